This design comes from an exercise in tuning for small area on the open sky130 flow, not from production work. Where RTL was checked, it was by simulation tests only, not by an equivalence proof against the original. Runs are listed by start time; runs that overlapped did not see each other's results, and the first one shown may already differ from the original design. Not every run is shown, and edits may drop behaviour that the tests do not exercise. The RTL of runs 1 to 3 was laid out without a check of its function. The clock port is modelled as an ideal driver; clocking choices that lean on that would not hold on a real chip. Power and IR drop assume default switching activity.

## flow/run.sh

```bash
#!/bin/bash
# The standard layout, with two synthesis/placement choices changed:
#  - no half/full adder cells (ADDER_MAP_FILE empty): abc maps the arithmetic,
#  - the port buffers are sky130_fd_sc_hd__buf_1.
# The registers are the standard synthesis's (same script, same names).
set -euo pipefail
bash standard.sh ADDER_MAP_FILE= "BUFFER_PORTS_ARGS=-buffer_cell sky130_fd_sc_hd__buf_1" finish > standard_flow.log 2>&1
```

## standard.sh

```bash
#!/bin/bash
# synth_recipe.tcl (not shown) runs the flow's synth.tcl, then flattens the netlist and writes it again
# the make line also repeats each setting of config.mk as NAME=value (left out here)
make -C /OpenROAD-flow-scripts/flow DESIGN_CONFIG=/design/flow/config.mk WORK_HOME=/design/flow/orfs CLKGATE_MAP_FILE= SYNTH_SCRIPT=/design/flow/synth_recipe.tcl "${@:-finish}"
```

## config.mk

```make
export PLATFORM = sky130hd
export DESIGN_NAME = flappy_core
export DESIGN_NICKNAME = flappy_core
export VERILOG_FILES = /design/flow/design.v
export SDC_FILE = /design/flow/constraint.sdc
export NUM_CORES = 4
export LEC_CHECK = 0
export ABC_AREA = 1
export CAP_MARGIN = 20
export CORE_MARGIN = 2
export CORE_UTILIZATION = 70
export PLACE_DENSITY = 0.8
export SLEW_MARGIN = 20
```

## constraint.sdc

```tcl
create_clock -name core_clock -period 20.0 [get_ports {clk}]
set_input_delay 4.0000 -clock core_clock [delete_from_list [all_inputs] [get_ports {clk}]]
set_output_delay 4.0000 -clock core_clock [all_outputs]
set_load 0.01 [all_outputs]
```

## design.v

```verilog
module flappy_core(
	input clk,
	input resetn,
	input go,
	input stop,
	input jump,
	input [1:0] sw,
	output [7:0] x,
	output [6:0] y,
	output [2:0] colour,
	output [7:0] HEX0,
	output [7:0] HEX1,
	output [7:0] HEX2,
	output [7:0] HEX3,
	output [14:0] LEDR
	);
	localparam S_READY = 2'd0, S_READY_WAIT = 2'd1, S_MOVE = 2'd2, S_STOP = 2'd3;
	reg [1:0] cur;
	reg lose;
	wire start = (cur == S_READY);
	always @(posedge clk) begin
		if (!resetn)
			cur <= S_READY;
		else case (cur)
			S_READY: cur <= go ? S_READY_WAIT : S_READY;
			S_READY_WAIT: cur <= S_MOVE;
			S_MOVE: cur <= stop ? S_STOP : (lose ? S_READY : S_MOVE);
			default: cur <= S_READY;
		endcase
	end
	localparam [10:0] TICK_STATE = 11'd1427;
	reg [10:0] timer;
	wire tick = (timer == TICK_STATE);
	wire [10:0] timer_load =
		(sw == 2'b00) ? 11'd1930 :    
		(sw == 2'b01) ? 11'd1946 :    
		(sw == 2'b10) ? 11'd1422 :    
		                11'd926;      
	reg [1:0] count2;
	reg [6:0] height;
	reg going_up;
	reg [3:0] start_falling;
	reg bird_vis;           
	reg p_neg;
	reg [3:0] p_a, p_b;
	reg [3:0] d0, d1, d2, d3;
	reg d4;                 
	wire shift = (count2 == 2'd0);
	localparam [16*8-1:0] OBST = {
		8'd0, 8'd0, 8'd0,
		8'd64 + 8'd10, 8'd64 + 8'd35, 8'd64 + 8'd25, 8'd64 + 8'd45,
		8'd64 + 8'd30, 8'd64 + 8'd20, 8'd64 + 8'd40, 8'd64 + 8'd35,
		8'd0, 8'd0, 8'd0, 8'd0, 8'd0};
	localparam [16*8-1:0] YHI = {
		8'd0, 8'd0, 8'd0,
		8'd75, 8'd50, 8'd60, 8'd40, 8'd55, 8'd65, 8'd45, 8'd50,
		8'd0, 8'd0, 8'd0, 8'd0, 8'd0};
	localparam [16*8-1:0] YLO = {
		8'd0, 8'd0, 8'd0,
		8'd51, 8'd26, 8'd36, 8'd16, 8'd31, 8'd41, 8'd21, 8'd26,
		8'd0, 8'd0, 8'd0, 8'd0, 8'd0};
	localparam [16*8-1:0] HHI = {
		8'd0, 8'd0, 8'd0,
		8'd34, 8'd59, 8'd49, 8'd69, 8'd54, 8'd44, 8'd64, 8'd59,
		8'd0, 8'd0, 8'd0, 8'd0, 8'd0};
	wire [7:0] p_obst = OBST[{p_a, 3'b000} +: 8];
	wire [7:0] p_hhi = HHI[{p_a, 3'b000} +: 8];
	wire bird_pipe_on = !p_neg && p_obst[6] && (shift ? (p_b == 4'd0) : (p_b == 4'd1));
	wire hit = (height == 7'd0) || (height == 7'd80) ||
		(bird_pipe_on && (height < {1'b0, p_obst[5:0]} || height > p_hhi[6:0]));
	wire sf_zero = (start_falling == 4'd0);
	wire up_next = jump | (going_up & !sf_zero);
	always @(posedge clk) begin
		if (!resetn)
			start_falling <= 4'd0;
		else if (!start && tick) begin
			if (jump)
				start_falling <= 4'd15;
			else if (!sf_zero)
				start_falling <= start_falling - 4'd1;
		end
	end
	always @(posedge clk) begin
		if (!resetn || start || tick)
			timer <= timer_load;
		else
			timer <= {timer[9:0], timer[10] ^ timer[8]};
	end
	always @(posedge clk) begin
		if (!resetn || start) begin
			count2 <= 2'd3;
			height <= 7'd40;
			going_up <= 1'b1;
			lose <= 1'b0;
			bird_vis <= 1'b0;
			p_neg <= 1'b1;
			p_a <= 4'd0;
			p_b <= 4'd0;
			d0 <= 4'd0; d1 <= 4'd0; d2 <= 4'd0; d3 <= 4'd0; d4 <= 1'b0;
		end else if (tick) begin
			count2 <= count2 - 2'd1;
			if (shift) begin
				if (p_a == 4'd12 && p_b == 4'd1) begin
					p_a <= 4'd0; p_b <= 4'd0; p_neg <= 1'b0;
				end else if (p_b == 4'd12) begin
					p_b <= 4'd0; p_a <= p_a + 4'd1;
				end else
					p_b <= p_b + 4'd1;
			end
			if (hit)
				lose <= 1'b1;
			going_up <= up_next;
			height <= up_next ? height + 7'd1 : height - 7'd1;
			bird_vis <= 1'b1;
			if (d4 && d3 == 4'd6 && d2 == 4'd3 && d1 == 4'd8 && d0 == 4'd3) begin
				d0 <= 4'd0; d1 <= 4'd0; d2 <= 4'd0; d3 <= 4'd0; d4 <= 1'b0;
			end else if (d0 != 4'd9)
				d0 <= d0 + 4'd1;
			else begin
				d0 <= 4'd0;
				if (d1 != 4'd9)
					d1 <= d1 + 4'd1;
				else begin
					d1 <= 4'd0;
					if (d2 != 4'd9)
						d2 <= d2 + 4'd1;
					else begin
						d2 <= 4'd0;
						if (d3 != 4'd9)
							d3 <= d3 + 4'd1;
						else begin
							d3 <= 4'd0;
							d4 <= 1'b1;
						end
					end
				end
			end
		end
	end
	assign LEDR[14:8] = height;
	assign LEDR[7] = 1'b0;
	assign LEDR[6] = going_up;
	assign LEDR[5:0] = 6'b0;
	reg [7:0] xr;
	reg [6:0] yr;
	reg c0, c1;             
	reg fstart;             
	reg q_neg;
	reg [3:0] q_a, q_b;
	wire col_end = (yr == 7'd5);
	wire last = !fstart && col_end && (xr == 8'd159);
	wire is_bird = fstart || (xr == 8'd0) || (xr == 8'd1 && !col_end);
	wire new_col = fstart || col_end;     
	wire [6:0] rh = bird_vis ? height : 7'd0;
	wire [7:0] bsum = {1'b0, yr} + {1'b0, rh};
	wire bird_on = !new_col && bsum >= 8'd82 && bsum <= 8'd85;
	wire [7:0] q_obst = OBST[{q_a, 3'b000} +: 8];
	wire [7:0] q_yhi = YHI[{q_a, 3'b000} +: 8];
	wire [7:0] q_ylo = YLO[{q_a, 3'b000} +: 8];
	wire pipe_on = !q_neg && q_obst[6] && (q_b == 4'd1) &&
		(new_col || yr > q_yhi[6:0] || yr < q_ylo[6:0]);
	wire q_step = (yr == 7'd6) && (xr[1:0] == 2'b01) && (xr[7:2] != 6'd0);
	always @(posedge clk) begin
		if (!resetn || last) begin
			q_neg <= p_neg; q_a <= p_a; q_b <= p_b;
		end else if (q_step) begin
			if (q_a == 4'd12 && q_b == 4'd1) begin
				q_a <= 4'd0; q_b <= 4'd0; q_neg <= 1'b0;
			end else if (q_b == 4'd12) begin
				q_b <= 4'd0; q_a <= q_a + 4'd1;
			end else
				q_b <= q_b + 4'd1;
		end
	end
	wire x_end = (xr == 8'd159);
	always @(posedge clk) begin
		fstart <= !resetn || last;
		xr <= fstart ? 8'd0 : xr + {7'd0, col_end && !x_end};
		yr <= (fstart || (col_end && !x_end)) ? 7'd84 : (col_end ? 7'd5 : yr - 7'd1);
		if (is_bird) begin
			c0 <= !bird_on;
			c1 <= !bird_on;
		end else begin
			c0 <= !pipe_on;
			c1 <= 1'b1;
		end
	end
	assign x = xr;
	assign y = yr;
	assign colour = {~c0, c1, c0};
	localparam [16*8-1:0] SEG = {
		{6{8'bxxxxxxxx}},
		8'b00011000, 8'b00000000, 8'b01111000, 8'b00000010, 8'b00010010,
		8'b00011001, 8'b00110000, 8'b00100100, 8'b01111001, 8'b01000000};
	assign HEX0 = {1'b0, SEG[{d0, 3'b000} +: 7]};
	assign HEX1 = {1'b0, SEG[{d1, 3'b000} +: 7]};
	assign HEX2 = {1'b0, SEG[{d2, 3'b000} +: 7]};
	assign HEX3 = {1'b0, SEG[{d3, 3'b000} +: 7]};
endmodule
```

==> results of run 1 <==
==> cell usage after synthesis (5+ instances only) <==
cell      number  area share (%)
a211oi_1       5            0.69
a21oi_1       49             4.5
buf_4         15             2.1
clkbuf_1       7            0.49
dfxtp_1       73              27
edfxtp_1       9             5.0
inv_1        103             7.2
inv_2         13            0.90
nand2_1      227              16
nand2_2        7            0.81
nand3_1       62             5.7
nand4_1       15             1.7
nor2_1        95             6.6
nor3_1        16             1.5
nor4_1        12             1.4
o211ai_1       6            0.83
o21ai_0       52             4.8
o22ai_1        5            0.58
xor2_1        13             2.1
==> worst max-delay path, stage by stage (launching register included) <==
cell and delay, ps:
dfxtp_1 370, or2_2 320, nor2_1 90, inv_1 50, nor2_1 120, inv_1 90, nand2_1 60, buf_1 140
==> where the power goes <==
part           switching [uW]  total [uW]  internal, uW
clock network            64.9         124          59.4
logic                    24.4        35.4          11.0
registers                5.70         177           171
==> kinds of logic (layout without fill, tap and decap cells) <==
kind of cell,count (synthesis),in the layout,synth area share (%)
AO/OA/AOI/OAI,146,146,15.60
flip-flops,82,82,32.03
buffers and inverters,146,195,11.48
XOR/XNOR,14,14,2.268
AND/OR/NAND/NOR,463,463,38.56
other,1,11,0.06936
==> layer usage <==
metal  part of all wire [%]  vias up
met1                     42     2675
met2                     49      265
met4                    3.1        0
met5                      0        -
li1                       -     2894
met3                    5.7       53
==> final cells by class <==
class                      instances  area, um^2  share of cell area, %
clock buffer                      10       127.6                  2.188
clock inverter                     6       72.57                  1.244
inverter                         117       441.7                  7.572
multi-input combinational        634        3092                  53.00
sequential                        82        1732                  29.69
tap                              102       127.6                  2.188
timing repair buffer              62       240.2                  4.118
==> metrics by stage <==
step | hold slack, ps | utilization [%] | area (um^2) | cells | setup slack (ps)
floorplan | 424.5 | - | 5444 | 862 | 14820
global placement | 443.1 | 74.05 | 5633 | 997 | 14370
detailed placement | 447.8 | 74.05 | 5633 | 997 | 14290
CTS | 459.4 | 76.68 | 5833 | 1013 | 14400
global route | 478.9 | 76.68 | 5833 | 1013 | 14280
finish | 458.6 | 76.68 | 5833 | 1013 | 14400
==> registers in the layout, indices dropped and copies added (netlist names) <==
name           cells
d1                 4
q_b                4
height             7
c1                 1
yr                 7
p_neg              1
fstart             1
d3                 4
d0                 4
timer             11
d4                 1
cur                2
bird_vis           1
start_falling      4
count2             2
xr                 8
d2                 4
going_up           1
p_a                4
p_b                4
lose               1
q_neg              1
c0                 1
q_a                4
==> worst max path at each step <==
stage | startpoint | cells past startpoint | slack (ps) | endpoint
floorplan | resetn | 6 | 14820 | d0[2]
global placement | resetn | 8 | 14370 | d0[2]
detailed placement | resetn | 8 | 14290 | d0[2]
CTS | d3[2] | 7 | 14400 | HEX3[4]
global route | d3[2] | 7 | 14280 | HEX3[4]
finish | d3[2] | 7 | 14400 | HEX3[4]
==> impl_results.md, run 1 <==
* Mapped Area at around 5400 um^2
* LEAKAGE at around 0.0026 uW
* Run status: no timing/DRC/antenna violations
* Pwr dens at roughly 58 nW/um^2
* Count of cell types in the netlist at between 50 and 60
* Hold violation total from the final report at 0
* Row count at 32
* Setup_tns at 0 ps
* Total power draw at 336.6 uW
* Core box area at about 7600 um^2
* Nets at just over 900
* First-pass GRT wire length at ~24 mm
* Critical path data required time at between 15000 and 20000 ps
* Internal reg-to-reg setup slack at 17630 ps
* Post-CTS Setup Inserts at 0
* GR Overflow Total at 0
* Slew HR at 57.18%
* Global-route total usage across every layer at around 34%
* # setup viols final at 0
* PortBufs at 60
* Min Tclk post-route at between 5000 and 6000 ps
* Commonest non-fill, non-tap cell in the layout: nand2_1
* Die area at around 8400 um^2
* Root Driver: clkbuf_8
* Met1 usage at 40.15%
* Final Cycle Share at roughly 28%
* CP endpoint kind: output port
* Final Slew Violations at 0
* DP Wirelength at approximately 11 mm
* Clock Sinks at 82
* RD Place Congestion at between 0.9 and 1
* TritonCTS buffer count at 9
* Critical Path AT at approximately 1600 ps
* Starting DRC count in detailed routing at 454
* Largest net degree at the start of global routing at 19
* #FFs+latches synth at 82
* Ant. Diodes at 0
* Final wirelength at roughly 14 mm
* Worst-path clk slew at ~90 ps
* Synthesized area per cell at approximately 6.3 um^2
* Most frequent cells in the layout: 227 x nand2_1, 103 x inv_1, 95 x nor2_1
* Initial Utilization at 71.07%
* Worst-skew pair later-pin latency at around 360 ps
* HP Class: reg2reg
* Worst Reg-to-Reg Cells at 6
* Via density at a little under 6
* Routed Antenna Nets at 0
* Die height at 91.89 um
* I/O pins at 72
* Met2 Use GR at roughly three fifths
* CTS tree: built
* Vias post-DR at 5887
* Synth Flop Type: dfxtp_1
* Antenna violations before repair at 0
* Post_cts resized at 0
* TritonRoute pass-1 iters at 9
* R2r startpoint: xr[3]
* Seq/Total Area, Yosys at about 32%
* Final Skew at 18.51 ps
* Share of cells above drive strength 1 at about 7%
* Die Wd at 91.89 um
* Fmax at 0.1786 GHz
* Hold Crit Depth at 2
* Post-synth EDFFs at 9
* Critical path fanouts, max at 7
* Hold worst-path end: timer[5]
* Unrepaired setup endpoints after global routing: no
* Fillers at a little over 600
* GRT Max-Usage Layer: met2
* DR WL/cell at 13.70 um
* Syn. warnings at 1
* Worst r2r dst: q_a[3]
* CTS HTree Levels at 3
* Post-Syn Instances at roughly 850
* Buffer depth of the longest clock path at 2
* Grt met3 use at a little under 5%
* Hold bufs inserted after CTS at 0
* Hold Startpoint: timer[4]
* Number of max-cap violations at 0
* Worst-margin pin slew at roughly 640 ps
* Via count of the first global-routing pass at roughly 5500
* Layout area overhead at 7.892%
* DRC viols at 0
* Asr flop ratio synth at 0%
* Setup CP Type: reg2out
* Max rail drop VDD at 0.00004665 V
* Setup crit start kind: register
==> run 2, diff against run 1 <==
--- a/flow/run.sh
+++ b/flow/run.sh
@@ -5,3 +5,3 @@
 # The registers are the standard synthesis's (same script, same names).
 set -euo pipefail
-bash standard.sh ADDER_MAP_FILE= "BUFFER_PORTS_ARGS=-buffer_cell sky130_fd_sc_hd__buf_1" finish > standard_flow.log 2>&1
+bash standard.sh ADDER_MAP_FILE= "BUFFER_PORTS_ARGS=-buffer_cell sky130_fd_sc_hd__buf_1" "CTS_ARGS=-sink_clustering_enable -repair_clock_nets -dont_use_dummy_load" finish > standard_flow.log 2>&1
==> run 2 against run 1 <==
Still clean on timing, DRC and antenna; die area stayed put; first-iteration DRC count increased by 11%; count of clock-buffer cells in the layout shrank 1; design area down 1.3%; core utilization decreased by 1.0 points; via count is 1.2% lower; combinational power about the same; synthesized area is the same; sequential cell count did not move; total power fell by 9.0%; synthesized cell count is the same; critical path depth did not move; critical path type unchanged; largest cell class unchanged.
==> impl_results.md, run 2 <==
* Run status: no timing/DRC/antenna violations
* Clock Sinks at 82 (unchanged)
* GR Overflow Total at 0 (unchanged)
* Internal reg-to-reg setup slack at 17620 ps (about the same)
* Pwr dens at 53.20 nW/um^2 (-7.8%)
* Die Wd at 91.89 um (unchanged)
* Max rail drop VDD at 0.00004104 V (-12%)
* Via density at 5.784 (-0.47%)
* Number of max-cap violations at 0 (unchanged)
* CP Buf/Inv Count at 3 (unchanged)
* Top delay family on crit path: simple AND/OR/NAND/NOR gates
* Largest regs: timer x11, xr x8
* Biggest register: timer
* Ant. Diodes at 0 (unchanged)
* Post_cts resized at 0 (unchanged)
* First-pass GRT wire length at 23.72 mm (-0.17%)
* Count of cell types in the netlist at 54 (unchanged)
* Setup crit start kind: register
* Area taken by multi-input logic gates at 3092 um^2 (unchanged)
* Post-synth EDFFs at 9 (unchanged)
* TritonRoute pass-1 iters at 9 (unchanged)
* Via count of the first global-routing pass at 5490 (-0.71%)
* Hold violation total from the final report at 0 (unchanged)
* Syn. warnings at 1 (unchanged)
* Synth Flop Type: dfxtp_1
* I/O pins at 72 (unchanged)
* CTS HTree Levels at 3 (unchanged)
* Slew HR at 55.25% (-1.9 points)
* Buffer depth of the longest clock path at 2 (unchanged)
* Commonest cells post-synth: 227 x nand2_1, 103 x inv_1, 95 x nor2_1
* HP Class: reg2reg
* Final wirelength at 13.75 mm (-0.95%)
* Share of cells above drive strength 1 at 6.195% (-0.61 points)
* Asr flop ratio synth at 0% (unchanged)
* Commonest non-fill, non-tap cell in the layout: nand2_1
* CP endpoint kind: output port
* Critical Path AT at 1600 ps (about the same)
* # setup viols final at 0 (unchanged)
* Register area at 1732 um^2 (unchanged)
* PortBufs at 60 (unchanged)
* CTS tree: built
* Largest net degree at the start of global routing at 19 (unchanged)
* Yosys top cell area share at 27.03% (unchanged)
* Post-CTS Setup Inserts at 0 (unchanged)
* Starting DRC count in detailed routing at 502 (+11%)
* Largest area contributor in the synthesized netlist: dfxtp_1
* LEAKAGE at 0.002557 uW (-1.3%)
* CP max stage delay at 370 ps (about the same)
* RD Place Congestion at 0.9691 (unchanged)
* DR WL/cell at 13.67 um (-0.26%)
* #FFs+latches synth at 82 (unchanged)
* Fmax at 0.1786 GHz (about the same)
* TritonCTS buffer count at 9 (unchanged)
* Worst-skew pair later-pin latency at 360 ps (about the same)
* Initial Utilization at 71.07% (unchanged)
* Synth area leaders: dfxtp_1 27%, nand2_1 16%, inv_1 7.2%
* Crit-path slowest cell: dfxtp_1
* Vias post-DR at 5819 (-1.2%)
* Core box area at 7607 um^2 (unchanged)
* Worst-path clk slew at 90 ps (about the same)
* Most frequent cell after synthesis: nand2_1
* Final Cycle Share at 27.99% (about the same)
* Min Tclk post-route at 5599 ps (+1.300 ps)
* Mapped Area at 5406 um^2 (unchanged)
* Setup_tns at 0 ps (unchanged)
* Pre-CTS WS at 14290 ps (unchanged)
* Die area at 8443 um^2 (unchanged)
* Antenna violations before repair at 0 (unchanged)
* Die height at 91.89 um (unchanged)
* Most frequent cells in the layout: 227 x nand2_1, 103 x inv_1, 95 x nor2_1
* Routed Antenna Nets at 0 (unchanged)
* Global-route total usage across every layer at 33.83% (+0.052 points)
* Synthesized area per cell at 6.346 um^2 (unchanged)
* Row count at 32 (unchanged)
* DRC viols at 0 (unchanged)
* Hold bufs inserted after CTS at 0 (unchanged)
* Final Skew at 30.63 ps (+12.12 ps)
* Post-Syn Instances at 852 (unchanged)
* CP Cell Sequence: or2_2, nor2_1, inv_1, nor2_1, inv_1, nand2_1, buf_1
* Seq/Total Area, Yosys at 32.03% (unchanged)
* Root Driver: clkbuf_8
* Fillers at 622 (+1.3%)
* Final Slew Violations at 0 (unchanged)
* Layout area overhead at 6.480%
* Nets at 913 (unchanged)
* Critical path fanouts, max at 7 (unchanged)
* Max reg flops at 11 (unchanged)
* Total power draw at 306.3 uW (-9.0%)
* Setup CP Type: reg2out
* Unrepaired setup endpoints after global routing: no
* Worst setup margin at 14400 ps (-1.300 ps)
* Worst-margin pin slew at 654.3 ps (+18.73 ps)
* Critical path data required time at 16000 ps (about the same)
* DP Wirelength at 10.55 mm (unchanged)
run 2: path summary, 6_finish.rpt:
kind	from	to	cells past startpoint
hold / removal	timer[4]	timer[5]	2
setup / recovery	d3[2]	HEX3[4]	7
setup reg to reg	xr[3]	q_a[3]	6
hold reg to reg	timer[4]	timer[5]	2
run 2: metal layers:
metal | GRT usage, % | vias to the layer above | routed length (um)
li1 | - | 2885 | -
met1 | 40.36 | 2627 | 5702
met2 | 59.87 | 272 | 6782
met3 | 5.998 | 35 | 908
met4 | 14.18 | 0 | 359
met5 | 0 | - | 0
run 2: logic make-up after synthesis:
| family | count (synthesis) | share of synthesized area [%] |
|---|---|---|
| simple gates | 463 | 38.56 |
| compound gates | 146 | 15.60 |
| buf+inv | 146 | 11.48 |
| flops | 82 | 32.03 |
| xor+xnor | 14 | 2.268 |
| other cells | 1 | 0.06936 |
run 2: through the flow:
stage | hold WS, ps | cell area, um^2 | utilization, % | instances
final | 456.6 | 5757 | 75.67 | 1006
after global routing | 476.7 | 5757 | 75.67 | 1006
after detailed placement | 447.8 | 5633 | 74.05 | 997
after CTS | 457.0 | 5757 | 75.67 | 1006
after floorplan | 424.5 | 5444 | - | 862
after global placement | 443.1 | 5633 | 74.05 | 997
run 2: worst min-delay path, stage by stage, from the launching register on:
cell and delay, ps:
dfxtp_1 310, inv_1 60, nor2_1 40
run 2: area by class of cell:
type / instances / share of cell area, %
Timing Repair Buffer: 62 / 4.173
Tap cell: 102 / 2.217
Inverter: 117 / 7.672
Multi-Input combinational cell: 634 / 53.71
Sequential cell: 82 / 30.08
Clock buffer: 9 / 2.152
run 2: report_power, final:
part	switching (uW)	total [uW]	internal [uW]
Sequential	5.72	177	171
Clock	53.6	93.9	40.3
Combinational	24.3	35.3	11.0
Total	83.7	306	223
==> run 3, diff against run 2 <==
==> flow/run.sh (replaced) <==
#!/bin/bash
# The standard layout, with two synthesis/placement choices changed:
#  - no half/full adder cells (ADDER_MAP_FILE empty): abc maps the arithmetic,
#  - the port buffers are sky130_fd_sc_hd__buf_1.
# The registers are the standard synthesis's (same script, same names).
set -euo pipefail
bash standard.sh ADDER_MAP_FILE= "BUFFER_PORTS_ARGS=-buffer_cell sky130_fd_sc_hd__buf_1" "CTS_ARGS=-sink_clustering_enable -repair_clock_nets -dont_use_dummy_load -buf_list sky130_fd_sc_hd__clkbuf_4 -root_buf sky130_fd_sc_hd__clkbuf_8 -sink_clustering_size 10 -sink_clustering_max_diameter 40" finish > standard_flow.log 2>&1
==> run 3 against run 2 <==
Fmax did not move; final cell count did not move; core utilization is the same; register-to-register slack hardly changed; global-route usage stayed put; sequential share of layout area stayed put; wire length unchanged; still clean on timing, DRC and antenna; clock skew unchanged; design area unchanged; die area is the same.
==> impl_results.md, run 3 <==
* Run status: no timing/DRC/antenna violations
* CTS tree: built
* Biggest register: timer
* First-pass GRT wire length at 23.72 mm (unchanged)
* Die height at 91.89 um (unchanged)
* Clock Sinks at 82 (unchanged)
* Global-route total usage across every layer at 33.83% (unchanged)
* CP Buf/Inv Count at 3 (unchanged)
* Worst-margin pin slew at 654.3 ps (unchanged)
* Pwr dens at 53.20 nW/um^2 (unchanged)
* Hold violation total from the final report at 0 (unchanged)
* TritonRoute pass-1 iters at 9 (unchanged)
* Fmax at 0.1786 GHz (unchanged)
* RD Place Congestion at 0.9691 (unchanged)
* Worst-path clk slew at 90 ps (about the same)
* Layout area overhead at 6.480% (unchanged)
* Core box area at 7607 um^2 (unchanged)
* Antenna violations before repair at 0 (unchanged)
* Min Tclk post-route at 5599 ps (unchanged)
* Seq/Total Area, Yosys at 32.03% (unchanged)
* Slew HR at 55.25% (unchanged)
* Nets at 913 (unchanged)
* Post-CTS Setup Inserts at 0 (unchanged)
* DRC viols at 0 (unchanged)
* Final instance area at 5757 um^2 (unchanged)
* Final wirelength at 13.75 mm (unchanged)
* Initial Utilization at 71.07% (unchanged)
* Via count of the first global-routing pass at 5490 (unchanged)
* I/O pins at 72 (unchanged)
* Die area at 8443 um^2 (unchanged)
* Synth Flop Type: dfxtp_1
* Post_cts resized at 0 (unchanged)
* CP max stage delay at 370 ps (about the same)
* #FFs+latches synth at 82 (unchanged)
* Buffer depth of the longest clock path at 2 (unchanged)
* Vias post-DR at 5819 (unchanged)
* Worst setup margin at 14400 ps (unchanged)
* Final Cycle Share at 27.99% (unchanged)
* Number of max-cap violations at 0 (unchanged)
* Commonest non-fill, non-tap cell in the layout: nand2_1
* Crit-path slowest cell: dfxtp_1
* # setup viols final at 0 (unchanged)
* Via density at 5.784 (unchanged)
* CTS HTree Levels at 3 (unchanged)
* Setup crit start kind: register
* Max rail drop VDD at 0.00004104 V (unchanged)
* GR Overflow Total at 0 (unchanged)
* Placed Area at 5633 um^2 (unchanged)
* Critical path data required time at 16000 ps (about the same)
* Starting DRC count in detailed routing at 502 (unchanged)
* Share of cells above drive strength 1 at 6.195% (unchanged)
* Syn. warnings at 1 (unchanged)
* DP Wirelength at 10.55 mm (unchanged)
* Pre-CTS WS at 14290 ps (unchanged)
* Most frequent cell after synthesis: nand2_1
* Worst-skew pair later-pin latency at 360 ps (about the same)
* Critical path fanouts, max at 7 (unchanged)
* Post-synth EDFFs at 9 (unchanged)
* Ant. Diodes at 0 (unchanged)
* Hold bufs inserted after CTS at 0 (unchanged)
* Setup CP Type: reg2out
* CP Cell Sequence: or2_2, nor2_1, inv_1, nor2_1, inv_1, nand2_1, buf_1
* DR WL/cell at 13.67 um (unchanged)
* CP endpoint kind: output port
* Largest net degree at the start of global routing at 19 (unchanged)
* Unrepaired setup endpoints after global routing: no
* Synth area leaders: dfxtp_1 27%, nand2_1 16%, inv_1 7.2%
* Mapped Area at 5406 um^2 (unchanged)
* Post-Syn Instances at 852 (unchanged)
* Final Skew at 30.63 ps (unchanged)
* Row count at 32 (unchanged)
* Largest regs: timer x11, xr x8
* Top delay family on crit path: simple AND/OR/NAND/NOR gates
* Routed Antenna Nets at 0 (unchanged)
* Setup_tns at 0 ps (unchanged)
* TritonCTS buffer count at 9 (unchanged)
* Critical Path AT at 1600 ps (about the same)
* Asr flop ratio synth at 0% (unchanged)
* HP Class: reg2reg
* LEAKAGE at 0.002557 uW (unchanged)
* PortBufs at 60 (unchanged)
* Most frequent cells in the layout: 227 x nand2_1, 103 x inv_1, 95 x nor2_1
* Count of cell types in the netlist at 54 (unchanged)
* Final Slew Violations at 0 (unchanged)
* Yosys top cell area share at 27.03% (unchanged)
* Max reg flops at 11 (unchanged)
* Synthesized area per cell at 6.346 um^2 (unchanged)
* Root Driver: clkbuf_8
* Commonest cells post-synth: 227 x nand2_1, 103 x inv_1, 95 x nor2_1
* Die Wd at 91.89 um (unchanged)
* Largest area contributor in the synthesized netlist: dfxtp_1
run 3: cell counts after synthesis:
No cell type changed its count.
run 3: worst register-to-register path, cell delays in order, from the launching register on:
cell and delay (ps):
dfxtp_1 500, nand4_1 210, nor4_1 450, a21oi_1 140, buf_4 210, o21ai_0 260, o21a_1 310
run 3: cells by family (layout without fill, tap and decap cells):
| family | count (synthesis) | in the layout | synth area share, % |
|---|---|---|---|
| flops | 82 | 82 | 32.03 |
| xor+xnor | 14 | 14 | 2.268 |
| compound gates | 146 | 146 | 15.60 |
| simple gates | 463 | 463 | 38.56 |
| buf+inv | 146 | 188 | 11.48 |
| other cells | 1 | 11 | 0.06936 |
run 3: worst paths after layout:
check                 from  endpoint  slack (ps)  depth (start not counted)
setup reg to reg     xr[3]    q_a[3]       17620                          6
hold / removal    timer[4]  timer[5]         460                          2
setup / recovery     d3[2]   HEX3[4]       14400                          7
hold reg to reg   timer[4]  timer[5]         460                          2
run 3: final cells by class:
class | count | area, um^2
clock buffers | 9 | 123.9
fillers | 622 | 1851
inverters | 117 | 441.7
multi-input cells | 634 | 3092
flip-flops and latches | 82 | 1732
well taps | 102 | 127.6
repair buffers | 62 | 240.2
run 3: routing by layer:
layer  share of wire [%]  vias to the layer above  global-route usage (%)
met5                   0                        -                       0
met4                 2.6                        0                   14.18
met3                 6.6                       35                   5.998
met2                  49                      272                   59.87
met1                  41                     2627                   40.36
li1                    -                     2885                       -
run 3: stage by stage:
stage	utilization [%]	hold slack, ps	cells	total power [uW]
4_1_cts	75.67	457.0	1006	305.5
5_1_grt	75.67	476.7	1006	317.5
3_5_place_dp	74.05	447.8	997	215.3
2_1_floorplan	-	424.5	862	208.0
3_3_place_gp	74.05	443.1	997	213.4
6_report	75.67	456.6	1006	306.3
run 3: where the power goes:
| group | switching (uW) | leakage, uW | total (uW) | internal, uW |
|---|---|---|---|---|
| Combinational | 24.3 | 0.00181 | 35.3 | 11.0 |
| Sequential | 5.72 | 0.000682 | 177 | 171 |
| Clock | 53.6 | 0.0000647 | 93.9 | 40.3 |
| Total | 83.7 | 0.00256 | 306 | 223 |
==> run 4, diff against run 3 <==
==> design.v (replaced) <==
module flappy_core(
	input clk,
	input resetn,
	input go,
	input stop,
	input jump,
	input [1:0] sw,
	output [7:0] x,
	output [6:0] y,
	output [2:0] colour,
	output [7:0] HEX0,
	output [7:0] HEX1,
	output [7:0] HEX2,
	output [7:0] HEX3,
	output [14:0] LEDR
	);
	localparam S_READY = 2'd0, S_READY_WAIT = 2'd1, S_MOVE = 2'd2, S_STOP = 2'd3;
	reg [1:0] cur;
	reg lose;
	wire start = (cur == S_READY);
	always @(posedge clk) begin
		if (!resetn)
			cur <= S_READY;
		else case (cur)
			S_READY: cur <= go ? S_READY_WAIT : S_READY;
			S_READY_WAIT: cur <= S_MOVE;
			S_MOVE: cur <= stop ? S_STOP : (lose ? S_READY : S_MOVE);
			default: cur <= S_READY;
		endcase
	end
	localparam [10:0] TICK_STATE = 11'd1427;
	reg [10:0] timer;
	wire tick = (timer == TICK_STATE);
	wire [10:0] timer_load =
		(sw == 2'b00) ? 11'd1930 :    
		(sw == 2'b01) ? 11'd1946 :    
		(sw == 2'b10) ? 11'd1422 :    
		                11'd926;      
	always @(posedge clk) begin
		if (!resetn || start || tick)
			timer <= timer_load;
		else
			timer <= {timer[9:0], timer[10] ^ timer[8]};
	end
	reg [1:0] count2;
	reg [6:0] height;
	reg going_up;
	reg [3:0] start_falling;
	reg bird_vis;           
	reg p_neg;
	reg [3:0] p_a, p_b;
	reg [3:0] d0, d1, d2, d3;
	reg d4;                 
	wire shift = (count2 == 2'd0);
	localparam [8*8-1:0] OBST = {8'd10, 8'd35, 8'd25, 8'd45, 8'd30, 8'd20, 8'd40, 8'd35};
	function [8:0] seq_next;
		input [8:0] p;    
		begin
			if (p[7:4] == 4'd15 && p[3:0] == 4'd1)
				seq_next = 9'd0;
			else if (p[3:0] == 4'd12)
				seq_next = {p[8], (p[7:4] == 4'd4) ? 4'd8 : p[7:4] + 4'd1, 4'd0};
			else
				seq_next = {p[8:4], p[3:0] + 4'd1};
		end
	endfunction
	wire [5:0] p_h = OBST[{p_a[2:0], 3'b000} +: 6];
	wire bird_pipe_on = !p_neg && p_a[3] && (shift ? (p_b == 4'd0) : (p_b == 4'd1));
	wire hit = (height == 7'd0) || (height == 7'd80) ||
		(bird_pipe_on && (height < {1'b0, p_h} || height > {1'b0, p_h} + 7'd24));
	wire sf_zero = (start_falling == 4'd0);
	wire up_next = jump | (going_up & !sf_zero);
	always @(posedge clk) begin
		if (!resetn)
			start_falling <= 4'd0;
		else if (!start && tick) begin
			if (jump)
				start_falling <= 4'd15;
			else if (!sf_zero)
				start_falling <= start_falling - 4'd1;
		end
	end
	wire c0_9 = (d0 == 4'd9);
	wire c1_9 = c0_9 && (d1 == 4'd9);
	wire c2_9 = c1_9 && (d2 == 4'd9);
	wire c3_9 = c2_9 && (d3 == 4'd9);
	wire wrap = d4 && d3 == 4'd6 && d2 == 4'd3 && d1 == 4'd8 && d0 == 4'd3;
	always @(posedge clk) begin
		if (!resetn || start) begin
			count2 <= 2'd3;
			height <= 7'd40;
			going_up <= 1'b1;
			lose <= 1'b0;
			bird_vis <= 1'b0;
			{p_neg, p_a, p_b} <= {1'b1, 8'd0};
			d0 <= 4'd0; d1 <= 4'd0; d2 <= 4'd0; d3 <= 4'd0; d4 <= 1'b0;
		end else if (tick) begin
			count2 <= count2 - 2'd1;
			if (shift)
				{p_neg, p_a, p_b} <= seq_next({p_neg, p_a, p_b});
			if (hit)
				lose <= 1'b1;
			going_up <= up_next;
			height <= up_next ? height + 7'd1 : height - 7'd1;
			bird_vis <= 1'b1;
			d0 <= (c0_9 || wrap) ? 4'd0 : d0 + 4'd1;
			d1 <= (c1_9 || wrap) ? 4'd0 : d1 + {3'd0, c0_9};
			d2 <= (c2_9 || wrap) ? 4'd0 : d2 + {3'd0, c1_9};
			d3 <= (c3_9 || wrap) ? 4'd0 : d3 + {3'd0, c2_9};
			d4 <= !wrap && (d4 || c3_9);
		end
	end
	assign LEDR[14:8] = height;
	assign LEDR[7] = 1'b0;
	assign LEDR[6] = going_up;
	assign LEDR[5:0] = 6'b0;
	reg [7:0] xr;
	reg [6:0] yr;
	reg c0;                 
	reg fstart;             
	reg q_neg;
	reg [3:0] q_a, q_b;
	wire col_end = (yr == 7'd5);
	wire x_end = (xr == 8'd159);
	wire last = !fstart && col_end && x_end;
	wire is_bird = fstart || (xr == 8'd0) || (xr == 8'd1 && !col_end);
	wire new_col = fstart || col_end;     
	wire [5:0] q_h = OBST[{q_a[2:0], 3'b000} +: 6];
	wire [6:0] opnd = is_bird ? height : {1'b0, q_h};
	wire [7:0] sum = {1'b0, yr} + {1'b0, opnd};
	wire bird_on = !new_col && (bird_vis ? (sum >= 8'd82 && sum <= 8'd85) : (yr >= 7'd82));
	wire pipe_on = !q_neg && q_a[3] && (q_b == 4'd1) && (new_col || sum > 8'd85 || sum < 8'd61);
	wire q_step = (yr == 7'd6) && (xr[1:0] == 2'b01) && (xr[7:2] != 6'd0);
	always @(posedge clk) begin
		if (!resetn || last)
			{q_neg, q_a, q_b} <= {p_neg, p_a, p_b};
		else if (q_step)
			{q_neg, q_a, q_b} <= seq_next({q_neg, q_a, q_b});
	end
	always @(posedge clk) begin
		fstart <= !resetn || last;
		xr <= fstart ? 8'd0 : xr + {7'd0, col_end && !x_end};
		yr <= (fstart || (col_end && !x_end)) ? 7'd84 : (col_end ? 7'd5 : yr - 7'd1);
		c0 <= is_bird ? !bird_on : !pipe_on;
	end
	assign x = xr;
	assign y = yr;
	assign colour = {~c0, c0 | (xr[7:1] != 7'd0), c0};
	localparam [16*8-1:0] SEG = {
		{6{8'bxxxxxxxx}},
		8'b00011000, 8'b00000000, 8'b01111000, 8'b00000010, 8'b00010010,
		8'b00011001, 8'b00110000, 8'b00100100, 8'b01111001, 8'b01000000};
	assign HEX0 = {1'b0, SEG[{d0, 3'b000} +: 7]};
	assign HEX1 = {1'b0, SEG[{d1, 3'b000} +: 7]};
	assign HEX2 = {1'b0, SEG[{d2, 3'b000} +: 7]};
	assign HEX3 = {1'b0, SEG[{d3, 3'b000} +: 7]};
endmodule
==> flow/run.sh (replaced) <==
#!/bin/bash
# The standard layout (standard.sh), with these changes:
#  - synthesis: ORFS's synth.tcl run through the standard flow's own synth_recipe.tcl, with
#    only the abc call changed to use flow/abc.script (area-oriented mapping),
#    and no half/full adder cells (ADDER_MAP_FILE empty), so abc maps the
#    arithmetic too. Everything before abc (and so every register, its name
#    and its cell) is the standard synthesis's.
#  - the port buffers are sky130_fd_sc_hd__buf_1,
#  - clock tree: see CTS_ARGS below.
# Each tool's log is under orfs/logs/; make's output goes to standard_flow.log.
set -euo pipefail
WORK=$(pwd)
FLOWDIR=$WORK/flow
sed "s#log_cmd abc {\*}\$abc_args#log_cmd abc -script $FLOWDIR/abc.script {*}[lrange \$abc_args 2 end]#" \
  "$FLOW_HOME/scripts/synth.tcl" > "$WORK/own_synth.tcl"
grep -q "abc -script $FLOWDIR/abc.script" "$WORK/own_synth.tcl"
sed "s#source \$::env(SCRIPTS_DIR)/synth.tcl#source $WORK/own_synth.tcl#" "$WORK/synth_recipe.tcl" > "$WORK/own_synth_recipe.tcl"
grep -q "source $WORK/own_synth.tcl" "$WORK/own_synth_recipe.tcl"
bash standard.sh SYNTH_SCRIPT="$WORK/own_synth_recipe.tcl" ADDER_MAP_FILE= \
  "BUFFER_PORTS_ARGS=-buffer_cell sky130_fd_sc_hd__buf_1" \
  "CTS_ARGS=-sink_clustering_enable -repair_clock_nets -dont_use_dummy_load" \
  finish > standard_flow.log 2>&1
==> flow/abc.script (new file) <==
strash
dch
map -a
mfs2
strash
dch
map -a
mfs2
strash
dch
map -a
topo
--- a/config.mk
+++ b/config.mk
@@ -6,5 +6,4 @@
 export NUM_CORES = 4
 export LEC_CHECK = 0
-export ABC_AREA = 1
 export CAP_MARGIN = 20
 export CORE_MARGIN = 2
==> run 4 against run 3 <==
Still clean on timing, DRC and antenna; register-to-register slack worse by 1600 ps; global-route usage is 3.9 points lower; first-iteration DRC count is 59% lower.
==> impl_results.md, run 4 <==
* Unrepaired setup endpoints after global routing: no
* Setup CP Type: in2reg
* Register area at 1712 um^2 (-1.2%)
* Seq/Total Area, Yosys at 37.70% (+5.7 points)
* Commonest cells post-synth: 133 x nor2_1, 127 x clkinv_1, 79 x nand2_1
* Placed insts at 817 (-18%)
* DRC viols at 0 (unchanged)
* Global-route total usage across every layer at 29.90% (-3.9 points)
* Worst-margin pin slew at 970.2 ps (+315.8 ps)
* Clock Sinks at 81 (-1.2%)
* CP Buf/Inv Count at 4 (+1)
* Mapped Area at 4541 um^2 (-16%)
* Starting DRC count in detailed routing at 206 (-59%)
* CTS HTree Levels at 3 (unchanged)
* HP Class: reg2reg
* I/O pins at 72 (unchanged)
* RD Place Congestion at 0.9358 (-3.4%)
* GR Overflow Total at 0 (unchanged)
* Setup_tns at 0 ps (unchanged)
* LEAKAGE at 0.001712 uW (-33%)
* Largest net degree at the start of global routing at 18 (-1)
* Final Skew at 22.13 ps (-8.504 ps)
* Ant. Diodes at 0 (unchanged)
* Core box area at 6314 um^2 (-17%)
* Fmax at 0.1559 GHz (-13%)
* Synth Area in Simple Gates at 26.62% (-12 points)
* First-pass GRT wire length at 17.84 mm (-25%)
* DR WL/cell at 12.65 um (-7.4%)
* Vias post-DR at 4765 (-18%)
* Via density at 5.769 (-0.27%)
* Critical Path AT at 6640 ps (+5040 ps)
* Fillers at 484 (-22%)
* Biggest register: timer
* Die height at 84.54 um (-8.0%)
* Largest regs: timer x11, xr x8
* # setup viols final at 0 (unchanged)
* TritonCTS buffer count at 9 (unchanged)
* Most frequent cell after synthesis: nor2_1
* Worst-skew pair later-pin latency at 350 ps (about the same)
* Count of cell types in the netlist at 34 (-37%)
* Synth Flop Type: dfxtp_1
* Die Wd at 84.54 um (-8.0%)
* Compound-Gate Fraction of Synth Area at 20.64% (+5.0 points)
* Synth Area in Adders at 0% (unchanged)
* Largest family of logic cells by synthesized area: simple AND/OR/NAND/NOR gates
* DP Wirelength at 8.017 mm (-24%)
* Post-synth EDFFs at 9 (unchanged)
* Number of max-cap violations at 0 (unchanged)
* Antenna violations before repair at 0 (unchanged)
* Largest area contributor in the synthesized netlist: dfxtp_1
* Mux contribution to synthesized area at 0% (unchanged)
* Initial Utilization at 71.92% (+0.85 points)
* Layout area overhead at 8.652%
* Syn. warnings at 1 (unchanged)
* CP max stage delay at 590 ps (+220 ps)
* CP Cell Sequence: buf_1, clkinv_1, nor2_1, clkinv_1, nor2_1, clkinv_1, or2_2
* CP endpoint kind: register
* Max rail drop VDD at 0.00004266 V (+3.9%)
* Top delay family on crit path: simple AND/OR/NAND/NOR gates
* Synth area leaders: dfxtp_1 32%, nor2_1 11%, clkinv_1 10%
* Nets at 758 (-17%)
* PortBufs at 60 (unchanged)
* Fin cells at 826 (-18%)
* TritonRoute pass-1 iters at 5 (-4)
* Pwr dens at 60.04 nW/um^2 (+13%)
* Critical path data required time at 20230 ps (+4230 ps)
* Run status: no timing/DRC/antenna violations
* Area taken by multi-input logic gates at 2292 um^2 (-26%)
* Hold violation total from the final report at 0 (unchanged)
* CP dominant cell by count: clkinv_1
* Buffer depth of the longest clock path at 2 (unchanged)
* Asr flop ratio synth at 0% (unchanged)
* Row count at 29 (-9.4%)
* Routed Antenna Nets at 0 (unchanged)
* Synth Area in XOR/XNOR at 2.315% (+0.047 points)
* Synthesized area per cell at 6.658 um^2 (+4.9%)
* Via count of the first global-routing pass at 4272 (-22%)
* Max reg flops at 11 (unchanged)
* Slew HR at 35.32% (-20 points)
* Final wirelength at 10.45 mm (-24%)
* Final Slew Violations at 0 (unchanged)
* Commonest non-fill, non-tap cell in the layout: nor2_1
* #FFs+latches synth at 81 (-1.2%)
* Min Tclk post-route at 6414 ps (+815.4 ps)
* Post_cts resized at 0 (unchanged)
* Most frequent cells in the layout: 133 x nor2_1, 127 x clkinv_1, 79 x nand2_1
* Worst-path clk slew at 80 ps (about the same)
* Setup crit start kind: input pin
* Hold bufs inserted after CTS at 0 (unchanged)
* CTS tree: built
* Critical path fanouts, max at 17 (+10)
* Post-CTS Setup Inserts at 0 (unchanged)
* Share of cells above drive strength 1 at 2.804% (-3.4 points)
* Final Cycle Share at 32.07% (+4.1 points)
* Crit-path slowest cell: nor2_1
* Post-Syn Instances at 682 (-20%)
* Die area at 7147 um^2 (-15%)
* Yosys top cell area share at 31.74% (+4.7 points)
* Root Driver: clkbuf_8
==> run 4: cell count changes after synthesis, moves of 9 or more <==
cell,previous run,this run
nand4_1,15,5
o21ai_0,52,61
clkinv_1,0,127
nor3_1,16,29
nor2_1,95,133
inv_1,103,0
nand3_1,62,19
inv_2,13,0
nand2_1,227,79
==> run 4: routing by layer <==
layer	track usage, %	vias up	part of all wire, %
met5	0	-	0
met2	52.68	200	50
met3	4.818	18	6.3
met1	36.06	2149	42
met4	12.70	0	1.8
li1	-	2398	-
==> run 4: worst reg2reg max path: stages (launching register included) <==
cell      delay [ps]
dfxtp_1          350
nor4_1           320
and2_2           230
clkinv_1          60
nor2_1           120
nand2_1           70
nand3_1          220
clkinv_1         250
o21ai_0          390
xor2_1           180
nor2_1           140
clkinv_1         100
nand2_1          100
nand2_1           60
nand2_1          100
nand2_1           80
a31oi_1          220
a21oi_1          160
nor2_1           140
clkinv_1          90
o41ai_1          370
a32oi_1           70
==> run 4: layout make-up <==
type                       count  area share (%)
clock buffer                   9           2.511
timing repair buffer          61           4.717
sequential                    81           34.69
inverter                     127           9.663
multi-input combinational    471           46.46
tap                           77           1.953
==> run 4: worst paths after layout <==
kind / start / endpoint / slack (ps) / cells past startpoint
worst max register to register: xr[2] / c0 / 16040 / 21
worst max-delay path: resetn / timer[3] / 13590 / 7
worst min-delay path: timer[4] / timer[5] / 430 / 2
worst min register to register: timer[4] / timer[5] / 430 / 2
==> run 4: per-stage QoR <==
stage | instance area, um^2 | worst slack (ps) | hold WS, ps | util [%] | power, uW
global placement | 4810 | 13340 | 412.8 | 76.18 | 205.9
floorplan | 4578 | 13870 | 402.6 | - | 201.2
CTS | 4933 | 13630 | 436.2 | 78.14 | 296.9
detailed placement | 4810 | 13270 | 421.3 | 76.18 | 207.5
finish | 4933 | 13590 | 432.8 | 78.14 | 296.2
global route | 4933 | 13260 | 453.9 | 78.14 | 307.6
==> run 4: cells by family (layout without fill, tap and decap cells) <==
family | Yosys count | count (layout)
buf+inv | 140 | 197
simple gates | 287 | 287
other cells | 1 | 11
compound gates | 161 | 161
flops | 81 | 81
xor+xnor | 12 | 12
==> run 4: power by group <==
group / internal [uW] / switching (uW)
Sequential: 169 / 4.31
Clock: 40.3 / 51.4
Combinational: 10.3 / 21.0
==> run 5, diff against run 4 <==
--- a/flow/run.sh
+++ b/flow/run.sh
@@ -19,4 +19,4 @@
 bash standard.sh SYNTH_SCRIPT="$WORK/own_synth_recipe.tcl" ADDER_MAP_FILE= \
   "BUFFER_PORTS_ARGS=-buffer_cell sky130_fd_sc_hd__buf_1" \
-  "CTS_ARGS=-sink_clustering_enable -repair_clock_nets -dont_use_dummy_load" \
+  "CTS_ARGS=-sink_clustering_enable -repair_clock_nets -dont_use_dummy_load -buf_list sky130_fd_sc_hd__clkbuf_4 -root_buf sky130_fd_sc_hd__clkbuf_8 -tree_buf sky130_fd_sc_hd__clkbuf_4" \
   finish > standard_flow.log 2>&1
==> flow/abc.script (replaced) <==
strash
&get -n
&deepsyn -T 60
&put
dch
amap
mfs2
strash
dch
amap
mfs2
strash
dch
amap
topo
==> run 5 against run 4 <==
Wire length fell by 6.4%; combinational power fell by 18%; core utilization is 0.11 points higher; first-iteration DRC count increased by 78%; total power decreased by 2.8%; via count down 9.2%; die area fell by 6.8%; sequential cell count unchanged; sequential power hardly changed; clock power is 2.3% lower; sequential share of layout area grew 2.5 points; critical path type is now reg2out; largest power group unchanged; highest routed layer unchanged.
==> impl_results.md, run 5 <==
* Synthesized area per cell at 7.344 um^2 (+10%)
* Biggest register: timer
* Synth Flop Type: dfxtp_1
* Worst-skew pair later-pin latency at 340 ps (about the same)
* Final Slew Violations at 0 (unchanged)
* Die area at 6659 um^2 (-6.8%)
* Setup CP Type: reg2out
* Final Skew at 21.50 ps (-0.6298 ps)
* Pwr dens at 62.49 nW/um^2 (+4.1%)
* Max reg flops at 11 (unchanged)
* Layout area overhead at 9.261%
* Max rail drop VDD at 0.00004591 V (+7.6%)
* Yosys top cell area share at 34.19% (+2.4 points)
* Slew HR at 43.56% (+8.2 points)
* Hold violation total from the final report at 0 (unchanged)
* Final wirelength at 9.778 mm (-6.4%)
* TritonRoute pass-1 iters at 6 (+1)
* Antenna violations before repair at 0 (unchanged)
* Most frequent cell after synthesis: nor2_1
* Largest net degree at the start of global routing at 28 (+10)
* Run status: no timing/DRC/antenna violations
* LEAKAGE at 0.001499 uW (-12%)
* Setup crit start kind: register
* Die height at 81.60 um (-3.5%)
* Number of max-cap violations at 0 (unchanged)
* Ant. Diodes at 0 (unchanged)
* Hold Startpoint: timer[4]
* Critical Path AT at 1990 ps (-4650 ps)
* Post-Syn Instances at 574 (-16%)
* Final Cycle Share at 29.96% (-2.1 points)
* Vias post-DR at 4325 (-9.2%)
* Clock Sinks at 81 (unchanged)
* Via density at 6.041 (+4.7%)
* Post-synth EDFFs at 9 (unchanged)
* Setup_tns at 0 ps (unchanged)
* PortBufs at 60 (unchanged)
* I/O pins at 72 (unchanged)
* Mapped Area at 4215 um^2 (-7.2%)
* Post_cts resized at 0 (unchanged)
* Routed Antenna Nets at 0 (unchanged)
* Syn. warnings at 1 (unchanged)
* Fmax at 0.1669 GHz (+7.0%)
* DP Wirelength at 7.371 mm (-8.1%)
* Share of cells above drive strength 1 at 1.560% (-1.2 points)
* DRC viols at 0 (unchanged)
* Critical path fanouts, max at 4 (-13)
* Row count at 28 (-3.4%)
* Asr flop ratio synth at 0% (unchanged)
* GR Overflow Total at 0 (unchanged)
* CTS tree: built
* Hold bufs inserted after CTS at 0 (unchanged)
* HP Class: reg2reg
* Post-CTS Setup Inserts at 0 (unchanged)
* DR WL/cell at 13.66 um (+7.9%)
* Via count of the first global-routing pass at 3675 (-14%)
* Most frequent cells in the layout: 113 x nor2_1, 88 x clkinv_1, 72 x dfxtp_1
* Global-route total usage across every layer at 29.70% (-0.20 points)
* Nets at 650 (-14%)
* Largest regs: timer x11, xr x8
* Starting DRC count in detailed routing at 367 (+78%)
* CP endpoint kind: output port
* Die Wd at 81.60 um (-3.5%)
* CTS HTree Levels at 3 (unchanged)
* Synth area leaders: dfxtp_1 34%, nor2_1 10%, clkinv_1 7.8%
* Commonest non-fill, non-tap cell in the layout: nor2_1
* Root Driver: clkbuf_8
* First-pass GRT wire length at 15.53 mm (-13%)
* RD Place Congestion at 0.9183 (-1.9%)
* Largest area contributor in the synthesized netlist: dfxtp_1
* #FFs+latches synth at 81 (unchanged)
* TritonCTS buffer count at 9 (unchanged)
* Commonest cells post-synth: 113 x nor2_1, 88 x clkinv_1, 72 x dfxtp_1
* Internal reg-to-reg setup slack at 15090 ps (-950 ps)
* Initial Utilization at 71.62% (-0.30 points)
* Unrepaired setup endpoints after global routing: no
* R2r startpoint: xr[5]
* Count of cell types in the netlist at 47 (+38%)
* Buffer depth of the longest clock path at 2 (unchanged)
* Worst-path clk slew at 80 ps (about the same)
* Worst-margin pin slew at 840.1 ps (-130.0 ps)
* CP Launch Point: d0[0]
* Seq/Total Area, Yosys at 40.61% (+2.9 points)
* # setup viols final at 0 (unchanged)
* Core box area at 5886 um^2 (-6.8%)
* Core Util, Final at 78.25% (+0.11 points)
* Critical path data required time at 16000 ps (-4230 ps)
* Min Tclk post-route at 5992 ps (-422.0 ps)
run 5: area by class of cell:
class	count	area [um^2]
sequential	81	1712
fill	447	1280
clock buffer	9	123.9
timing repair buffer	61	232.7
tap	75	93.84
multi-input combinational	402	2113
inverter	88	330.3
run 5: path summary, 6_finish.rpt:
| path | endpoint | cells past startpoint |
|---|---|---|
| setup / recovery | HEX0[0] | 7 |
| setup reg to reg | c0 | 20 |
| hold reg to reg | timer[5] | 2 |
| hold / removal | timer[5] | 2 |
run 5: kinds of logic after synthesis:
logic type | synth area share, %
simple gates | 25.41
compound gates | 23.75
buf+inv | 10.15
flops | 40.61
other cells | 0.08896
run 5: report_power, final:
group,internal (uW),switching (uW)
Clock,40.2,49.3
Sequential,169,3.93
Combinational,8.16,17.4
run 5: metal layers:
metal	vias to the layer above	share of wire, %	GRT usage [%]
met5	-	0	0
met4	0	1.5	11.50
met3	19	7.7	7.143
met2	188	47	47.54
met1	1965	44	38.93
li1	2153	-	-
run 5: critical path: stages (launching register included):
cell and delay [ps]:
dfxtp_1 380, clkinv_1 140, nor2_1 180, clkinv_1 120, o32ai_1 220, clkinv_1 220
nor3_1 200, buf_1 180
run 5: metrics by stage:
stage	setup WS (ps)	instances	hold slack, ps	power (uW)	area, um^2
3_3_place_gp	14060	707	402.1	200.3	4482
3_5_place_dp	13960	707	407.1	201.2	4482
4_1_cts	14010	716	423.6	289.5	4606
6_report	14010	716	418.5	287.8	4606
5_1_grt	13810	716	443.8	300.8	4606
2_1_floorplan	14370	584	397.4	196.0	4253
==> run 6, diff against run 5 <==
--- a/flow/run.sh
+++ b/flow/run.sh
@@ -19,4 +19,4 @@
 bash standard.sh SYNTH_SCRIPT="$WORK/own_synth_recipe.tcl" ADDER_MAP_FILE= \
   "BUFFER_PORTS_ARGS=-buffer_cell sky130_fd_sc_hd__buf_1" \
-  "CTS_ARGS=-sink_clustering_enable -repair_clock_nets -dont_use_dummy_load -buf_list sky130_fd_sc_hd__clkbuf_4 -root_buf sky130_fd_sc_hd__clkbuf_8 -tree_buf sky130_fd_sc_hd__clkbuf_4" \
-  finish > standard_flow.log 2>&1
+  "CTS_ARGS=-sink_clustering_enable -repair_clock_nets -dont_use_dummy_load -buf_list sky130_fd_sc_hd__clkbuf_4 -root_buf sky130_fd_sc_hd__clkbuf_4 -tree_buf sky130_fd_sc_hd__clkbuf_4" \
+ SKIP_REPAIR_TIE_FANOUT=1 finish > standard_flow.log 2>&1
==> run 6 against run 5 <==
Still clean on timing, DRC and antenna; clock skew grew 4.7 ps; global-route usage grew 0.67 points; synthesized cell count is the same; sequential share of layout area grew 0.77 points; critical path depth is the same; synthesized area is the same; core utilization shrank 1.6 points; worst hold slack gained 11 ps; final cell count shrank 1.4%; largest cell class unchanged.
==> impl_results.md, run 6 <==
* Most frequent cell after synthesis: nor2_1
* Buffer depth of the longest clock path at 2 (unchanged)
* Setup_tns at 0 ps (unchanged)
* LEAKAGE at 0.001443 uW (-3.7%)
* Routed Antenna Nets at 0 (unchanged)
* Max reg flops at 11 (unchanged)
* Antenna violations before repair at 0 (unchanged)
* Final instance area at 4512 um^2 (-2.0%)
* # setup viols final at 0 (unchanged)
* Count of cell types in the netlist at 47 (unchanged)
* Initial Utilization at 71.62% (unchanged)
* Number of max-cap violations at 0 (unchanged)
* Internal reg-to-reg setup slack at 14910 ps (-180 ps)
* Largest area contributor in the synthesized netlist: dfxtp_1
* Core Util, Final at 76.66% (-1.6 points)
* Pwr dens at 59.35 nW/um^2 (-5.0%)
* Critical path fanouts, max at 4 (unchanged)
* Hold violation total from the final report at 0 (unchanged)
* Die area at 6659 um^2 (unchanged)
* Die height at 81.60 um (unchanged)
* Root Driver: clkbuf_4
* Post-synth EDFFs at 9 (unchanged)
* CP Launch Point: d0[0]
* Post-CTS Setup Inserts at 0 (unchanged)
* Critical path data required time at 16000 ps (about the same)
* Core box area at 5886 um^2 (unchanged)
* Unrepaired setup endpoints after global routing: no
* CP dominant cell by count: clkinv_1
* Final wirelength at 9.950 mm (+1.8%)
* DP Wirelength at 7.564 mm (+2.6%)
* DRC viols at 0 (unchanged)
* Final Cycle Share at 30.21% (+0.25 points)
* Final Skew at 26.21 ps (+4.715 ps)
* Synth Flop Type: dfxtp_1
* Global-route total usage across every layer at 30.37% (+0.67 points)
* I/O pins at 72 (unchanged)
* GR Overflow Total at 0 (unchanged)
* Most frequent cells in the layout: 113 x nor2_1, 88 x clkinv_1, 72 x dfxtp_1
* Hold Startpoint: timer[4]
* Row count at 28 (unchanged)
* Commonest cells post-synth: 113 x nor2_1, 88 x clkinv_1, 72 x dfxtp_1
* Asr flop ratio synth at 0% (unchanged)
* #FFs+latches synth at 81 (unchanged)
* Synthesized area per cell at 7.344 um^2 (unchanged)
* Largest net degree at the start of global routing at 28 (unchanged)
* TritonCTS buffer count at 9 (unchanged)
* HP Class: reg2reg
* First-pass GRT wire length at 15.88 mm (+2.3%)
* Biggest register: timer
* Commonest non-fill, non-tap cell in the layout: nor2_1
* CTS tree: built
* PortBufs at 60 (unchanged)
* Ant. Diodes at 0 (unchanged)
* Hold bufs inserted after CTS at 0 (unchanged)
* R2r startpoint: xr[5]
* Layout area overhead at 7.035%
* Worst-skew pair later-pin latency at 420 ps (+80 ps)
* Worst-path clk slew at 120 ps (+40 ps)
* Share of cells above drive strength 1 at 1.585% (+0.025 points)
* Fmax at 0.1655 GHz (-0.83%)
* CP max stage delay at 390 ps (about the same)
* Synth area leaders: dfxtp_1 34%, nor2_1 10%, clkinv_1 7.8%
* CTS HTree Levels at 3 (unchanged)
* Post_cts resized at 0 (unchanged)
* Min Tclk post-route at 6043 ps (+50.20 ps)
* Largest regs: timer x11, xr x8
* Post-Syn Instances at 574 (unchanged)
* Total power draw at 267.8 uW (-7.0%)
* Seq/Total Area, Yosys at 40.61% (unchanged)
* Run status: no timing/DRC/antenna violations
* Critical Path AT at 2040 ps (+50 ps)
* Via density at 6.164 (+2.0%)
* TritonRoute pass-1 iters at 13 (+7)
* Yosys top cell area share at 34.19% (unchanged)
* CP endpoint kind: output port
* Clock Sinks at 81 (unchanged)
* Vias post-DR at 4352 (+0.62%)
* Via count of the first global-routing pass at 3791 (+3.2%)
* CP Cell Sequence: clkinv_1, nor2_1, clkinv_1, o32ai_1, clkinv_1, nor3_1, buf_1
* RD Place Congestion at 0.8925 (-2.8%)
* Setup CP Type: reg2out
* Starting DRC count in detailed routing at 274 (-25%)
* Setup crit start kind: register
* Worst-margin pin slew at 758.7 ps (-81.46 ps)
* Slew HR at 48.11% (+4.6 points)
* Max rail drop VDD at 0.00004170 V (-9.2%)
* Placed Area at 4444 um^2 (-0.84%)
* Die Wd at 81.60 um (unchanged)
* DR WL/cell at 14.09 um (+3.2%)
* Final Slew Violations at 0 (unchanged)
* Nets at 640 (-1.5%)
* Mapped Area at 4215 um^2 (unchanged)
* Syn. warnings at 1 (unchanged)
* Crit-path slowest cell: dfxtp_1
run 6: cell types whose count changed in the layout (fill, tap and decap cells not counted):
cell | previous run | this run
conb_1 | 11 | 1
clkbuf_4 | 0 | 9
clkbuf_8 | 9 | 0
run 6: metal layers:
| metal | up-vias | global-route usage (%) | share of wire (%) |
|---|---|---|---|
| li1 | 2152 | - | - |
| met1 | 1989 | 39.54 | 45 |
| met2 | 186 | 50.90 | 46 |
| met3 | 25 | 4.725 | 7.3 |
| met4 | 0 | 11.67 | 1.9 |
| met5 | - | 0 | 0 |
run 6: per-stage QoR:
stage	worst slack, ps	hold slack, ps	std cells
after floorplan	14370	397.4	574
after global placement	14050	404.8	697
after detailed placement	14000	416.8	697
after CTS	13960	431.9	706
after global routing	13690	457.1	706
final	13960	429.8	706
run 6: final timing paths:
check	endpoint	cells past startpoint
max	HEX0[0]	7
min	timer[5]	2
max reg2reg	c0	20
min reg2reg	timer[5]	2
run 6: power breakdown:
group / total, uW / switching [uW] / internal, uW / leakage [uW]
clock network: 69.3 / 48.3 / 21.0 / 0.0000414
logic: 25.8 / 17.6 / 8.17 / 0.000728
registers: 173 / 3.99 / 169 / 0.000674
total: 268 / 69.8 / 198 / 0.00144
run 6: critical path, delay by kind of cell, from the launching register on:
kind / cells / cell delay [ps]
flip-flops: 1 / 390
AND/OR/NAND/NOR: 2 / 360
buffers and inverters: 4 / 650
AO/OA/AOI/OAI: 1 / 220
run 6: area by class of cell:
class | count | area, um^2
multi-input cells | 392 | 2076
flip-flops and latches | 81 | 1712
fillers | 481 | 1374
inverters | 88 | 330.3
repair buffers | 61 | 232.7
well taps | 75 | 93.84
clock buffers | 9 | 67.56
run 6: kinds of logic after synthesis:
| group | after synthesis | synth area share, % |
|---|---|---|
| AOI/OAI and AO/OA | 150 | 23.75 |
| buffers and inverters | 101 | 10.15 |
| DFF | 81 | 40.61 |
| other | 1 | 0.08896 |
| and+or+nand+nor | 241 | 25.41 |
==> run 7, diff against run 6 <==
--- a/flow/run.sh
+++ b/flow/run.sh
@@ -19,4 +19,4 @@
 bash standard.sh SYNTH_SCRIPT="$WORK/own_synth_recipe.tcl" ADDER_MAP_FILE= \
   "BUFFER_PORTS_ARGS=-buffer_cell sky130_fd_sc_hd__buf_1" \
-  "CTS_ARGS=-sink_clustering_enable -repair_clock_nets -dont_use_dummy_load -buf_list sky130_fd_sc_hd__clkbuf_4 -root_buf sky130_fd_sc_hd__clkbuf_4 -tree_buf sky130_fd_sc_hd__clkbuf_4" \
+  "CTS_ARGS=-sink_clustering_enable -repair_clock_nets -dont_use_dummy_load -buf_list sky130_fd_sc_hd__clkbuf_4 -root_buf sky130_fd_sc_hd__clkbuf_8 -tree_buf sky130_fd_sc_hd__clkbuf_4" \
  SKIP_REPAIR_TIE_FANOUT=1 finish > standard_flow.log 2>&1
==> run 7 against run 6 <==
Still clean on timing, DRC and antenna; sequential power about the same; worst hold slack worse by 7.9 ps; critical path depth up 1; non-clock buffer count unchanged; core utilization increased by 0.96 points; global-route usage up 0.33 points; worst setup slack better by 80 ps; final cell count unchanged; wire length up 0.18%; sequential share of layout area shrank 0.47 points; critical path type unchanged; highest routed layer unchanged.
==> impl_results.md, run 7 <==
* Mux contribution to synthesized area at 0% (unchanged)
* Count of cell types in the netlist at 47 (unchanged)
* Worst r2r dst: c0
* Crit-path slowest cell: dfxtp_1
* Max rail drop VDD at 0.00004968 V (+19%)
* # setup viols final at 0 (unchanged)
* DR WL/cell at 14.12 um (+0.18%)
* Synth Area in Simple Gates at 25.41% (unchanged)
* Post-synth EDFFs at 9 (unchanged)
* Fmax at 0.1677 GHz (+1.3%)
* Seq/Total Area, Yosys at 40.61% (unchanged)
* DRC viols at 0 (unchanged)
* TritonCTS buffer count at 9 (unchanged)
* Ant. Diodes at 0 (unchanged)
* Commonest non-fill, non-tap cell in the layout: nor2_1
* Yosys top cell area share at 34.19% (unchanged)
* Synth Flop Type: dfxtp_1
* First-pass GRT wire length at 15.97 mm (+0.52%)
* Clock Sinks at 81 (unchanged)
* Initial Utilization at 71.62% (unchanged)
* Setup CP Type: reg2out
* Pwr dens at 63.46 nW/um^2 (+6.9%)
* Largest area contributor in the synthesized netlist: dfxtp_1
* Hold bufs inserted after CTS at 0 (unchanged)
* Hold Startpoint: timer[4]
* Die Wd at 81.60 um (unchanged)
* Largest net degree at the start of global routing at 28 (unchanged)
* R2r startpoint: xr[5]
* I/O pins at 72 (unchanged)
* RD Place Congestion at 0.8925 (unchanged)
* Register area at 1712 um^2 (unchanged)
* Post_cts resized at 0 (unchanged)
* LEAKAGE at 0.001467 uW (+1.6%)
* Via count of the first global-routing pass at 3763 (-0.74%)
* TritonRoute pass-1 iters at 5 (-8)
* Fin cells at 706 (unchanged)
* Worst-skew pair later-pin latency at 350 ps (-70 ps)
* Final Slew Violations at 0 (unchanged)
* Antenna violations before repair at 0 (unchanged)
* Vias post-DR at 4305 (-1.1%)
* Largest regs: timer x11, xr x8
* Post-Syn Instances at 574 (unchanged)
* Met1 usage at 39.75% (+0.21 points)
* Global-route total usage across every layer at 30.70% (+0.33 points)
* #FFs+latches synth at 81 (unchanged)
* Critical Path AT at 1960 ps (-80 ps)
* Asr flop ratio synth at 0% (unchanged)
* Via density at 6.098 (-1.1%)
* Root Driver: clkbuf_8
* Largest family of logic cells by synthesized area: simple AND/OR/NAND/NOR gates
* Routed Antenna Nets at 0 (unchanged)
* Layout area overhead at 8.370%
* Synthesized area per cell at 7.344 um^2 (unchanged)
* Core Util, Final at 77.61% (+0.96 points)
* CP endpoint kind: output port
* Final Cycle Share at 29.81% (-0.40 points)
* Synth Area in XOR/XNOR at 0% (unchanged)
* Row count at 28 (unchanged)
* Core box area at 5886 um^2 (unchanged)
* Most frequent cells in the layout: 113 x nor2_1, 88 x clkinv_1, 72 x dfxtp_1
* PortBufs at 60 (unchanged)
* Top delay family on crit path: simple AND/OR/NAND/NOR gates
* Hold worst-path end: timer[5]
* Setup crit start kind: register
* Setup_tns at 0 ps (unchanged)
* Critical path fanouts, max at 7 (+3)
* CP Buf/Inv Count at 3 (-1)
* CTS tree: built
* Slew HR at 43.45% (-4.7 points)
* Met2 Use GR at 52.05% (+1.1 points)
* Worst-path clk slew at 70 ps (-50 ps)
* Placed insts at 697 (unchanged)
* Syn. warnings at 1 (unchanged)
* CP max stage delay at 400 ps (about the same)
* Critical path data required time at 16000 ps (about the same)
* Biggest register: timer
* GR Overflow Total at 0 (unchanged)
* Number of max-cap violations at 0 (unchanged)
* Worst Reg-to-Reg Cells at 20 (unchanged)
* Die area at 6659 um^2 (unchanged)
* Hold Crit Depth at 2 (unchanged)
* Share of cells above drive strength 1 at 1.585% (unchanged)
* Run status: no timing/DRC/antenna violations
* Unrepaired setup endpoints after global routing: no
* Worst-margin pin slew at 826.8 ps (+68.14 ps)
* DP Wirelength at 7.564 mm (unchanged)
* Synth area leaders: dfxtp_1 34%, nor2_1 10%, clkinv_1 7.8%
* Post-CTS Setup Inserts at 0 (unchanged)
* Mapped Area at 4215 um^2 (unchanged)
* Most frequent cell after synthesis: nor2_1
* CP Cell Sequence: clkinv_1, nor2_1, clkinv_1, nor2_1, nand2_1, o211ai_1, or2_0, buf_1
* Max reg flops at 11 (unchanged)
* Starting DRC count in detailed routing at 270 (-1.5%)
* Synth Area in Adders at 0% (unchanged)
* Final hold slack at 421.8 ps (-7.937 ps)
* Commonest cells post-synth: 113 x nor2_1, 88 x clkinv_1, 72 x dfxtp_1
* GRT Max-Usage Layer: met2
* Nets at 640 (unchanged)
* Area taken by multi-input logic gates at 2076 um^2 (unchanged)
* Hold violation total from the final report at 0 (unchanged)
* Min Tclk post-route at 5963 ps (-79.50 ps)
* CTS HTree Levels at 3 (unchanged)
* Die height at 81.60 um (unchanged)
* Final wirelength at 9.968 mm (+0.18%)
* Compound-Gate Fraction of Synth Area at 23.75% (unchanged)
* Final Skew at 15.21 ps (-11.00 ps)
* Grt met3 use at 4.615% (-0.11 points)
* Fillers at 467 (-2.9%)
* Stages on the worst setup path at 8 (+1)
* Internal reg-to-reg setup slack at 14980 ps (+70 ps)
* HP Class: reg2reg
* Buffer depth of the longest clock path at 2 (unchanged)
run 7: cell counts after synthesis:
No cell type changed its count.
run 7: metrics by stage:
stage | power [uW] | area, um^2 | setup slack [ps]
2_1_floorplan | 196.0 | 4215 | 14370
3_3_place_gp | 200.4 | 4444 | 14050
3_5_place_dp | 201.6 | 4444 | 14000
4_1_cts | 290.0 | 4568 | 14050
5_1_grt | 299.4 | 4568 | 13780
6_report | 289.9 | 4568 | 14040
run 7: area by class of cell:
cell class | count | share of cell area [%]
repair buffers | 61 | 5.094
multi-input cells | 392 | 45.44
inverters | 88 | 7.231
clock buffers | 9 | 2.712
well taps | 75 | 2.054
flip-flops and latches | 81 | 37.47
run 7: cell families after synthesis:
logic type | after synthesis
simple gates | 241
flops | 81
compound gates | 150
buf+inv | 101
other cells | 1
run 7: power breakdown:
group / leakage, uW / internal (uW) / switching [uW] / total (uW)
Combinational: 0.000728 / 8.17 / 17.6 / 25.8
Sequential: 0.000674 / 169 / 3.99 / 173
Clock: 0.0000647 / 40.2 / 51.1 / 91.3
Total: 0.00147 / 217 / 72.7 / 290
run 7: metal layers:
layer / vias up / wire (um)
li1: 2152 / -
met1: 1948 / 4391
met2: 187 / 4651
met3: 18 / 751
met4: 0 / 173
met5: - / 0
run 7: worst min-delay path: cells and delay by family, from the launching register on:
family,cells,cell delay [ps]
AND/OR/NAND/NOR,1,30
flip-flops,1,300
buffers and inverters,1,50
run 7: worst max path at each step:
stage | startpoint | endpoint | slack, ps
finish | d1[0] | HEX1[4] | 14040
global route | d0[0] | HEX0[0] | 13780
CTS | d1[0] | HEX1[4] | 14050
detailed placement | resetn | q_b[2] | 14000
global placement | resetn | q_a[0] | 14050
floorplan | resetn | timer[10] | 14370
==> run 8, diff against run 7 <==
--- a/design.v
+++ b/design.v
@@ -43,14 +43,13 @@
 			timer <= {timer[9:0], timer[10] ^ timer[8]};
 	end
-	reg [1:0] count2;
 	reg [6:0] height;
 	reg going_up;
 	reg [3:0] start_falling;
-	reg bird_vis;           
 	reg p_neg;
 	reg [3:0] p_a, p_b;
 	reg [3:0] d0, d1, d2, d3;
 	reg d4;                 
-	wire shift = (count2 == 2'd0);
+	wire shift = d0[0] && (d0[1] ^ d1[0]);
+	wire bird_vis = !(p_neg && p_a == 4'd0 && p_b == 4'd0 && d0[1:0] == 2'd0);
 	localparam [8*8-1:0] OBST = {8'd10, 8'd35, 8'd25, 8'd45, 8'd30, 8'd20, 8'd40, 8'd35};
 	function [8:0] seq_next;
@@ -88,13 +87,10 @@
 	always @(posedge clk) begin
 		if (!resetn || start) begin
-			count2 <= 2'd3;
 			height <= 7'd40;
 			going_up <= 1'b1;
 			lose <= 1'b0;
-			bird_vis <= 1'b0;
 			{p_neg, p_a, p_b} <= {1'b1, 8'd0};
 			d0 <= 4'd0; d1 <= 4'd0; d2 <= 4'd0; d3 <= 4'd0; d4 <= 1'b0;
 		end else if (tick) begin
-			count2 <= count2 - 2'd1;
 			if (shift)
 				{p_neg, p_a, p_b} <= seq_next({p_neg, p_a, p_b});
@@ -103,5 +99,4 @@
 			going_up <= up_next;
 			height <= up_next ? height + 7'd1 : height - 7'd1;
-			bird_vis <= 1'b1;
 			d0 <= (c0_9 || wrap) ? 4'd0 : d0 + 4'd1;
 			d1 <= (c1_9 || wrap) ? 4'd0 : d1 + {3'd0, c0_9};
--- a/flow/run.sh
+++ b/flow/run.sh
@@ -7,5 +7,7 @@
 #    and its cell) is the standard synthesis's.
 #  - the port buffers are sky130_fd_sc_hd__buf_1,
-#  - clock tree: see CTS_ARGS below.
+#  - the constant outputs share one tie cell (SKIP_REPAIR_TIE_FANOUT),
+#  - the clock tree is built from clkbuf_4, without dummy loads; leaves with
+#    slow clock pins are upsized afterwards (flow/post_cts.tcl).
 # Each tool's log is under orfs/logs/; make's output goes to standard_flow.log.
 set -euo pipefail
@@ -19,4 +21,6 @@
 bash standard.sh SYNTH_SCRIPT="$WORK/own_synth_recipe.tcl" ADDER_MAP_FILE= \
   "BUFFER_PORTS_ARGS=-buffer_cell sky130_fd_sc_hd__buf_1" \
-  "CTS_ARGS=-sink_clustering_enable -repair_clock_nets -dont_use_dummy_load -buf_list sky130_fd_sc_hd__clkbuf_4 -root_buf sky130_fd_sc_hd__clkbuf_8 -tree_buf sky130_fd_sc_hd__clkbuf_4" \
- SKIP_REPAIR_TIE_FANOUT=1 finish > standard_flow.log 2>&1
+  SKIP_REPAIR_TIE_FANOUT=1 \
+  "CTS_ARGS=-sink_clustering_enable -repair_clock_nets -dont_use_dummy_load -buf_list sky130_fd_sc_hd__clkbuf_4 -root_buf sky130_fd_sc_hd__clkbuf_4 -tree_buf sky130_fd_sc_hd__clkbuf_4" \
+  POST_CTS_TCL="$FLOWDIR/post_cts.tcl" \
+  finish > standard_flow.log 2>&1
==> flow/post_cts.tcl (new file) <==
set_propagated_clock [all_clocks]
estimate_parasitics -placement
set resized 0
foreach inst [get_cells clkbuf_*] {
  if { [get_property $inst ref_name] ne "sky130_fd_sc_hd__clkbuf_4" } { continue }
  set net [get_nets -of_objects [get_pins [get_full_name $inst]/X]]
  set worst 0
  foreach p [get_pins -of_objects $net -filter "direction==input"] {
    foreach k {slew_max_rise slew_max_fall} {
      set s [get_property $p $k]
      if { $s > $worst } { set worst $s }
    }
  }
  if { $worst > 0.100 } {
    puts "post_cts: [get_full_name $inst] sink slew $worst ns, clkbuf_4 -> clkbuf_8"
    replace_cell $inst sky130_fd_sc_hd__clkbuf_8
    incr resized
  }
}
if { $resized > 0 } {
  detailed_placement
  check_placement -verbose
}
==> run 8 against run 7 <==
Sequential cell count fell by 3; highest routed layer unchanged; worst setup slack got worse by 91 ps; via count rose by 1.7%; final cell count fell by 1.6%; sequential power fell by 3%; wire length rose by 2.0%; largest power group unchanged; global-route usage rose by 1.4 points; critical endpoint is now timer[7].
==> impl_results.md, run 8 <==
* Critical path fanouts, max at 16 (+9)
* Worst setup margin at 13950 ps (-91.10 ps)
* Grt met3 use at 7.191% (+2.6 points)
* Post-synth EDFFs at 9 (unchanged)
* Nets at 632 (-1.3%)
* CP Buf/Inv Count at 3 (unchanged)
* Core box area at 5608 um^2 (-4.7%)
* Top delay family on crit path: simple AND/OR/NAND/NOR gates
* Max reg flops at 11 (unchanged)
* Hold violation total from the final report at 0 (unchanged)
* Post-Syn Instances at 567 (-1.2%)
* Fillers at 402 (-14%)
* HP Class: reg2reg
* CP Cell Sequence: buf_1, clkinv_1, nor2_1, clkinv_1, or3_1
* I/O pins at 72 (unchanged)
* Met2 Use GR at 54.67% (+2.6 points)
* Sw Ratio at 25.18% (+0.10 points)
* Fmax at 0.1652 GHz (-1.5%)
* Via count of the first global-routing pass at 3861 (+2.6%)
* Hold Startpoint: timer[4]
* Antenna violations before repair at 0 (unchanged)
* TritonRoute pass-1 iters at 5 (unchanged)
* GR Overflow Total at 0 (unchanged)
* Pint at 199.9 uW (-8.0%)
* Crit-path slowest cell: nor2_1
* Met1 usage at 38.97% (-0.78 points)
* Final instance area at 4437 um^2 (-2.9%)
* Worst-path clk slew at 90 ps (+20 ps)
* Register area at 1652 um^2 (-3.5%)
* PortBufs at 60 (unchanged)
* Synth Flop Type: dfxtp_1
* Asr flop ratio synth at 0% (unchanged)
* Worst-margin pin slew at 985.4 ps (+158.6 ps)
* Min Tclk post-route at 6054 ps (+91.10 ps)
* Internal reg-to-reg setup slack at 15120 ps (+140 ps)
* Hold worst-path end: timer[5]
* Worst r2r dst: c0
* #FFs+latches synth at 78 (-3.7%)
* Slew HR at 34.06% (-9.4 points)
* CP endpoint kind: register
* Vias post-DR at 4377 (+1.7%)
* Share of cells above drive strength 1 at 1.605% (+0.020 points)
* DRC viols at 0 (unchanged)
* Pwr dens at 60.21 nW/um^2 (-5.1%)
* Count of cell types in the netlist at 40 (-15%)
* Die Wd at 80.71 um (-1.1%)
* Max rail drop VDD at 0.00005876 V (+18%)
* CP max stage delay at 800 ps (+400 ps)
* Final Skew at 21.48 ps (+6.269 ps)
* Hold Crit Depth at 2 (unchanged)
* Mapped Area at 4119 um^2 (-2.3%)
* Die area at 6514 um^2 (-2.2%)
* Routed Antenna Nets at 0 (unchanged)
* # setup viols final at 0 (unchanged)
* Clk pwr share at 28.4% (-3.1 points)
* DP Wirelength at 7.632 mm (+0.90%)
* Row count at 27 (-3.6%)
* Setup_tns at 0 ps (unchanged)
* Setup CP Type: in2reg
* Pre-CTS WS at 13730 ps (-268.3 ps)
* GRT Max-Usage Layer: met2
* Final Slew Violations at 0 (unchanged)
* Ant. Diodes at 0 (unchanged)
* Clock Sinks at 78 (-3.7%)
* Layout area overhead at 7.716%
* Worst-skew pair later-pin latency at 350 ps (about the same)
* Sequential power share at 62.6% (+3.0 points)
* Biggest register: timer
* Final Cycle Share at 30.27% (+0.46 points)
* Initial Utilization at 73.45% (+1.8 points)
* Final wirelength at 10.17 mm (+2.0%)
* Worst Reg-to-Reg Cells at 20 (unchanged)
* Most frequent cells in the layout: 95 x nor2_1, 84 x clkinv_1, 69 x dfxtp_1
* Critical path data required time at 20230 ps (+4230 ps)
* Placed insts at 686 (-1.6%)
* Syn. warnings at 1 (unchanged)
* Number of max-cap violations at 0 (unchanged)
* Starting DRC count in detailed routing at 400 (+48%)
* Unrepaired setup endpoints after global routing: no
* Logic gate share of total power at 9.0% (about the same)
* Area taken by multi-input logic gates at 2062 um^2 (-0.66%)
* Largest regs: timer x11, xr x8
* NetSw at 67.27 uW (-7.5%)
* First-pass GRT wire length at 16.47 mm (+3.2%)
* Synth area leaders: dfxtp_1 34%, nor2_1 8.7%, clkinv_1 7.7%
* Yosys top cell area share at 33.54% (-0.66 points)
* Commonest non-fill, non-tap cell in the layout: nor2_1
* Via density at 6.298 (+3.3%)
* Run status: no timing/DRC/antenna violations
* Commonest cells post-synth: 95 x nor2_1, 84 x clkinv_1, 69 x dfxtp_1
* Setup crit start kind: input pin
* Fin cells at 695 (-1.6%)
* CP dominant cell by count: clkinv_1
* Seq/Total Area, Yosys at 40.10% (-0.51 points)
* RD Place Congestion at 0.9794 (+9.7%)
* Critical Path AT at 6280 ps (+4320 ps)
* Placed Area at 4337 um^2 (-2.4%)
* Largest area contributor in the synthesized netlist: dfxtp_1
* Most frequent cell after synthesis: nor2_1
* Synthesized area per cell at 7.264 um^2 (-1.1%)
* Die height at 80.71 um (-1.1%)
* Largest net degree at the start of global routing at 17 (-39%)
* LEAKAGE at 0.001437 uW (-2.0%)
* CTS tree: built
* Global-route total usage across every layer at 32.14% (+1.4 points)
* DR WL/cell at 14.63 um (+3.6%)
* R2r startpoint: yr[3]
run 8: cell types whose count changed after synthesis, moves of 6 or more:
cell,change
o22ai_1,+7
nor2_1,-18
nand2_1,-6
o21ai_0,+19
nor4_1,-7
nor3_1,+16
run 8: tightest hold or removal path: cells and delay by family, from the launching register on:
family	cells	cell delay, ps
DFF	1	310
buffers and inverters	1	50
and+or+nand+nor	1	40
run 8: final cells by class:
cell class / instances / area share, %
well taps: 72 / 2.030
clock buffers: 9 / 2.087
multi-input cells: 392 / 46.47
flip-flops and latches: 78 / 37.22
repair buffers: 60 / 5.076
inverters: 84 / 7.107
run 8: per-layer routing:
layer | up-vias | wire (um)
met5 | - | 0
met4 | 0 | 250
met2 | 212 | 4837
met3 | 23 | 755
met1 | 2008 | 4325
li1 | 2134 | -
run 8: how the worst max path moves through the flow:
stage | from | endpoint | slack (ps) | cells after the start
after global placement | resetn | timer[7] | 13850 | 5
after detailed placement | resetn | timer[7] | 13730 | 5
after floorplan | d1[3] | HEX1[2] | 14100 | 7
after global routing | d1[3] | HEX1[2] | 13730 | 8
final | resetn | timer[7] | 13950 | 5
run 8: cell families (layout without fill, tap and decap cells):
kind of cell / count (synthesis) / in the layout / share of synthesized area, %
and+or+nand+nor: 232 / 232 / 25.58
AOI/OAI and AO/OA: 159 / 159 / 24.21
buffers and inverters: 97 / 153 / 10.02
DFF: 78 / 78 / 40.10
other: 1 / 1 / 0.09104
run 8: power by group through the flow:
stage                     sequential [uW]  combinational (uW)  clock [uW]
after floorplan                       170                18.7           0
after global placement                171                22.3           0
after detailed placement              171                23.3           0
after global routing                  168                26.8        82.8
final                                 167                24.0        75.8
run 8: stage by stage:
step | utilization (%) | power [uW] | hold slack, ps
2_1_floorplan | - | 188.7 | 397.4
3_3_place_gp | 77.33 | 192.8 | 421.3
3_5_place_dp | 77.33 | 194.2 | 428.6
5_1_grt | 79.12 | 277.5 | 450.2
6_report | 79.12 | 267.1 | 436.8
==> run 9, diff against run 8 <==
--- a/design.v
+++ b/design.v
@@ -52,18 +52,37 @@
 	wire shift = d0[0] && (d0[1] ^ d1[0]);
 	wire bird_vis = !(p_neg && p_a == 4'd0 && p_b == 4'd0 && d0[1:0] == 2'd0);
-	localparam [8*8-1:0] OBST = {8'd10, 8'd35, 8'd25, 8'd45, 8'd30, 8'd20, 8'd40, 8'd35};
+	localparam [16*8-1:0] PIPE = {
+		8'd0,          
+		8'd64 + 8'd35,   
+		8'd64 + 8'd40,   
+		8'd64 + 8'd35,   
+		8'd64 + 8'd45,   
+		8'd64 + 8'd20,   
+		8'bxxxxxxxx,   
+		8'd64 + 8'd10,   
+		8'd0,          
+		8'd64 + 8'd25,   
+		8'd64 + 8'd30,   
+		8'bxxxxxxxx,   
+		8'd0,          
+		8'bxxxxxxxx,   
+		8'd0,          
+		8'd0};    
+	function [3:0] step;
+		input [3:0] v;
+		step = {v[2:0], v[0] ^ v[3] ^ !(v[0] | v[1])};
+	endfunction
 	function [8:0] seq_next;
 		input [8:0] p;    
 		begin
-			if (p[7:4] == 4'd15 && p[3:0] == 4'd1)
-				seq_next = 9'd0;
-			else if (p[3:0] == 4'd12)
-				seq_next = {p[8], (p[7:4] == 4'd4) ? 4'd8 : p[7:4] + 4'd1, 4'd0};
+			if (p[7:4] == 4'd8 && p[3:0] == 4'd1)
+				seq_next = {1'b0, step(p[7:4]), 4'd0};
 			else
-				seq_next = {p[8:4], p[3:0] + 4'd1};
+				seq_next = {p[8], (p[3:0] == 4'd8) ? step(p[7:4]) : p[7:4], step(p[3:0])};
 		end
 	endfunction
-	wire [5:0] p_h = OBST[{p_a[2:0], 3'b000} +: 6];
-	wire bird_pipe_on = !p_neg && p_a[3] && (shift ? (p_b == 4'd0) : (p_b == 4'd1));
+	wire [7:0] p_pipe = PIPE[{p_a, 3'b000} +: 8];
+	wire [5:0] p_h = p_pipe[5:0];
+	wire bird_pipe_on = !p_neg && p_pipe[6] && (shift ? (p_b == 4'd0) : (p_b == 4'd1));
 	wire hit = (height == 7'd0) || (height == 7'd80) ||
 		(bird_pipe_on && (height < {1'b0, p_h} || height > {1'b0, p_h} + 7'd24));
@@ -121,9 +140,10 @@
 	wire is_bird = fstart || (xr == 8'd0) || (xr == 8'd1 && !col_end);
 	wire new_col = fstart || col_end;     
-	wire [5:0] q_h = OBST[{q_a[2:0], 3'b000} +: 6];
+	wire [7:0] q_pipe = PIPE[{q_a, 3'b000} +: 8];
+	wire [5:0] q_h = q_pipe[5:0];
 	wire [6:0] opnd = is_bird ? height : {1'b0, q_h};
 	wire [7:0] sum = {1'b0, yr} + {1'b0, opnd};
 	wire bird_on = !new_col && (bird_vis ? (sum >= 8'd82 && sum <= 8'd85) : (yr >= 7'd82));
-	wire pipe_on = !q_neg && q_a[3] && (q_b == 4'd1) && (new_col || sum > 8'd85 || sum < 8'd61);
+	wire pipe_on = !q_neg && q_pipe[6] && (q_b == 4'd1) && (new_col || sum > 8'd85 || sum < 8'd61);
 	wire q_step = (yr == 7'd6) && (xr[1:0] == 2'b01) && (xr[7:2] != 6'd0);
 	always @(posedge clk) begin
==> run 9 against run 8 <==
Core utilization rose by 0.52 points; worst hold slack got worse by 15 ps; design area barely moved; largest power group unchanged; still clean; total power rose by 1.8%; sequential cell count did not move; count of clock-buffer cells in the layout did not move.
==> impl_results.md, run 9 <==
* CTS tree: built
* Critical path data required time at 20230 ps (about the same)
* CP dominant cell by count: clkinv_1
* Min Tclk post-route at 6200 ps (+145.8 ps)
* LEAKAGE at 0.001454 uW (+1.2%)
* Post-synth EDFFs at 9 (unchanged)
* DP Wirelength at 7.584 mm (-0.64%)
* Asr flop ratio synth at 0% (unchanged)
* Unrepaired setup endpoints after global routing: no
* Max reg flops at 11 (unchanged)
* # setup viols final at 0 (unchanged)
* Critical path fanouts, max at 25 (+9)
* CP max stage delay at 690 ps (-110 ps)
* DR WL/cell at 14.56 um (-0.48%)
* Setup CP Type: in2reg
* Nets at 636 (+0.63%)
* Routed Antenna Nets at 0 (unchanged)
* Largest regs: timer x11, xr x8
* #FFs+latches synth at 78 (unchanged)
* Die area at 6488 um^2 (-0.41%)
* Worst-path clk slew at 80 ps (about the same)
* Largest area contributor in the synthesized netlist: dfxtp_1
* Fmax at 0.1613 GHz (-2.4%)
* Initial Utilization at 73.58% (+0.13 points)
* Final Skew at 23.78 ps (+2.306 ps)
* Worst-skew pair later-pin latency at 340 ps (about the same)
* Run status: no timing/DRC/antenna violations
* DRC viols at 0 (unchanged)
* Vias post-DR at 4347 (-0.69%)
* Most frequent cell after synthesis: nor2_1
* Setup crit start kind: input pin
* Logic gate share of total power at 8.3% (-0.7 points)
* Synth area leaders: dfxtp_1 34%, nor2_1 11%, clkinv_1 7.4%
* Most frequent cells in the layout: 115 x nor2_1, 81 x clkinv_1, 69 x dfxtp_1
* Via density at 6.219 (-1.3%)
* CP endpoint kind: register
* Share of cells above drive strength 1 at 1.754% (+0.15 points)
* Biggest register: timer
* Count of cell types in the netlist at 42 (+5.0%)
* Antenna violations before repair at 0 (unchanged)
* Pint at 203.9 uW (+2.0%)
* Ant. Diodes at 0 (unchanged)
* Number of max-cap violations at 0 (unchanged)
* Sw Ratio at 25.00% (-0.18 points)
* Die height at 80.55 um (-0.20%)
* Synthesized area per cell at 7.208 um^2 (-0.78%)
* Pre-CTS WS at 13540 ps (-191.7 ps)
* Die Wd at 80.55 um (-0.20%)
* Commonest cells post-synth: 115 x nor2_1, 81 x clkinv_1, 69 x dfxtp_1
* Critical Path AT at 6430 ps (+150 ps)
* First-pass GRT wire length at 16.76 mm (+1.8%)
* Placed insts at 690 (+0.58%)
* Max rail drop VDD at 0.00003691 V (-37%)
* Worst-margin pin slew at 840.4 ps (-145.1 ps)
* Clk pwr share at 30.2% (+1.8 points)
* Worst setup margin at 13800 ps (-145.8 ps)
* Fillers at 424 (+5.5%)
* HP Class: reg2reg
* Slew HR at 43.38% (+9.3 points)
* Core box area at 5574 um^2 (-0.60%)
* Mapped Area at 4101 um^2 (-0.43%)
* Largest net degree at the start of global routing at 26 (+9)
* Layout area overhead at 8.237%
* NetSw at 67.97 uW (+1.0%)
* PortBufs at 60 (unchanged)
* Final Slew Violations at 0 (unchanged)
* Global-route total usage across every layer at 32.75% (+0.62 points)
* Fin cells at 699 (+0.58%)
* Row count at 27 (unchanged)
* Crit-path slowest cell: clkinv_1
* Final wirelength at 10.18 mm (about the same)
* Pwr dens at 61.25 nW/um^2 (+1.7%)
* CP Cell Sequence: buf_1, clkinv_1, nor2_1, clkinv_1, a31oi_1, clkinv_1, o32ai_1
* Commonest non-fill, non-tap cell in the layout: nor2_1
* TritonRoute pass-1 iters at 7 (+2)
* Yosys top cell area share at 33.68% (+0.14 points)
* Seq/Total Area, Yosys at 40.27% (+0.17 points)
* Post-Syn Instances at 569 (+0.35%)
* Sequential power share at 61.5% (-1.1 points)
* Synth Flop Type: dfxtp_1
* Hold violation total from the final report at 0 (unchanged)
* Final Cycle Share at 31.00% (+0.73 points)
* I/O pins at 72 (unchanged)
* Clock Sinks at 78 (unchanged)
* GR Overflow Total at 0 (unchanged)
* Via count of the first global-routing pass at 3932 (+1.8%)
* Setup_tns at 0 ps (unchanged)
* Syn. warnings at 1 (unchanged)
* Starting DRC count in detailed routing at 357 (-11%)
* RD Place Congestion at 0.9233 (-5.7%)
run 9: cell count changes in the layout (fill, tap and decap cells not counted), sizes merged, moves of 4 or more:
cell,change
nor2,+20
or4,-4
o21ai,-23
o22a,-4
a31oi,+4
o22ai,+14
a21oi,+7
o32ai,-7
nor3,-15
nand2,+4
run 9: area by class of cell:
class / count / area, um^2 / area share (%)
Inverter: 81 / 304.0 / 6.849
Multi-Input combinational cell: 397 / 2048 / 46.14
Timing Repair Buffer: 62 / 240.2 / 5.411
Sequential cell: 78 / 1652 / 37.20
Tap cell: 72 / 90.09 / 2.029
Clock buffer: 9 / 105.1 / 2.368
run 9: through the flow:
stage / power [uW] / hold WS [ps] / utilization [%] / area, um^2
2_1_floorplan: 187.9 / 397.4 / - / 4101
3_3_place_gp: 192.2 / 405.5 / 77.76 / 4334
3_5_place_dp: 193.0 / 411.1 / 77.76 / 4334
5_1_grt: 282.5 / 445.4 / 79.64 / 4439
6_report: 271.9 / 421.9 / 79.64 / 4439
run 9: routing by layer:
metal  part of all wire (%)  track usage [%]  vias to the layer above
met1                     40            37.71                     1946
li1                       -                -                     2120
met4                    3.4            18.14                        0
met5                      0                0                        -
met3                    7.8            4.382                       41
met2                     49            58.17                      240
run 9: critical path: cells and delay by family:
family	cells	cell delay, ps
buf+inv	4	1240
simple gates	1	420
compound gates	2	770
run 9: cell families (layout without fill, tap and decap cells):
family                 Yosys count  count (layout)  synth area share [%]
DFF                             78              78                 40.27
AOI/OAI and AO/OA              157             157                 24.10
other                            1               1               0.09143
buffers and inverters           94             152                 9.792
and+or+nand+nor                239             239                 25.75
run 9: worst paths after layout:
path         startpoint        to  slack, ps  depth (start not counted)
max reg2reg       xr[5]        c0      14620                         24
min reg2reg    timer[4]  timer[5]        420                          2
min            timer[4]  timer[5]        420                          2
max              resetn     d2[1]      13800                          7
run 9: power by group through the flow:
stage / sequential (uW) / clock (uW) / combinational (uW)
2_1_floorplan: 170 / 0 / 17.9
3_3_place_gp: 171 / 0 / 21.6
3_5_place_dp: 171 / 0 / 22.3
5_1_grt: 168 / 89.3 / 25.3
6_report: 167 / 82.0 / 22.6
==> run 10, diff against run 9 <==
--- a/design.v
+++ b/design.v
@@ -52,37 +52,18 @@
 	wire shift = d0[0] && (d0[1] ^ d1[0]);
 	wire bird_vis = !(p_neg && p_a == 4'd0 && p_b == 4'd0 && d0[1:0] == 2'd0);
-	localparam [16*8-1:0] PIPE = {
-		8'd0,          
-		8'd64 + 8'd35,   
-		8'd64 + 8'd40,   
-		8'd64 + 8'd35,   
-		8'd64 + 8'd45,   
-		8'd64 + 8'd20,   
-		8'bxxxxxxxx,   
-		8'd64 + 8'd10,   
-		8'd0,          
-		8'd64 + 8'd25,   
-		8'd64 + 8'd30,   
-		8'bxxxxxxxx,   
-		8'd0,          
-		8'bxxxxxxxx,   
-		8'd0,          
-		8'd0};    
-	function [3:0] step;
-		input [3:0] v;
-		step = {v[2:0], v[0] ^ v[3] ^ !(v[0] | v[1])};
-	endfunction
+	localparam [8*8-1:0] OBST = {8'd10, 8'd35, 8'd25, 8'd45, 8'd30, 8'd20, 8'd40, 8'd35};
 	function [8:0] seq_next;
 		input [8:0] p;    
 		begin
-			if (p[7:4] == 4'd8 && p[3:0] == 4'd1)
-				seq_next = {1'b0, step(p[7:4]), 4'd0};
+			if (p[7:4] == 4'd15 && p[3:0] == 4'd1)
+				seq_next = 9'd0;
+			else if (p[3:0] == 4'd12)
+				seq_next = {p[8], (p[7:4] == 4'd4) ? 4'd8 : p[7:4] + 4'd1, 4'd0};
 			else
-				seq_next = {p[8], (p[3:0] == 4'd8) ? step(p[7:4]) : p[7:4], step(p[3:0])};
+				seq_next = {p[8:4], p[3:0] + 4'd1};
 		end
 	endfunction
-	wire [7:0] p_pipe = PIPE[{p_a, 3'b000} +: 8];
-	wire [5:0] p_h = p_pipe[5:0];
-	wire bird_pipe_on = !p_neg && p_pipe[6] && (shift ? (p_b == 4'd0) : (p_b == 4'd1));
+	wire [5:0] p_h = OBST[{p_a[2:0], 3'b000} +: 6];
+	wire bird_pipe_on = !p_neg && p_a[3] && (shift ? (p_b == 4'd0) : (p_b == 4'd1));
 	wire hit = (height == 7'd0) || (height == 7'd80) ||
 		(bird_pipe_on && (height < {1'b0, p_h} || height > {1'b0, p_h} + 7'd24));
@@ -140,10 +121,9 @@
 	wire is_bird = fstart || (xr == 8'd0) || (xr == 8'd1 && !col_end);
 	wire new_col = fstart || col_end;     
-	wire [7:0] q_pipe = PIPE[{q_a, 3'b000} +: 8];
-	wire [5:0] q_h = q_pipe[5:0];
+	wire [5:0] q_h = OBST[{q_a[2:0], 3'b000} +: 6];
 	wire [6:0] opnd = is_bird ? height : {1'b0, q_h};
 	wire [7:0] sum = {1'b0, yr} + {1'b0, opnd};
 	wire bird_on = !new_col && (bird_vis ? (sum >= 8'd82 && sum <= 8'd85) : (yr >= 7'd82));
-	wire pipe_on = !q_neg && q_pipe[6] && (q_b == 4'd1) && (new_col || sum > 8'd85 || sum < 8'd61);
+	wire pipe_on = !q_neg && q_a[3] && (q_b == 4'd1) && (new_col || sum > 8'd85 || sum < 8'd61);
 	wire q_step = (yr == 7'd6) && (xr[1:0] == 2'b01) && (xr[7:2] != 6'd0);
 	always @(posedge clk) begin
--- a/flow/abc.script
+++ b/flow/abc.script
@@ -13,3 +13,11 @@
 dch
 amap
+mfs2
+strash
+dch
+amap
+mfs2
+strash
+dch
+amap
 topo
--- a/flow/post_cts.tcl
+++ b/flow/post_cts.tcl
@@ -7,4 +7,5 @@
   set worst 0
   foreach p [get_pins -of_objects $net -filter "direction==input"] {
+    if { [get_property $p name] ne "CLK" } { continue }
     foreach k {slew_max_rise slew_max_fall} {
       set s [get_property $p $k]
@@ -12,6 +13,6 @@
     }
   }
-  if { $worst > 0.100 } {
-    puts "post_cts: [get_full_name $inst] sink slew $worst ns, clkbuf_4 -> clkbuf_8"
+  if { $worst > 0.105 } {
+    puts "post_cts: [get_full_name $inst] clock pin slew $worst ns, clkbuf_4 -> clkbuf_8"
     replace_cell $inst sky130_fd_sc_hd__clkbuf_8
     incr resized
==> run 10 against run 9 <==
Synthesized cell count decreased by 1.1%; critical path depth increased by 1; core utilization decreased by 1.0 points; critical endpoint is now HEX1[2]; non-clock buffer count decreased by 2; sequential share of layout area increased by 0.48 points; still clean; register-to-register slack improved by 130 ps; combinational power increased by 8.8%; critical path type is now reg2out; design area decreased by 1.3%; fmax decreased by 3.8%; global-route usage about the same.
==> impl_results.md, run 10 <==
* Run status: no timing/DRC/antenna violations
* Worst-skew pair later-pin latency at 420 ps (+80 ps)
* Count of cell types in the netlist at 40 (-4.8%)
* Largest net degree at the start of global routing at 19 (-27%)
* Global-route total usage across every layer at 32.74% (about the same)
* Core box area at 5574 um^2 (unchanged)
* Slew HR at 45.53% (+2.1 points)
* HP Class: reg2reg
* CTS tree: built
* Clock Sinks at 78 (unchanged)
* Final Slew Violations at 0 (unchanged)
* Share of cells above drive strength 1 at 1.454% (-0.30 points)
* Post-synth EDFFs at 9 (unchanged)
* Syn. warnings at 1 (unchanged)
* Pwr dens at 61.19 nW/um^2 (about the same)
* Mapped Area at 4079 um^2 (-0.55%)
* Antenna violations before repair at 0 (unchanged)
* Worst Reg-to-Reg Cells at 23 (-4.2%)
* Most frequent cells in the layout: 97 x nor2_1, 83 x clkinv_1, 69 x dfxtp_1
* Ant. Diodes at 0 (unchanged)
* Final instance area at 4383 um^2 (-1.3%)
* Hold worst-path end: timer[5]
* Seq/Total Area, Yosys at 40.49% (+0.22 points)
* RD Place Congestion at 0.9254 (+0.23%)
* Worst-margin pin slew at 814.0 ps (-26.34 ps)
* Synth Flop Type: dfxtp_1
* Layout area overhead at 7.454%
* R2r startpoint: yr[5]
* GR Overflow Total at 0 (unchanged)
* Area taken by multi-input logic gates at 2018 um^2 (-1.5%)
* Die Wd at 80.34 um (-0.26%)
* Yosys top cell area share at 33.87% (+0.19 points)
* # setup viols final at 0 (unchanged)
* Largest area contributor in the synthesized netlist: dfxtp_1
* TritonRoute pass-1 iters at 5 (-2)
* Starting DRC count in detailed routing at 430 (+20%)
* Commonest cells post-synth: 97 x nor2_1, 83 x clkinv_1, 69 x dfxtp_1
* Setup CP Type: reg2out
* LEAKAGE at 0.001412 uW (-2.9%)
* Commonest non-fill, non-tap cell in the layout: nor2_1
* Internal reg-to-reg setup slack at 14750 ps (+130 ps)
* Initial Utilization at 73.18% (-0.40 points)
* Die height at 80.34 um (-0.26%)
* Via count of the first global-routing pass at 3713 (-5.6%)
* Core Util, Final at 78.63% (-1.0 points)
* Final Skew at 22.53 ps (-1.257 ps)
* Max reg flops at 11 (unchanged)
* Synthesized area per cell at 7.245 um^2 (+0.51%)
* Setup crit start kind: register
* Crit-path slowest cell: dfxtp_1
* I/O pins at 72 (unchanged)
* First-pass GRT wire length at 16.70 mm (-0.33%)
* DRC viols at 0 (unchanged)
* DR WL/cell at 14.88 um (+2.2%)
* Hold violation total from the final report at 0 (unchanged)
* Asr flop ratio synth at 0% (unchanged)
* CP max stage delay at 430 ps (-260 ps)
* Unrepaired setup endpoints after global routing: no
* Routed Antenna Nets at 0 (unchanged)
* Synth area leaders: dfxtp_1 34%, nor2_1 8.9%, clkinv_1 7.6%
* Max rail drop VDD at 0.00007299 V (+98%)
* Final wirelength at 10.28 mm (+1.0%)
* CP endpoint kind: output port
* Worst r2r dst: c0
* DP Wirelength at 7.736 mm (+2.0%)
* Via density at 6.185 (-0.54%)
* Hold Startpoint: timer[4]
* Critical Path AT at 2450 ps (-3980 ps)
* Row count at 27 (unchanged)
* Min Tclk post-route at 6446 ps (+246.4 ps)
* Fmax at 0.1551 GHz (-3.8%)
* Critical path data required time at 16000 ps (-4230 ps)
* #FFs+latches synth at 78 (unchanged)
* Fillers at 402 (-5.2%)
* Biggest register: timer
* CP Cell Sequence: clkinv_1, o32ai_1, nor3_1, o21ai_0, clkinv_1, o21ai_0, nor3_1, buf_1
* Vias post-DR at 4274 (-1.7%)
* Nets at 628 (-1.3%)
* Placed Area at 4297 um^2 (-0.87%)
* PortBufs at 60 (unchanged)
* Most frequent cell after synthesis: nor2_1
* Die area at 6454 um^2 (-0.52%)
* Post-Syn Instances at 563 (-1.1%)
* Worst-path clk slew at 100 ps (+20 ps)
* Final Cycle Share at 32.23% (+1.2 points)
* Register area at 1652 um^2 (unchanged)
* Critical path fanouts, max at 6 (-76%)
* Largest regs: timer x11, xr x8
* Setup_tns at 0 ps (unchanged)
* Hold Crit Depth at 2 (unchanged)
* Number of max-cap violations at 0 (unchanged)
-- run 10: how the worst max path moves through the flow --
stage                          to  startpoint  slack (ps)  cells after the start
after floorplan           HEX1[2]       d1[1]       14000                      7
after global placement      d2[1]      resetn       13530                      7
after detailed placement    d2[1]      resetn       13230                      7
after global routing        d2[1]      resetn       13300                      7
final                     HEX1[2]       d1[0]       13550                      8
-- run 10: layout make-up --
class	instances	area share, %
tap	72	2.055
inverter	83	7.108
clock buffer	9	1.970
multi-input combinational	389	46.05
sequential	78	37.68
timing repair buffer	60	5.138
-- run 10: worst max-delay path: cells and delay by family (launching register included) --
kind,cells,cell delay (ps)
buffers and inverters,3,530
AO/OA/AOI/OAI,3,820
AND/OR/NAND/NOR,2,250
flip-flops,1,430
-- run 10: metrics by stage --
step	hold slack, ps	setup WS, ps	instances	total power (uW)
floorplan	397.4	14000	563	189.2
global placement	421.4	13530	682	193.5
detailed placement	426.4	13230	682	194.6
global route	443.3	13300	691	276.7
finish	439.8	13550	691	268.2
-- run 10: kinds of logic (layout without fill, tap and decap cells) --
kind of cell	count (synthesis)	after routing	synth area share (%)
flops	78	78	40.49
compound gates	161	161	24.69
simple gates	227	227	24.69
buf+inv	96	152	10.03
other cells	1	1	0.09194
-- run 10: report_power, final --
part	total, uW	leakage, uW	switching [uW]	internal (uW)
clock	76.5	0.0000492	49.2	27.3
combinational	24.6	0.000713	17.0	7.64
sequential	167	0.000650	4.33	163
total	268	0.00141	70.5	198
-- run 10: layer usage --
layer / global-route usage [%] / up-vias / routed length, um
li1: - / 2119 / -
met1: 41.25 / 1937 / 4377
met2: 55.50 / 191 / 4925
met3: 6.404 / 27 / 735
met4: 12.20 / 0 / 244
met5: 0 / - / 0
==> run 11, diff against run 10 <==
--- a/config.mk
+++ b/config.mk
@@ -8,5 +8,5 @@
 export CAP_MARGIN = 20
 export CORE_MARGIN = 2
-export CORE_UTILIZATION = 70
-export PLACE_DENSITY = 0.8
+export CORE_UTILIZATION = 85
+export PLACE_DENSITY = 0.9
 export SLEW_MARGIN = 20
==> run 11 against run 10 <==
The flow now stops in global placement without I/O (3_1_place_gp_skip_io); synthesized area did not move; synthesized cell count unchanged.
==> impl_results.md, run 11 <==
* Yosys top cell area share at 33.87% (unchanged)
* Largest area contributor in the synthesized netlist: dfxtp_1
* Mapped Area at 4079 um^2 (unchanged)
* Most frequent cell after synthesis: nor2_1
* Post-Syn Instances at 563 (unchanged)
* Synth Flop Type: dfxtp_1
* Synthesized area per cell at 7.245 um^2 (unchanged)
* Syn. warnings at 1 (unchanged)
* Die Wd at 73.27 um (-8.8%)
* Count of cell types in the netlist at 40 (unchanged)
* #FFs+latches synth at 78 (unchanged)
* Commonest cells post-synth: 97 x nor2_1, 83 x clkinv_1, 69 x dfxtp_1
* Row count at 25 (-7.4%)
* Initial Utilization at 87.52% (+14 points)
* Stopped at: global placement without I/O (3_1_place_gp_skip_io)
* Run status: did not finish
* Asr flop ratio synth at 0% (unchanged)
* Die height at 73.27 um (-8.8%)
* Seq/Total Area, Yosys at 40.49% (unchanged)
* Synth area leaders: dfxtp_1 34%, nor2_1 8.9%, clkinv_1 7.6%
* Error: [ERROR GPL-0301] Utilization 103.030 % exceeds 100%.
* Post-synth EDFFs at 9 (unchanged)
[run 11: cell counts after synthesis]
No cell type changed its count.
[run 11: logic make-up after synthesis]
group	share of synthesized area [%]
AO/OA/AOI/OAI	24.69
AND/OR/NAND/NOR	24.69
buffers and inverters	10.03
other	0.09194
flip-flops	40.49
==> run 12, diff against run 11 <==
--- a/config.mk
+++ b/config.mk
@@ -8,5 +8,5 @@
 export CAP_MARGIN = 20
 export CORE_MARGIN = 2
-export CORE_UTILIZATION = 85
+export CORE_UTILIZATION = 78
 export PLACE_DENSITY = 0.9
 export SLEW_MARGIN = 20
==> run 12 against run 11 <==
Now clean on timing, DRC and antenna; synthesized area unchanged; synthesized cell count did not move.
==> impl_results.md, run 12 <==
* Post-Syn Instances at 563 (unchanged)
* Fillers at ~310
* Max rail drop VDD at slightly above 0.00007 V
* Hold violation total from the final report at 0
* Unrepaired setup endpoints after global routing: no
* Critical path fanouts, max at 4
* Clock Sinks at 78
* Register area at between 1500 and 2000 um^2
* Most frequent cells in the layout: 97 x nor2_1, 83 x clkinv_1, 69 x dfxtp_1
* Most frequent cell after synthesis: nor2_1
* LEAKAGE at ~0.0014 uW
* Die height at 76.32 um (+4.2%)
* Final Cycle Share at about a third
* Commonest cells post-synth: 97 x nor2_1, 83 x clkinv_1, 69 x dfxtp_1
* Share of cells above drive strength 1 at approximately 1.5%
* Synth Flop Type: dfxtp_1
* Biggest register: timer
* Yosys top cell area share at 33.87% (unchanged)
* Routed Antenna Nets at 0
* Min Tclk post-route at 6336 ps
* Top delay family on crit path: compound AO/OA/AOI/OAI gates
* Largest regs: timer x11, xr x8
* First-pass GRT wire length at roughly 18 mm
* Asr flop ratio synth at 0% (unchanged)
* Seq/Total Area, Yosys at 40.49% (unchanged)
* Pre-CTS WS at 13380 ps
* Largest net degree at the start of global routing at 19
* Worst-skew pair later-pin latency at 450 ps
* Setup_tns at 0 ps
* Largest area contributor in the synthesized netlist: dfxtp_1
* Commonest non-fill, non-tap cell in the layout: nor2_1
* DP Wirelength at 7.879 mm
* Final Slew Violations at 0
* Core box area at between 5000 and 6000 um^2
* RD Place Congestion at 1.080
* Placed insts at slightly below 700
* Worst-path clk slew at around 100 ps
* Pwr dens at 61.45 nW/um^2
* Mapped Area at 4079 um^2 (unchanged)
* Via density at around 6.4
* Crit-path slowest cell: dfxtp_1
* Max reg flops at 11
* Nets at roughly 630
* Slew HR at between 40 and 50%
* # setup viols final at 0
* Antenna violations before repair at 0
* Synthesized area per cell at 7.245 um^2 (unchanged)
* Vias post-DR at 4425
* Row count at 26 (+4.0%)
* Critical path data required time at about 16000 ps
* Global-route total usage across every layer at 37.66%
* TritonRoute pass-1 iters at 6
* Critical Path AT at between 2000 and 2500 ps
* Number of max-cap violations at 0
* Run status: no timing/DRC/antenna violations
* Area taken by multi-input logic gates at between 2000 and 2500 um^2
* CTS tree: built
* Worst-margin pin slew at ~840 ps
* Setup CP Type: reg2out
* Die area at between 5000 and 6000 um^2
* CP Buf/Inv Count at 3
* Fmax at 0.1578 GHz
* GR Overflow Total at 0
* Layout area overhead at 7.546%
* DRC viols at 0
* Syn. warnings at 1 (unchanged)
* #FFs+latches synth at 78 (unchanged)
* Via count of the first global-routing pass at just over 4000
* I/O pins at 72
* Ant. Diodes at 0
* Count of cell types in the netlist at 40 (unchanged)
* Starting DRC count in detailed routing at ~480
* Post-synth EDFFs at 9 (unchanged)
* DR WL/cell at between 15 and 20 um
* Final hold slack at approximately 430 ps
* Setup crit start kind: register
* CP max stage delay at approximately 410 ps
* PortBufs at 60
* CP Cell Sequence: clkinv_1, o32ai_1, nor3_1, o21ai_0, clkinv_1, o21ai_0, nor3_1, buf_1
* Synth area leaders: dfxtp_1 34%, nor2_1 8.9%, clkinv_1 7.6%
* Final Skew at ~33 ps
* Worst setup margin at ~14000 ps
* CP endpoint kind: output port
* Die Wd at 76.32 um (+4.2%)
* Final wirelength at around 11 mm
* Initial Utilization at 80.37% (-7.1 points)
* Fin cells at between 600 and 700
* HP Class: reg2reg
==> run 12: cell counts after synthesis <==
No cell type changed its count.
==> run 12: power by group <==
group	switching [uW]	internal [uW]	total, uW
Combinational	16.7	7.64	24.4
Clock	48.9	29.3	78.1
Sequential	4.27	163	167
==> run 12: final timing paths <==
kind | startpoint | endpoint | slack (ps) | cells past startpoint
hold reg to reg | timer[4] | timer[5] | 430 | 2
setup reg to reg | yr[5] | c0 | 14550 | 25
hold / removal | timer[4] | timer[5] | 430 | 2
setup / recovery | d1[1] | HEX1[2] | 13660 | 8
==> run 12: logic make-up (layout without fill, tap and decap cells) <==
group / Yosys count / in the layout / share of synthesized area, %
AO/OA/AOI/OAI: 161 / 161 / 24.69
buffers and inverters: 96 / 152 / 10.03
flip-flops: 78 / 78 / 40.49
other: 1 / 1 / 0.09194
AND/OR/NAND/NOR: 227 / 227 / 24.69
==> run 12: tightest hold or removal path: stages (launching register included) <==
cell,delay [ps]
dfxtp_1,310
clkinv_1,40
nor2_1,30
==> run 12: metal layers <==
| metal | global-route usage, % | up-vias | part of all wire, % |
|---|---|---|---|
| li1 | - | 2104 | - |
| met1 | 44.77 | 1997 | 38 |
| met2 | 63.81 | 267 | 48 |
| met3 | 5.687 | 57 | 8.5 |
| met4 | 23.82 | 0 | 4.8 |
| met5 | 0 | - | 0 |
==> run 12: metrics by stage <==
| step | power (uW) | cell area (um^2) | utilization, % |
|---|---|---|---|
| global route | 278.2 | 4387 | 86.44 |
| floorplan | 189.2 | 4079 | - |
| finish | 269.5 | 4387 | 86.44 |
| detailed placement | 194.0 | 4294 | 84.62 |
| global placement | 192.9 | 4294 | 84.62 |
==> run 12: area by class of cell <==
cell class | instances | share of cell area (%)
tap | 70 | 1.997
multi-input combinational | 389 | 46.01
inverter | 83 | 7.102
sequential | 78 | 37.65
clock buffer | 9 | 2.111
timing repair buffer | 60 | 5.134

==> port drivers added, routing unchanged <==
No port has a modelled driver above. Below, the same layouts with a new extraction and two added sets of constraints. Step 1 assumes that a clkbuf_16 drives the clock port and a buf_2 every other input. Step 2, shift: input delay + t, output delay - t, t = (earliest + latest rising clock arrival at the registers) / 2. This alone moves slack from input paths to output paths. Three values: ideal ports, drivers, drivers and shift; two values: the first two.
run | t, ns | slack for setup (ns) | latest minus earliest clock arrival (ns) | worst data-port slew with drivers (ns) | pins driven straight from the clock port
run 1 | 0.388 | 14.402 / 14.370 / 14.231 | 0.019 / 0.018 | 0.03 | 1
run 2 | 0.380 | 14.401 / 14.367 / 14.268 | 0.030 / 0.030 | 0.03 | 1
run 3 | 0.380 | 14.401 / 14.367 / 14.268 | 0.030 / 0.030 | 0.03 | 1
run 4 | 0.376 | 13.586 / 13.598 / 13.222 | 0.022 / 0.022 | 0.03 | 1
run 5 | 0.368 | 14.008 / 13.976 / 13.902 | 0.031 / 0.030 | 0.03 | 1
run 6 | 0.433 | 13.957 / 13.930 / 13.916 | 0.027 / 0.026 | 0.04 | 1
run 7 | 0.377 | 14.037 / 14.007 / 13.925 | 0.016 / 0.015 | 0.04 | 1
run 8 | 0.367 | 13.946 / 13.926 / 13.589 | 0.021 / 0.021 | 0.03 | 1
run 9 | 0.365 | 13.800 / 13.809 / 13.444 | 0.024 / 0.024 | 0.03 | 1
run 10 | 0.438 | 13.554 / 13.525 / 13.185 | 0.023 / 0.022 | 0.03 | 1
run 12 | 0.459 | 13.664 / 13.637 / 13.247 | 0.033 / 0.033 | 0.03 | 1
After both steps setup and hold are still met in every run listed. The setup slack of run 12, which loses most, moves by -0.027 ns with the drivers and by -0.417 ns with both steps.
